Source: an optimization exercise on an open RTL-to-GDS flow (aim: small area). Production flows keep margins and buffers that such runs may drop. In this exercise RTL edits were held to simulation tests only and were not proved equivalent to the original. Order is by start time. A run may have started before the one above it ended, and the first run may already hold edits. Not every run is shown, and edits may drop behaviour that the tests do not exercise. Power figures rest on the tool's default switching activity, not on a simulated workload. The clock port is modelled as an ideal driver; clocking choices that lean on that would not hold on a real chip.

==> design.v <==
`timescale 1 ps / 1 ps
module instruction_cache (
		input  wire        clock,
		input  wire        reset,
		output wire [31:0] memory_address,
		output wire        memory_read,
		input  wire [63:0] memory_readdata,
		input  wire        memory_waitrequest,
		output wire [3:0]  memory_burstcount,
		input  wire        memory_readdatavalid,
		input  wire [31:0] core_inst_address,
		output wire [31:0] core_instruction,
		output wire        core_waitrequest,
		input  wire        core_read,
		output wire        core_inst_valid
	);
	integer i;
	genvar s, w, k;
	wire [23:0] tag    = core_inst_address[31:8];
	wire [1:0]  index  = core_inst_address[7:6];
	wire [2:0]  beat   = core_inst_address[5:3];
	wire [3:0]  word   = core_inst_address[5:2];
	reg        miss_recovery;
	reg [1:0]  active_index;
	reg [23:0] tag_t;
	reg [1:0]  transfer_state;
	reg [2:0]  burst_count;
	reg [7:0]  burst_state;
	reg [15:0] valid_lanes;		 
	reg [11:0] LRU;			 
	reg [2:0]  active_LRU;
	reg [23:0]  tags  [0:15];	 
	reg [511:0] lines [0:15];	 
	reg [511:0] new_lane;
	wire data_ready = (transfer_state == 2'd3);
	assign memory_read = (transfer_state == 2'd1);
	assign memory_burstcount = 4'd8;
	assign memory_address = {core_inst_address[31:3], 3'b000};
	wire [3:0] set_sel = 4'b0001 << active_index;
	wire [3:0] valid_act = valid_lanes[4*active_index+:4];
	wire [3:0] h;
	generate
		for (w = 0; w < 4; w = w + 1) begin : cmp
			wire [23:0] t = tags[{active_index, w[1:0]}];
			assign h[w] = (t == tag) & valid_act[w];
		end
	endgenerate
	wire [1:0] lane_add = {h[2] | h[3], h[1] | h[3]};
	wire index_hit = (active_index == index);
	wire hit = index_hit & (|h);
	wire [1:0] lane_to_replace =
		!valid_act[0] ? 2'd0 :
		!valid_act[1] ? 2'd1 :
		!valid_act[2] ? 2'd2 :
		!valid_act[3] ? 2'd3 :
		{active_LRU[1], active_LRU[1] ? active_LRU[2] : active_LRU[0]};
	wire [2:0] new_LRU = lane_add[1] ? {!lane_add[0], 1'b0, active_LRU[0]}
	                                 : {active_LRU[2], 1'b1, !lane_add[0]};
	wire switch_set = core_read & !hit & !index_hit & !miss_recovery;
	wire start_miss = core_read & !hit &  index_hit & !miss_recovery;
	always @(posedge clock or posedge reset) begin
		if (reset) begin
			miss_recovery <= 1'b0;
			active_index <= 2'd0;
			active_LRU <= 3'd0;
			valid_lanes <= 16'd0;
			LRU <= 12'd0;
		end else begin
			if (switch_set) begin
				active_index <= index;
				LRU[3*active_index+:3] <= active_LRU;
				active_LRU <= LRU[3*active_index+:3];
			end
			if (start_miss)
				miss_recovery <= 1'b1;
			if (hit && core_read)
				active_LRU <= new_LRU;
			if (data_ready) begin
				miss_recovery <= 1'b0;
				valid_lanes[{active_index, lane_to_replace}] <= 1'b1;
				active_LRU <= new_LRU;
			end
		end
	end
	always @(posedge clock)
		if (start_miss)
			tag_t <= tag;
	always @(posedge clock or posedge reset) begin
		if (reset) begin
			transfer_state <= 2'd0;
			burst_count <= 3'd0;
		end else begin
			case (transfer_state)
			2'd0: if (miss_recovery) begin
					burst_count <= beat;
					transfer_state <= 2'd1;
				end
			2'd1: if (!memory_waitrequest)
					transfer_state <= 2'd2;
			2'd2: begin
					if (&burst_state)
						transfer_state <= 2'd3;
					if (memory_readdatavalid)
						burst_count <= burst_count + 3'd1;
				end
			2'd3: transfer_state <= 2'd0;
			endcase
		end
	end
	always @(posedge clock) begin
		if (transfer_state == 2'd0) begin
			if (miss_recovery)
				burst_state <= 8'd0;
		end else if (transfer_state == 2'd2 && memory_readdatavalid)
			burst_state[burst_count] <= 1'b1;
	end
	generate
		for (k = 0; k < 8; k = k + 1) begin : fill
			always @(posedge clock)
				if (transfer_state == 2'd2 && memory_readdatavalid && burst_count == k)
					new_lane[64*k+:64] <= memory_readdata;
		end
	endgenerate
	generate
		for (s = 0; s < 4; s = s + 1) begin : wset
			for (w = 0; w < 4; w = w + 1) begin : wway
				wire we = data_ready & (active_index == s) & (lane_to_replace == w);
				always @(posedge clock)
					if (we) begin
						lines[4*s+w] <= new_lane;
						tags[4*s+w] <= tag_t;
					end
			end
		end
	endgenerate
	wire bypass_hit = (transfer_state != 2'd0) & index_hit & (tag == tag_t) & burst_state[beat];
	wire [16:0] line_sel;
	generate
		for (s = 0; s < 4; s = s + 1) begin : lsel
			for (w = 0; w < 4; w = w + 1) begin : lw
				assign line_sel[4*s+w] = set_sel[s] & h[w];
			end
		end
	endgenerate
	assign line_sel[16] = bypass_hit;
	wire [15:0] word_sel = 16'd1 << word;
	reg [31:0] rdata;
	integer j;
	always @(*) begin
		rdata = 32'd0;
		for (i = 0; i < 16; i = i + 1)
			for (j = 0; j < 16; j = j + 1)
				rdata = rdata | ({32{line_sel[i] & word_sel[j]}} & lines[i][32*j+:32]);
		for (j = 0; j < 16; j = j + 1)
			rdata = rdata | ({32{line_sel[16] & word_sel[j]}} & new_lane[32*j+:32]);
	end
	assign core_instruction = rdata;
	assign core_waitrequest = (!hit | miss_recovery) & !bypass_hit;
	assign core_inst_valid = hit | bypass_hit;
endmodule
==> run.sh <==
#!/bin/bash
# synth_recipe.tcl (not shown) runs the flow's synth.tcl, then flattens the netlist and writes it again
# the make line also repeats each setting of config.mk as NAME=value (left out here)
make -C /OpenROAD-flow-scripts/flow DESIGN_CONFIG=/design/flow/config.mk WORK_HOME=/design/flow/orfs CLKGATE_MAP_FILE= SYNTH_SCRIPT=/design/flow/synth_recipe.tcl finish
==> config.mk <==
export PLATFORM = sky130hd
export DESIGN_NAME = instruction_cache
export DESIGN_NICKNAME = instruction_cache
export VERILOG_FILES = /design/flow/design.v
export SDC_FILE = /design/flow/constraint.sdc
export NUM_CORES = 8
export LEC_CHECK = 0
export CAP_MARGIN = 20
export CORE_MARGIN = 2
export CORE_UTILIZATION = 30
export SLEW_MARGIN = 20
export SYNTH_MEMORY_MAX_BITS = 16384
==> constraint.sdc <==
create_clock -name core_clock -period 15.0 [get_ports {clock}]
set_input_delay 3.0000 -clock core_clock [delete_from_list [all_inputs] [get_ports {clock}]]
set_output_delay 3.0000 -clock core_clock [all_outputs]
set_load 0.01 [all_outputs]
==> results of run 1 <==
## logic make-up after synthesis
logic type | Yosys count
other cells | 2
mux | 25
fa+ha+maj | 24
xor+xnor | 45
buf+inv | 1233
simple gates | 2575
compound gates | 4903
flops | 9159
## layout make-up
type / instances / area [sq um] / share of cell area [%]
clock buffer: 1093 / 23000 / 5.94
tap: 14700 / 18400 / 4.77
inverter: 53 / 201 / 0.0521
multi-input combinational: 7579 / 54100 / 14.0
antenna: 220 / 551 / 0.142
timing repair buffer: 1178 / 11000 / 2.83
clock inverter: 532 / 4620 / 1.19
sequential: 9159 / 275000 / 71.1
## cell usage after synthesis (113+ instances only)
cell type	n	area share, %
clkbuf_1	817	0.92
nor2_1	179	0.20
edfxtp_1	9120	82
nand3_1	398	0.60
a22o_1	565	1.5
a221oi_1	485	1.3
nand2_1	713	0.80
and3_1	306	0.58
nor3_1	133	0.20
nor4_1	178	0.33
buf_1	238	0.27
a22oi_1	3028	6.8
a222oi_1	153	0.46
a21oi_1	113	0.17
nand4_1	441	0.83
## sequential cells by signal, indices dropped and copies added, names as in the netlist
signal / count
LRU: 12
lines: 8192
valid_lanes: 16
tag_t: 24
miss_recovery: 1
transfer_state: 2
active_LRU: 3
tags: 384
burst_count: 3
active_index: 2
new_lane: 512
burst_state: 8
## worst reg2reg max path: stages, from the launching register on
cell,delay [ns]
dfrtp_1,0.98
inv_1,0.40
ha_4,0.38
or4_2,0.87
buf_4,0.33
and3_1,0.24
or3_1,0.31
a2111oi_0,0.61
buf_4,0.24
and4_1,0.81
and3_4,1.10
buf_4,0.51
nor4_2,0.21
nor4bb_4,0.26
buf_4,0.30
## per-stage QoR
step	total power, mW	area, sq um	worst slack (ns)	util [%]
2_1_floorplan	35.1	333000	-1.40	-
3_3_place_gp	36.9	358000	2.42	32.4
3_5_place_dp	37.0	359000	2.35	32.4
4_1_cts	58.0	386000	2.12	34.9
5_1_grt	59.4	386000	1.85	34.9
6_report	58.3	387000	1.52	35.0
## worst max-delay path by stage
stage / from / end
after global placement: core_inst_address[26] / core_instruction[15]
after global routing: active_index[0]$_DFFE_PP0P_ / core_instruction[9]
final: active_index[0]$_DFFE_PP0P_ / core_instruction[9]
after detailed placement: core_inst_address[30] / core_instruction[15]
after floorplan: active_index[0]$_DFFE_PP0P_ / lines[15][0]$_DFFE_PP_
after CTS: active_index[0]$_DFFE_PP0P_ / core_instruction[15]
## routing by layer
metal / wire [microns] / share of wire [%] / vias to the layer above
li1: - / - / 78200
met3: 239000 / 17 / 4739
met2: 595000 / 43 / 24500
met1: 462000 / 33 / 111000
met4: 91100 / 6.6 / 81
met5: 921 / 0.066 / -
## power breakdown
group          switching [mW]  internal [mW]
registers               0.588           30.3
logic                    4.67           1.16
clock network            9.86           11.7
total                    15.1           43.2
==> flow_summary.ini, run 1 <==
[status]
status = timing/DRC/antenna clean

[timing]
hold_viol_final = 0
fin_crit_ns = 13.48
worstMarginPinSlew_ns = 1.31
hold_slack_ns = 0.453
finalSetupViolCount = 0
drv_slew = 0
rsz0062_at_grt = false
fin_skew_ns = 0.0880
fmax_ghz = 0.0742
finalSetupTns_ns = 0
post-route-period-util_pct = 89.9
relSlewSlack_pct = 12.5

[finish]
layout_common_cells = edfxtp_1 (9120), a22oi_1 (3028), clkbuf_16 (886)
drive_above_1_share_pct = 12.3
fillers = 102000
area_growth_syn_to_layout_pct = 16.2
layout_commonest_cell = edfxtp_1
instances_no_fill = 34600
nets = 19000

[clocking]
post_cts_buffers = 0
htreeDepth = 6
cts_resized = 0
clk_latency_ns = 1.23
cts.path.max_buffers = 4
cts_hold_buf = 0
cts_tree = built
cts.clk_slew.worst_paths_ns = 0.06
root_buffer = clkbuf_16
clock-sinks = 9159
cts_made_buffers = 880

[synthesis]
yosysWarnings = 3
ys_seq_area_share_pct = 82.6
syn-instance-count = 18000
synth-compound-area-share_pct = 11.6
synth_edf_count = 9120
syn-cell-area_sq_um = 333000
ys.flop_type = edfxtp_1
synth_top_family_by_area = compound AO/OA/AOI/OAI gates
yosys.area_share.xor_xnor_pct = 0.118
ys_async_sr_fraction_pct = 0.426
synth_adder_area_share_pct = 0.0902
synth-seq-cells = 9159
synth_cell_type_count = 88
yosys.area_share.simple_pct = 4.07
synth_mux_area_share_pct = 0.111
syn_area_per_cell_sq_um = 18.5

[power]
ir_worst_vdd_mv = 0.167
power_density_nw_per_um2 = 151
p_leak_nw = 119

[flow_run]
cap_viol_max_count = 0

[hold_path]
min_path_type = reg2reg
min_to = valid_lanes[9]$_DFFE_PP0P_
hold_depth = 1
min_from = valid_lanes[9]$_DFFE_PP0P_

[grt]
grt_overflow = 0
grt_usage_pct = 23.6
antenna_found_initial = 174
met3_usage_pct = 8.58
grt_pass1_vias = 200000
met1_usage_pct = 30.1
grt_max_degree = 131
grt_busiest_layer = met2
met2_usage_pct = 34.8
grt_pass1_wl_microns = 1830000

[route]
drt_iter0_markers = 47700
wire_per_inst_microns = 40.1
ant_nets = 0
first_pass_iters = 10
viasPerCell = 6.33
drc = 0
vias = 219000
routed_wl_microns = 1390000

[setup_path]
r2r-start = active_index[0]$_DFFE_PP0P_
worst-r2r-cell-count = 14
cp_max_fo = 48
cp-start-kind = register
critical_path_arrival_ns = 10.48
cp_top_family = simple AND/OR/NAND/NOR gates
worst_path_largest_cell_delay_ns = 0.98
crit_buf_inv = 5
cp_common_cell = buf_4
worst_r2r_endpoint = tag_t[12]$_DFFE_PP_
crit_path_end_kind = output pin
reg2reg_slack_ns = 7.06
slowest_stage = dfrtp_1
critPathKind = reg2out
path_cells = inv_1, ha_4, or4_2, buf_4, nand3_1, mux2_2, nand4_1, nor4_2, buf_4, nand3_4, buf_4, o221ai_1, a2111oi_0, nand4_1, clkdlybuf4s50_1
required_ns = 12.00
path_depth = 15

[placement]
port_buffers = 162
dpl.cell_count = 32700
routabilityCongestion = 0.847
hpwl_microns = 705000

[die]
core_sq_um = 1110000
fp.dieArea_sq_um = 1120000
start_util_pct = 30.1
die_h_microns = 1060
rows = 386
dieWidth_microns = 1060
io_pins = 172
==> run 2, diff against run 1 <==
==> design.v (replaced) <==
`timescale 1 ps / 1 ps
module rd_aoi3 (
		input  wire d0, s0, d1, s1, d2, s2,
		output wire y
	);
	assign y = ~((d0 & s0) | (d1 & s1) | (d2 & s2));
endmodule
module rd_oh4 (
		input  wire [3:0] d, s,
		output wire y
	);
	assign y = |(d & s);
endmodule
module rd_bit #(
		parameter n = 272
	)(
		input  wire [n-1:0] d,
		input  wire [n-1:0] s,
		output wire y
	);
	localparam m = (n + 2) / 3;
	wire [3*m-1:0] dd, ss;
	wire [m-1:0] p;		 
	genvar i;
	generate
		if (3*m > n) begin : pad
			assign dd = {{(3*m-n){1'b0}}, d};
			assign ss = {{(3*m-n){1'b0}}, s};
		end else begin : nopad
			assign dd = d;
			assign ss = s;
		end
		for (i = 0; i < m; i = i + 1) begin : leaf
			rd_aoi3 a (.d0(dd[3*i]), .s0(ss[3*i]), .d1(dd[3*i+1]), .s1(ss[3*i+1]),
			           .d2(dd[3*i+2]), .s2(ss[3*i+2]), .y(p[i]));
		end
	endgenerate
	assign y = ~&p;
endmodule
`timescale 1 ps / 1 ps
module ring_mux (
		input  wire [3:0] a, b,
		input  wire       s, sn,
		output wire [3:0] y
	);
	assign y = (a & {4{sn}}) | (b & {4{s}});
endmodule
module sel_mux16 (
		input  wire [15:0] a, b,
		input  wire        s,
		output wire [15:0] y
	);
	assign y = s ? b : a;
endmodule
`timescale 1 ps / 1 ps
module instruction_cache (
		input  wire        clock,
		input  wire        reset,
		output wire [31:0] memory_address,
		output wire        memory_read,
		input  wire [63:0] memory_readdata,
		input  wire        memory_waitrequest,
		output wire [3:0]  memory_burstcount,
		input  wire        memory_readdatavalid,
		input  wire [31:0] core_inst_address,
		output wire [31:0] core_instruction,
		output wire        core_waitrequest,
		input  wire        core_read,
		output wire        core_inst_valid
	);
	genvar s, w, k, j;
	wire [23:0] tag   = core_inst_address[31:8];
	wire [1:0]  index = core_inst_address[7:6];
	wire [2:0]  beat  = core_inst_address[5:3];
	wire        half  = core_inst_address[2];
	reg        miss_recovery;
	reg [1:0]  active_index;
	reg [23:0] tag_t;		 
	reg [1:0]  transfer_state;
	reg [2:0]  burst_count;		 
	reg [7:0]  burst_state;		 
	reg [15:0] valid_lanes;		 
	reg [11:0] LRU;			 
	reg [2:0]  active_LRU;
	reg [2:0]  phase;		 
	reg [2:0]  off;			 
	reg [7:0]  cp_pend;		 
	reg [3:0]  cp_line;		 
	reg [2:0]  cp_first;		 
	reg [2:0]  cp_off;		 
	wire       cp_busy = |cp_pend;	 
	wire data_ready = (transfer_state == 2'd3);
	assign memory_read = (transfer_state == 2'd1);
	assign memory_burstcount = 4'd8;
	assign memory_address = {core_inst_address[31:3], 3'b000};
	wire [3:0] set_sel = 4'b0001 << active_index;
	wire [3:0] valid_act = valid_lanes[4*active_index+:4];
	wire tag_late = cp_pend[{1'b0, cp_line[3:2]}] & cp_pend[{1'b1, cp_line[3:2]}];
	wire eq_t = (tag == tag_t);
	wire [1:0] tslot = active_index - phase[1:0];
	wire [3:0] tslot_sel = 4'b0001 << tslot;
	wire [3:0] tins;
	wire [3:0] h;
	generate
		for (w = 0; w < 4; w = w + 1) begin : tway
			reg [95:0] tring;
			wire [23:0] tin;
			ring_mux tm [5:0] (.a(tring[23:0]), .b(tag_t), .s(tins[w]), .sn(~tins[w]), .y(tin));
			always @(posedge clock)
				tring <= {tin, tring[95:24]};
			wire [23:0] t;
			for (k = 0; k < 24; k = k + 1) begin : tb
				rd_oh4 m (.d({tring[72+k], tring[48+k], tring[24+k], tring[k]}), .s(tslot_sel), .y(t[k]));
			end
			wire over = tag_late & (cp_line == {active_index, w[1:0]});
			assign h[w] = (over ? eq_t : (t == tag)) & valid_act[w];
		end
	endgenerate
	wire [1:0] lane_add = {h[2] | h[3], h[1] | h[3]};
	wire index_hit = (active_index == index);
	wire hit = index_hit & (|h);
	wire [1:0] lane_to_replace =
		!valid_act[0] ? 2'd0 :
		!valid_act[1] ? 2'd1 :
		!valid_act[2] ? 2'd2 :
		!valid_act[3] ? 2'd3 :
		{active_LRU[1], active_LRU[1] ? active_LRU[2] : active_LRU[0]};
	wire [3:0] victim = {active_index, lane_to_replace};
	generate
		for (w = 0; w < 4; w = w + 1) begin : ti
			assign tins[w] = (data_ready & (lane_to_replace == w) & (phase[1:0] == active_index)) |
			                 (tag_late & (cp_line[1:0] == w) & (phase[1:0] == cp_line[3:2]));
		end
	endgenerate
	wire [2:0] new_LRU = lane_add[1] ? {!lane_add[0], 1'b0, active_LRU[0]}
	                                 : {active_LRU[2], 1'b1, !lane_add[0]};
	wire switch_set = core_read & !hit & !index_hit & !miss_recovery;
	wire start_miss = core_read & !hit &  index_hit & !miss_recovery;
	wire start_fill = (transfer_state == 2'd0) & miss_recovery;
	wire accept = (transfer_state == 2'd1) & !memory_waitrequest;
	always @(posedge clock or posedge reset) begin
		if (reset) begin
			miss_recovery <= 1'b0;
			active_index <= 2'd0;
			active_LRU <= 3'd0;
			valid_lanes <= 16'd0;
			LRU <= 12'd0;
		end else begin
			if (switch_set) begin
				active_index <= index;
				LRU[3*active_index+:3] <= active_LRU;
				active_LRU <= LRU[3*active_index+:3];
			end
			if (start_miss)
				miss_recovery <= 1'b1;
			if (hit && core_read)
				active_LRU <= new_LRU;
			if (data_ready) begin
				miss_recovery <= 1'b0;
				valid_lanes[victim] <= 1'b1;
				active_LRU <= new_LRU;
			end
		end
	end
	always @(posedge clock)
		if (accept)
			tag_t <= tag;
	always @(posedge clock or posedge reset) begin
		if (reset) begin
			transfer_state <= 2'd0;
			burst_count <= 3'd0;
		end else begin
			case (transfer_state)
			2'd0: if (miss_recovery) begin
					burst_count <= beat;
					transfer_state <= 2'd1;
				end
			2'd1: if (!memory_waitrequest)
					transfer_state <= 2'd2;
			2'd2: begin
					if (&burst_state)
						transfer_state <= 2'd3;
					if (memory_readdatavalid)
						burst_count <= burst_count + 3'd1;
				end
			2'd3: transfer_state <= 2'd0;
			endcase
		end
	end
	always @(posedge clock) begin
		if (start_fill)
			burst_state <= 8'd0;
		else if (transfer_state == 2'd2 && memory_readdatavalid)
			burst_state[burst_count] <= 1'b1;
	end
	wire [2:0] wslot = burst_count + off;
	wire [511:0] fbuf;
	generate
		for (k = 0; k < 8; k = k + 1) begin : fill
			reg [63:0] q;
			wire [63:0] d;
			wire we = (transfer_state == 2'd2) & memory_readdatavalid & (wslot == k);
			ring_mux fm [15:0] (.a(q), .b(memory_readdata), .s(we), .sn(~we), .y(d));
			always @(posedge clock)
				q <= d;
			assign fbuf[64*k+:64] = q;
		end
	endgenerate
	wire [2:0] roff = cp_busy ? cp_off : off;
	wire [2:0] rslot = phase + roff;
	wire [7:0] rslot_sel = 8'd1 << rslot;
	wire [63:0] copy_beat;
	generate
		for (k = 0; k < 64; k = k + 1) begin : cm
			wire [7:0] d;
			for (w = 0; w < 8; w = w + 1) begin : cw
				assign d[w] = fbuf[64*w+k];
			end
			rd_bit #(8) m (.d(d), .s(rslot_sel), .y(copy_beat[k]));
		end
	endgenerate
	always @(posedge clock or posedge reset) begin
		if (reset) begin
			phase <= 3'd0;
			off <= 3'd0;
			cp_pend <= 8'd0;
			cp_first <= 3'd0;
			cp_off <= 3'd0;
		end else begin
			phase <= phase + 3'd1;
			if (start_fill)
				off <= cp_first - beat;
			if (data_ready) begin
				cp_pend <= ~(8'd1 << phase);
				cp_first <= rslot;
				cp_off <= off;
			end else
				cp_pend <= cp_pend & ~(8'd1 << phase);
		end
	end
	always @(posedge clock)
		if (data_ready)
			cp_line <= victim;
	wire [15:0] ins;
	wire [511:0] ring_q [0:15];
	generate
		for (s = 0; s < 16; s = s + 1) begin : wline
			reg [511:0] ring;
			wire [63:0] ring_in;
			assign ring_q[s] = ring;
			assign ins[s] = (data_ready & (victim == s)) | (cp_busy & (cp_line == s));
			ring_mux m [15:0] (.a(ring[63:0]), .b(copy_beat), .s(ins[s]), .sn(~ins[s]), .y(ring_in));
			always @(posedge clock)
				ring <= {ring_in, ring[511:64]};
		end
	endgenerate
	wire bypass_hit = (transfer_state != 2'd0) & index_hit & eq_t & burst_state[beat];
	wire from_fbuf = cp_pend[beat];
	wire pend_hit = from_fbuf & (active_index == cp_line[3:2]) & h[cp_line[1:0]];
	wire [3:0] hq;
	generate
		for (w = 0; w < 4; w = w + 1) begin : hqw
			assign hq[w] = h[w] & ~(from_fbuf & (cp_line == {active_index, w[1:0]}));
		end
	endgenerate
	wire [2:0] rbeat = beat - phase;
	wire [2:0] fbeat_b = beat + off;	 
	wire [2:0] fbeat_p = beat + cp_off;	 
	wire [15:0] word_sel_r = 16'd1 << {rbeat, half};
	wire [15:0] word_sel_b = 16'd1 << {fbeat_b, half};
	wire [15:0] word_sel_p = 16'd1 << {fbeat_p, half};
	wire [15:0] word_sel_f;
	sel_mux16 fsel (.a(word_sel_p), .b(word_sel_b), .s(bypass_hit), .y(word_sel_f));
	wire fbuf_hit = bypass_hit | pend_hit;
	wire [63:0] sw;		 
	generate
		for (s = 0; s < 4; s = s + 1) begin : ssel
			for (w = 0; w < 16; w = w + 1) begin : wsel
				assign sw[16*s+w] = set_sel[s] & word_sel_r[w];
			end
		end
	endgenerate
	wire [31:0] rdata;
	generate
		for (k = 0; k < 32; k = k + 1) begin : rb
			wire [3:0] tw;		 
			wire tf;		 
			for (w = 0; w < 4; w = w + 1) begin : way
				wire [63:0] d;
				for (s = 0; s < 4; s = s + 1) begin : rl
					for (j = 0; j < 16; j = j + 1) begin : rw
						assign d[16*s+j] = ring_q[4*s+w][32*j+k];
					end
				end
				rd_bit #(64) m (.d(d), .s(sw), .y(tw[w]));
			end
			wire [15:0] df;
			for (j = 0; j < 16; j = j + 1) begin : fw
				assign df[j] = fbuf[32*j+k];
			end
			rd_bit #(16) mf (.d(df), .s(word_sel_f), .y(tf));
			assign rdata[k] = |({fbuf_hit, hq} & {tf, tw});
		end
	endgenerate
	assign core_instruction = rdata;
	assign core_waitrequest = (!hit | miss_recovery) & !bypass_hit;
	assign core_inst_valid = hit | bypass_hit;
endmodule
--- a/config.mk
+++ b/config.mk
@@ -9,4 +9,7 @@
 export CORE_MARGIN = 2
-export CORE_UTILIZATION = 30
+export CORE_UTILIZATION = 60
+export CTS_CLUSTER_DIAMETER = 80
+export CTS_CLUSTER_SIZE = 24
 export SLEW_MARGIN = 20
+export SYNTH_HIERARCHICAL = 1
 export SYNTH_MEMORY_MAX_BITS = 16384
==> flow_summary.ini, run 2 <==
[die]
dieWidth_microns = 646
io_pins = 172
rows = 235
core_sq_um = 410000
die_h_microns = 646
start_util_pct = 60.3
fp.dieArea_sq_um = 417000

[synthesis]
synth_top_area_share_pct = 73.7
synth_top_area_cell = dfxtp_1
yosysWarnings = 7
synth-seq-cells = 9183
ys_seq_area_share_pct = 74.6
ys_top_cells_by_area = dfxtp_1 (74%), a222oi_1 (13%), a22o_1 (5.8%)
ys.flop_type = dfxtp_1
syn-cell-area_sq_um = 247000
synth_adder_area_share_pct = 0.206
synth_edf_count = 28
yosys.area_share.xor_xnor_pct = 0.511
synth-compound-area-share_pct = 20.0
yosys-top-cells-count = dfxtp_1 (9096), a222oi_1 (3200), a22o_1 (1649), nand4_1 (649), a22oi_1 (258)
synth_top_family_by_area = compound AO/OA/AOI/OAI gates
synth_mux_area_share_pct = 0.256
yosys.area_share.simple_pct = 3.59
synthMostInstantiatedCell = dfxtp_1
synth_cell_type_count = 74
syn_area_per_cell_sq_um = 14.9
ys_async_sr_fraction_pct = 0.642
syn-instance-count = 16500

[route]
drt_iter0_markers = 46300
wire_per_inst_microns = 41.8
first_pass_iters = 13
ant_nets = 0
drc = 0
routed_wl_microns = 983000
viasPerCell = 7.65
vias = 180000

[timing]
fmax_ghz = 0.0798
relSlewSlack_pct = 13.1
finalSetupViolCount = 0
drv_slew = 0
fin_skew_ns = 0.0479
worstMarginPinSlew_ns = 1.30
hold_viol_final = 0
rsz0062_at_grt = false
fin_crit_ns = 12.53
post-route-period-util_pct = 83.5
finalSetupTns_ns = 0

[status]
status = timing/DRC/antenna clean

[setup_path]
crit_path_end_kind = output pin
cp_max_fo = 22
worst_r2r_endpoint = wline[8].ring[498]$_DFF_P_
required_ns = 12.00
critical_path_arrival_ns = 9.53
reg2reg_slack_ns = 9.43
worst-r2r-cell-count = 15
critPathKind = in2out
cp-start-kind = input port
r2r-start = cp_pend[4]$_DFF_PP0_

[grt]
grt_usage_pct = 45.1
grt_pass1_wl_microns = 1320000
grt_pass1_vias = 168000
grt_overflow = 0
grt_max_degree = 97
antenna_found_initial = 96

[clocking]
htreeDepth = 5
cts_hold_buf = 0
cts.path.max_buffers = 4
root_buffer = clkbuf_16
cts_tree = built
clock-sinks = 9183
cts_made_buffers = 421
cts.clk_slew.worst_paths_ns = 0.09
clk_latency_ns = 1.08
post_cts_buffers = 0
cts_resized = 0

[finish]
regMostFlops = wline.ring
nets = 18100
instances_no_fill = 23500
design_area_sq_um = 273000
reg_top3 = wline.ring (8192), fill.q (512), tway.tring (384)
area_growth_syn_to_layout_pct = 10.5
layout_common_cells = dfxtp_1 (9096), a222oi_1 (3200), a22o_1 (1641)
largest_register_ffs = 8192
drive_above_1_share_pct = 5.96
layout_commonest_cell = dfxtp_1
fillers = 30300

[placement]
place_area_sq_um = 262000
port_buffers = 162
routabilityCongestion = 0.894
hpwl_microns = 532000
dpl.cell_count = 23000

[hold_path]
min_from = wline[11].ring[411]$_DFF_P_
min_path_type = reg2reg
min_to = wline[11].ring[347]$_DFF_P_
hold_depth = 0

[power]
ir_worst_vdd_mv = 0.159
power_mw = 60.5
power_density_nw_per_um2 = 222
p_leak_nw = 103

[flow_run]
cap_viol_max_count = 0
-- run 2: cell types whose count changed in the layout (fill, tap and decap cells not counted), sizes merged, moves of 291 or more --
cell,previous run,this run
clkinv,451,18
a22oi,3028,258
a22o,565,1649
nand3,398,107
conb,7,775
a221oi,485,0
clkbuf,1094,445
buf,1019,401
edfxtp,9120,28
a222oi,153,3200
nand2,713,161
and3,306,6
dfxtp,0,9096
-- run 2: cell families after synthesis --
family                     count (synthesis)
muxes                                     41
AOI/OAI and AO/OA                       5241
DFF                                     9183
and+or+nand+nor                         1470
other                                    226
adders and majority gates                 37
buffers and inverters                    190
xor gates and xnor gates                 144
-- run 2: report_power, final --
part | switching (mW) | leakage (nW) | internal (mW)
clock | 7.47 | 5.40 | 5.13
sequential | 4.44 | 75.7 | 32.4
combinational | 7.80 | 21.5 | 3.30
total | 19.7 | 103 | 40.8
-- run 2: worst max path at each step --
stage | startpoint | to | slack [ns] | cells past startpoint
floorplan | core_inst_address[3] | core_instruction[30] | 4.35 | 15
detailed placement | core_inst_address[23] | core_instruction[30] | 2.72 | 14
global route | core_inst_address[23] | core_instruction[30] | 2.57 | 14
CTS | core_inst_address[23] | core_instruction[30] | 2.71 | 14
global placement | core_inst_address[23] | core_instruction[30] | 2.76 | 14
finish | core_inst_address[23] | core_instruction[30] | 2.47 | 14
-- run 2: worst max-delay path: stages --
cell and delay [ns]:
clkdlybuf4s50_1 0.80, xor2_1 0.20, nor4_1 0.70, nand4_1 0.39, or2_1 0.40, nor4b_4 0.28
buf_4 0.42, mux2_2 1.02, a222oi_1 0.14, and4_1 0.27, nand3_1 0.19, inv_1 0.10
o211ai_1 0.82, clkdlybuf4s50_1 0.73
-- run 2: routing by layer --
metal  vias up  wire length [microns]  track usage, %
li1      71100                      -               -
met1     90200                 365000            60.9
met2     15800                 401000            63.4
met3      3010                 154000            15.2
met4        18                  62800            25.4
met5         -                    199           0.127
-- run 2: cell type report --
type                            instances  area [sq um]  area share (%)
Antenna cell                           88           220          0.0807
Clock buffer                          445         10700            3.93
Clock inverter                         22           289           0.106
Inverter                               81           394           0.144
Multi-Input combinational cell       7708         64200            23.5
Sequential cell                      9183        184000            67.6
Tap cell                             5451          6820            2.50
Timing Repair Buffer                  563          5800            2.13
-- run 2: metrics by stage --
| step | worst slack, ns | hold slack [ns] | utilization [%] |
|---|---|---|---|
| global placement | 2.76 | 0.331 | 63.8 |
| global route | 2.57 | 0.335 | 66.6 |
| detailed placement | 2.72 | 0.334 | 63.8 |
| CTS | 2.71 | 0.334 | 66.5 |
| floorplan | 4.35 | 0.330 | - |
| finish | 2.47 | 0.322 | 66.6 |
-- run 2: Yosys stat by module (local to each module, per instance), excerpt --
module | copies in the design | cell area [sq um] | cells | flops+latches
rd_aoi3 | 3200 | 10.0 | 1 | 0
rd_oh4 | 96 | 18.8 | 3 | 0
ring_mux | 408 | 35.0 | 4 | 0
instruction_cache | 1 | 191000 | 10100 | 9183
sel_mux16 | 1 | 249 | 18 | 0
==> run 3, diff against run 2 <==
--- a/design.v
+++ b/design.v
@@ -47,9 +47,2 @@
 endmodule
-module sel_mux16 (
-		input  wire [15:0] a, b,
-		input  wire        s,
-		output wire [15:0] y
-	);
-	assign y = s ? b : a;
-endmodule
 `timescale 1 ps / 1 ps
@@ -164,5 +157,6 @@
 	end
+	wire [23:0] tag_t_in;
+	ring_mux ttm [5:0] (.a(tag_t), .b(tag), .s(accept), .sn(~accept), .y(tag_t_in));
 	always @(posedge clock)
-		if (accept)
-			tag_t <= tag;
+		tag_t <= tag_t_in;
 	always @(posedge clock or posedge reset) begin
@@ -170,17 +164,10 @@
 			transfer_state <= 2'd0;
-			burst_count <= 3'd0;
 		end else begin
 			case (transfer_state)
-			2'd0: if (miss_recovery) begin
-					burst_count <= beat;
+			2'd0: if (miss_recovery)
 					transfer_state <= 2'd1;
-				end
 			2'd1: if (!memory_waitrequest)
 					transfer_state <= 2'd2;
-			2'd2: begin
-					if (&burst_state)
-						transfer_state <= 2'd3;
-					if (memory_readdatavalid)
-						burst_count <= burst_count + 3'd1;
-				end
+			2'd2: if (&burst_state)
+					transfer_state <= 2'd3;
 			2'd3: transfer_state <= 2'd0;
@@ -191,2 +178,8 @@
 		if (start_fill)
+			burst_count <= beat;
+		else if (transfer_state == 2'd2 && memory_readdatavalid)
+			burst_count <= burst_count + 3'd1;
+	end
+	always @(posedge clock) begin
+		if (start_fill)
 			burst_state <= 8'd0;
@@ -272,3 +265,3 @@
 	wire [15:0] word_sel_f;
-	sel_mux16 fsel (.a(word_sel_p), .b(word_sel_b), .s(bypass_hit), .y(word_sel_f));
+	ring_mux fsel [3:0] (.a(word_sel_p), .b(word_sel_b), .s(bypass_hit), .sn(~bypass_hit), .y(word_sel_f));
 	wire fbuf_hit = bypass_hit | pend_hit;
--- a/config.mk
+++ b/config.mk
@@ -9,5 +9,5 @@
 export CORE_MARGIN = 2
-export CORE_UTILIZATION = 60
-export CTS_CLUSTER_DIAMETER = 80
-export CTS_CLUSTER_SIZE = 24
+export CORE_UTILIZATION = 70
+export CTS_CLUSTER_DIAMETER = 70
+export CTS_CLUSTER_SIZE = 28
 export SLEW_MARGIN = 20
==> flow_summary.ini, run 3 <==
[die]
core_sq_um = 350000
io_pins = 172
dieWidth_microns = 598
start_util_pct = 70.5
die_h_microns = 598
fp.dieArea_sq_um = 357000
rows = 217

[power]
power_density_nw_per_um2 = 221
p_leak_nw = 101
power_mw = 59.7
ir_worst_vdd_mv = 0.231

[placement]
routabilityCongestion = 0.908
dp_slack_ns = 3.23
dpl.cell_count = 22100
port_buffers = 162
hpwl_microns = 501000

[timing]
hold_viol_final = 0
fin_crit_ns = 12.16
finalSetupViolCount = 0
worstMarginPinSlew_ns = 1.36
drv_slew = 0
fmax_ghz = 0.0822
fin_skew_ns = 0.0563
fin_ws_ns = 2.84
relSlewSlack_pct = 9.48
rsz0062_at_grt = false
finalSetupTns_ns = 0
post-route-period-util_pct = 81.1

[setup_path]
worst_r2r_endpoint = active_LRU[0]$_DFFE_PP0P_
required_ns = 12.00
reg2reg_slack_ns = 9.41
critPathKind = in2out
r2r-start = active_index[0]$_DFFE_PP0P_
worst_path_largest_cell_delay_ns = 0.92
crit_path_end_kind = output pin
cp_max_fo = 37
cp-start-kind = input port
critical_path_arrival_ns = 9.16
worst-r2r-cell-count = 16
slowest_stage = and2_4
path_cells = clkdlybuf4s50_1, buf_4, inv_1, ha_1, inv_1, fa_1, xnor2_1, xnor2_1, or2_2, nor3_1, and2_4, buf_4, a222oi_1, and4_1, nand4_1, a22oi_1, nand3_1, clkdlybuf4s50_1

[grt]
grt_overflow = 0
grt_pass1_vias = 171000
grt_usage_pct = 50.5
grt_max_degree = 89
antenna_found_initial = 86
grt_pass1_wl_microns = 1280000

[route]
drt_iter0_markers = 48900
drc = 0
viasPerCell = 8.09
vias = 183000
ant_nets = 0
routed_wl_microns = 942000
first_pass_iters = 22
wire_per_inst_microns = 41.6

[synthesis]
ys.flop_type = dfxtp_1
syn-instance-count = 16600
synth_cell_type_count = 60
ys_top_cells_by_area = dfxtp_1 (74%), a222oi_1 (13%), a22o_1 (6.0%)
synth_top_area_cell = dfxtp_1
synth_edf_count = 7
synthMostInstantiatedCell = dfxtp_1
syn-cell-area_sq_um = 247000
yosysWarnings = 7
synth-seq-cells = 9183
synth_top_area_share_pct = 74.0
yosys-top-cells-count = dfxtp_1 (9120), a222oi_1 (3201), a22o_1 (1681), nand4_1 (681), a22oi_1 (258)
syn_area_per_cell_sq_um = 14.9
ys_seq_area_share_pct = 74.7
ys_async_sr_fraction_pct = 0.610

[clocking]
cts_tree = built
clk_latency_ns = 1.05
clock-sinks = 9183
cts_resized = 0
cts.clk_slew.worst_paths_ns = 0.10
cts_made_buffers = 374
cts_hold_buf = 0
post_cts_buffers = 0
htreeDepth = 5
root_buffer = clkbuf_16
cts.path.max_buffers = 4

[hold_path]
min_path_type = reg2reg
min_from = wline[6].ring[326]$_DFF_P_
hold_depth = 0
min_to = wline[6].ring[262]$_DFF_P_

[finish]
layout_common_cells = dfxtp_1 (9120), a222oi_1 (3201), a22o_1 (1665)
nets = 18000
largest_register_ffs = 8192
area_growth_syn_to_layout_pct = 9.60
regMostFlops = wline.ring
drive_above_1_share_pct = 5.55
layout_commonest_cell = dfxtp_1
reg_top3 = wline.ring (8192), fill.q (512), tway.tring (384)
instances_no_fill = 22700

[flow_run]
cap_viol_max_count = 0

[status]
status = timing/DRC/antenna clean
-- run 3: changes by cell type after synthesis, sizes merged, moves of 24 or more --
cell	delta
a22o	+32
dfxtp	+24
nand2	+35
nand3	+27
nand4	+32
nor4	-27
o211ai	-33
xnor2	+123
xor2	-121
-- run 3: layout make-up --
| class | count | area [sq um] |
|---|---|---|
| flip-flops and latches | 9183 | 184000 |
| fillers | 21800 | 79700 |
| multi-input cells | 7758 | 64300 |
| clock buffers | 402 | 9790 |
| well taps | 4599 | 5750 |
| repair buffers | 513 | 5290 |
| clock inverters | 44 | 449 |
| inverters | 58 | 305 |
| diodes | 103 | 258 |
-- run 3: critical path: cells and delay by family --
kind / cells / cell delay, ns
and+or+nand+nor: 6 / 2.60
buffers and inverters: 6 / 2.23
adders and majority gates: 2 / 0.51
AOI/OAI and AO/OA: 2 / 0.40
xor gates and xnor gates: 2 / 0.34
-- run 3: per-module statistics from Yosys (local to each module, per instance), excerpt --
module / flip-flops and latches / cell area, sq um
instruction_cache: 9183 / 191000
ring_mux: 0 / 35.0
rd_oh4: 0 / 18.8
rd_aoi3: 0 / 10.0
-- run 3: cells by family (layout without fill, tap and decap cells) --
group | count (synthesis) | in the layout | synth area share [%]
buf+inv | 166 | 1017 | 0.335
compound gates | 5240 | 5240 | 20.0
fa+ha+maj | 37 | 37 | 0.206
mux | 25 | 25 | 0.170
other cells | 226 | 878 | 0.344
flops | 9183 | 9183 | 74.7
xor+xnor | 146 | 146 | 0.518
simple gates | 1535 | 1535 | 3.72
-- run 3: per-stage QoR --
stage	util, %	hold WS (ns)	cell area, sq um
floorplan	-	0.330	249000
global route	77.2	0.336	270000
detailed placement	74.2	0.334	260000
finish	77.2	0.318	270000
global placement	74.2	0.331	260000
CTS	77.1	0.327	270000
-- run 3: worst max-delay path by stage --
stage	startpoint	endpoint	depth (start not counted)
3_3_place_gp	core_inst_address[3]	core_instruction[4]	20
3_5_place_dp	core_inst_address[13]	core_instruction[2]	14
2_1_floorplan	core_inst_address[3]	core_instruction[27]	15
6_report	core_inst_address[3]	core_instruction[26]	18
5_1_grt	core_inst_address[3]	core_instruction[3]	20
4_1_cts	core_inst_address[22]	core_instruction[2]	14
-- run 3: where the power goes --
part	internal (mW)	switching [mW]	total, mW
clock network	4.75	7.34	12.1
logic	3.17	7.28	10.5
registers	32.5	4.63	37.1
total	40.4	19.2	59.7
-- run 3: routing by layer --
metal,track usage (%),vias up,share of wire (%)
met4,35.4,38,8.3
met3,20.3,4395,17
met1,63.9,89700,34
met5,0.374,-,0.032
li1,-,71100,-
met2,70.4,18200,41
==> run 4, diff against run 3 <==
--- a/design.v
+++ b/design.v
@@ -13,2 +13,8 @@
 endmodule
+module rd_nand (
+		input  wire d0, s0,
+		output wire y
+	);
+	assign y = ~(d0 & s0);
+endmodule
 module rd_bit #(
@@ -20,17 +26,13 @@
 	);
-	localparam m = (n + 2) / 3;
-	wire [3*m-1:0] dd, ss;
-	wire [m-1:0] p;		 
+	localparam m3 = n / 3;		 
+	localparam m1 = n % 3;		 
+	wire [m3+m1-1:0] p;		 
 	genvar i;
 	generate
-		if (3*m > n) begin : pad
-			assign dd = {{(3*m-n){1'b0}}, d};
-			assign ss = {{(3*m-n){1'b0}}, s};
-		end else begin : nopad
-			assign dd = d;
-			assign ss = s;
+		for (i = 0; i < m3; i = i + 1) begin : leaf
+			rd_aoi3 a (.d0(d[3*i]), .s0(s[3*i]), .d1(d[3*i+1]), .s1(s[3*i+1]),
+			           .d2(d[3*i+2]), .s2(s[3*i+2]), .y(p[i]));
 		end
-		for (i = 0; i < m; i = i + 1) begin : leaf
-			rd_aoi3 a (.d0(dd[3*i]), .s0(ss[3*i]), .d1(dd[3*i+1]), .s1(ss[3*i+1]),
-			           .d2(dd[3*i+2]), .s2(ss[3*i+2]), .y(p[i]));
+		for (i = 0; i < m1; i = i + 1) begin : one
+			rd_nand a (.d0(d[3*m3+i]), .s0(s[3*m3+i]), .y(p[m3+i]));
 		end
==> flow_summary.ini, run 4 <==
[status]
status = complete, but fails checks
failed_checks = slew limit

[synthesis]
yosys-top-cells-count = dfxtp_1 (9120), a222oi_1 (2977), a22o_1 (1682), nand4_1 (744), nand2_1 (485)
syn-instance-count = 16400
ys.flop_type = dfxtp_1
yosys.area_share.simple_pct = 4.20
ys_seq_area_share_pct = 75.2
synth_top_area_cell = dfxtp_1
synth_top_family_by_area = compound AO/OA/AOI/OAI gates
synth_mux_area_share_pct = 0.179
synth-compound-area-share_pct = 19.3
yosys.area_share.xor_xnor_pct = 0.522
ys_async_sr_fraction_pct = 0.610
syn-cell-area_sq_um = 245000
syn_area_per_cell_sq_um = 14.9
synth_cell_type_count = 66
synth_edf_count = 7
synth_adder_area_share_pct = 0.207
synth_top_area_share_pct = 74.6
synth-seq-cells = 9183
yosysWarnings = 7
synthMostInstantiatedCell = dfxtp_1
ys_top_cells_by_area = dfxtp_1 (75%), a222oi_1 (12%), a22o_1 (6.0%)

[finish]
area_growth_syn_to_layout_pct = 8.85
nets = 17300
regMostFlops = wline.ring
largest_register_ffs = 8192
fillers = 22000
layout_commonest_cell = dfxtp_1
fin_util_pct = 76.4
drive_above_1_share_pct = 5.77
reg_top3 = wline.ring (8192), fill.q (512), tway.tring (384)
layout_common_cells = dfxtp_1 (9120), a222oi_1 (2977), a22o_1 (1666)

[clocking]
post_cts_buffers = 0
clock-sinks = 9183
clk_latency_ns = 1.07
cts_made_buffers = 374
htreeDepth = 5
root_buffer = clkbuf_16
cts_resized = 0
cts_tree = built
cts.path.max_buffers = 4
cts_hold_buf = 0
cts.clk_slew.worst_paths_ns = 0.10

[timing]
fin_skew_ns = 0.0528
drv_slew = 17
post-route-period-util_pct = 82.7
relSlewSlack_pct = -2.26
finalSetupTns_ns = 0
finalSetupViolCount = 0
hold_viol_final = 0
fmax_ghz = 0.0806
worstMarginPinSlew_ns = 1.53
fin_crit_ns = 12.41
rsz0062_at_grt = false

[setup_path]
cp_top_family = simple AND/OR/NAND/NOR gates
critical_path_arrival_ns = 9.41
required_ns = 12.00
path_cells = clkdlybuf4s50_1, buf_4, inv_1, ha_1, inv_1, fa_1, nand2b_1, nor2_1, and2_4, buf_4, a222oi_1, nand4_1, nor4_1, nand4_1, a22oi_1, nand3_1, clkdlybuf4s50_1
worst-r2r-cell-count = 16
slowest_stage = and2_4
cp-start-kind = input port
cp_max_fo = 34
crit_path_end_kind = output pin
path_depth = 17
worst_path_largest_cell_delay_ns = 1.09
critPathKind = in2out
crit_buf_inv = 6

[die]
die_h_microns = 595
start_util_pct = 70.2
fp.dieArea_sq_um = 355000
core_sq_um = 349000
io_pins = 172
dieWidth_microns = 595
rows = 217

[power]
p_leak_nw = 98.1
ir_worst_vdd_mv = 0.184
power_density_nw_per_um2 = 228

[route]
ant_nets = 0
drt_iter0_markers = 48600
vias = 181000
viasPerCell = 8.22
first_pass_iters = 15
wire_per_inst_microns = 42.7
routed_wl_microns = 940000
drc = 0

[grt]
antenna_found_initial = 96
grt_max_degree = 88
grt_pass1_vias = 169000
grt_overflow = 0
grt_pass1_wl_microns = 1270000
grt_usage_pct = 50.6

[placement]
hpwl_microns = 495000
routabilityCongestion = 0.915
port_buffers = 162

[hold_path]
min_path_type = reg2reg
hold_depth = 0

[flow_run]
cap_viol_max_count = 0
-- run 4: cell count changes after synthesis, moves of 11 or more --
| cell | delta |
|---|---|
| nand2_1 | +309 |
| nand2_2 | -20 |
| clkbuf_8 | +11 |
| conb_1 | -224 |
| a222oi_1 | -224 |
| buf_2 | -12 |
| nand4_1 | +63 |
| nand3_1 | -62 |
-- run 4: final timing paths --
check	start	end	slack, ns
setup / recovery	core_inst_address[3]	core_instruction[26]	2.59
max in group asynchronous	reset	off[2]$_DFFE_PP0P_	12.02
setup reg to reg	active_index[0]$_DFFE_PP0P_	active_LRU[2]$_DFFE_PP0P_	9.13
hold / removal	wline[12].ring[310]$_DFF_P_	wline[12].ring[246]$_DFF_P_	0.32
hold reg to reg	wline[12].ring[310]$_DFF_P_	wline[12].ring[246]$_DFF_P_	0.32
min in group asynchronous	reset	transfer_state[1]$_DFFE_PP0P_	2.47
-- run 4: per-layer routing --
metal  track usage [%]  vias to the layer above  wire (microns)
li1                  -                    69700               -
met1              64.9                    88600          324000
met2              68.8                    18300          373000
met3              22.1                     4136          168000
met4              34.5                       52           74200
met5             0.690                        -             654
-- run 4: Yosys stat by module (local to each module, per instance), excerpt --
module,cells,cell area (sq um),flip-flops and latches
rd_aoi3,1,10.0,0
ring_mux,4,35.0,0
rd_oh4,3,18.8,0
rd_nand,1,3.75,0
instruction_cache,10100,191000,9183
-- run 4: cells by family (layout without fill, tap and decap cells) --
logic type,count (synthesis),in the layout
AO/OA/AOI/OAI,5015,5015
XOR/XNOR,146,146
adder cells (fa/ha/maj),37,37
buffers and inverters,166,1048
flip-flops,9183,9183
multiplexers,26,26
other,2,129
AND/OR/NAND/NOR,1816,1816
-- run 4: area by class of cell --
cell class | count | area, sq um | area share (%)
sequential | 9183 | 184000 | 69.1
multi-input combinational | 7047 | 60300 | 22.6
clock buffer | 402 | 9760 | 3.66
tap | 4599 | 5750 | 2.16
timing repair buffer | 538 | 5330 | 2.00
clock inverter | 50 | 614 | 0.231
inverter | 58 | 308 | 0.115
antenna | 122 | 305 | 0.115
-- run 4: worst register-to-register path, stage by stage (launching register included) --
cell and delay, ns:
dfrtp_1 0.34, buf_4 0.29, inv_1 0.24, ha_1 0.30, xor2_1 0.31, and2_4 0.73
buf_4 0.55, a22oi_1 0.18, nand2_1 0.13, xnor2_1 0.22, nand4_1 0.24, nor4_1 0.97
a21oi_1 0.39, nand2_1 0.23, a22o_1 0.24, a21oi_1 0.13, a311oi_1 0.30
-- run 4: report_power, final --
group	switching (mW)	leakage, nW	internal [mW]
Combinational	7.74	18.1	3.28
Sequential	4.82	74.9	32.8
Clock	7.34	5.10	4.84
-- run 4: through the flow --
step	setup slack, ns	area (sq um)	cells	hold WS (ns)	power (mW)
after floorplan	4.39	245000	16400	0.330	41.5
after global placement	3.21	256000	21400	0.330	47.4
after detailed placement	3.11	256000	21400	0.335	47.9
after CTS	3.09	266000	21900	0.329	59.5
after global routing	2.83	266000	21900	0.336	62.0
final	2.59	267000	22000	0.321	60.9
==> run 5, diff against run 4 <==
--- a/config.mk
+++ b/config.mk
@@ -10,5 +10,5 @@
 export CORE_UTILIZATION = 70
-export CTS_CLUSTER_DIAMETER = 70
-export CTS_CLUSTER_SIZE = 28
-export SLEW_MARGIN = 20
+export CTS_CLUSTER_DIAMETER = 80
+export CTS_CLUSTER_SIZE = 24
+export SLEW_MARGIN = 35
 export SYNTH_HIERARCHICAL = 1
==> flow_summary.ini, run 5 <==
[finish]
reg_top3 = wline.ring (8192), fill.q (512), tway.tring (384)
largest_register_ffs = 8192
area_growth_syn_to_layout_pct = 9.38
fillers = 21700
regArea_sq_um = 184000
drive_above_1_share_pct = 6.02
design_area_sq_um = 268000
fin_util_pct = 76.8
instances_no_fill = 22000
nets = 17400
layout_common_cells = dfxtp_1 (9120), a222oi_1 (2977), a22o_1 (1666)
layout_commonest_cell = dfxtp_1
multiInputGateArea_sq_um = 60300
regMostFlops = wline.ring

[setup_path]
critPathKind = in2out
critical_path_arrival_ns = 9.34
crit_path_end_kind = output pin
cp-start-kind = input port
required_ns = 12.00
worst_path_largest_cell_delay_ns = 0.66
cp_top_family = simple AND/OR/NAND/NOR gates
crit_buf_inv = 6
path_cells = clkdlybuf4s50_1, buf_4, inv_1, ha_1, inv_1, fa_1, xnor2_1, xnor2_1, nand2b_1, nor3_1, and2_4, buf_4, a222oi_1, nand4_1, nor4_1, nand4_1, a22oi_1, nand3_1, clkdlybuf4s50_1
slowest_stage = a222oi_1
cp_max_fo = 35

[synthesis]
syn-cell-area_sq_um = 245000
synthMostInstantiatedCell = dfxtp_1
syn_area_per_cell_sq_um = 14.9
synth_top_area_share_pct = 74.6
synth-compound-area-share_pct = 19.3
ys_seq_area_share_pct = 75.2
synth_top_area_cell = dfxtp_1
synth-seq-cells = 9183
synth_top_family_by_area = compound AO/OA/AOI/OAI gates
ys_async_sr_fraction_pct = 0.610
synth_adder_area_share_pct = 0.207
syn-instance-count = 16400
synth_edf_count = 7
yosys-top-cells-count = dfxtp_1 (9120), a222oi_1 (2977), a22o_1 (1682), nand4_1 (744), nand2_1 (485)
ys.flop_type = dfxtp_1
yosys.area_share.simple_pct = 4.20
yosys.area_share.xor_xnor_pct = 0.522
yosysWarnings = 7
synth_cell_type_count = 66
synth_mux_area_share_pct = 0.179
ys_top_cells_by_area = dfxtp_1 (75%), a222oi_1 (12%), a22o_1 (6.0%)

[clocking]
cts.path.max_buffers = 4
root_buffer = clkbuf_16
cts_resized = 0
clock-sinks = 9183
cts_hold_buf = 0
cts_tree = built
clk_latency_ns = 1.07
cts_made_buffers = 422
htreeDepth = 5
post_cts_buffers = 0
cts.clk_slew.worst_paths_ns = 0.09

[timing]
rsz0062_at_grt = false
post-route-period-util_pct = 82.3
finalSetupViolCount = 0
finalSetupTns_ns = 0
hold_viol_final = 0
worstMarginPinSlew_ns = 1.16
fin_skew_ns = 0.0673
fin_crit_ns = 12.34
drv_slew = 0
hold_slack_ns = 0.304
fin_ws_ns = 2.66
fmax_ghz = 0.0810
relSlewSlack_pct = 22.5

[power]
ir_worst_vdd_mv = 0.172
power_density_nw_per_um2 = 229
power_mw = 61.4
p_leak_nw = 98.7

[placement]
place_area_sq_um = 256000
routabilityCongestion = 0.915
port_buffers = 162
hpwl_microns = 502000
dpl.cell_count = 21400
dp_slack_ns = 3.13

[grt]
grt_overflow = 0
met2_usage_pct = 68.9
grt_max_degree = 88
met1_usage_pct = 65.3
met3_usage_pct = 21.5
grt_pass1_wl_microns = 1280000
antenna_found_initial = 101
grt_busiest_layer = met2
grt_usage_pct = 50.8
grt_pass1_vias = 170000

[route]
first_pass_iters = 21
routed_wl_microns = 943000
wire_per_inst_microns = 42.8
vias = 182000
ant_nets = 0
viasPerCell = 8.24
drc = 0
drt_iter0_markers = 47900

[status]
status = timing/DRC/antenna clean

[flow_run]
cap_viol_max_count = 0

[hold_path]
min_path_type = reg2reg

[die]
die_h_microns = 595
core_sq_um = 349000
start_util_pct = 70.2
rows = 217
dieWidth_microns = 595
io_pins = 172
fp.dieArea_sq_um = 355000
-- run 5: final cells by class --
type / count / share of cell area, %
diodes: 112 / 0.105
repair buffers: 564 / 2.20
flip-flops and latches: 9183 / 68.8
multi-input cells: 7047 / 22.5
inverters: 58 / 0.117
clock inverters: 20 / 0.0967
clock buffers: 440 / 4.05
well taps: 4599 / 2.15
-- run 5: where the power goes --
part / internal [mW] / switching [mW]
sequential: 32.9 / 4.84
combinational: 3.33 / 7.78
clock: 5.19 / 7.39
-- run 5: worst paths after layout --
| kind | startpoint | slack, ns | endpoint | cells after the start |
|---|---|---|---|---|
| setup reg to reg | active_index[0]$_DFFE_PP0P_ | 9.20 | active_LRU[0]$_DFFE_PP0P_ | 16 |
| hold / removal | wline[15].ring[292]$_DFF_P_ | 0.30 | wline[15].ring[228]$_DFF_P_ | 0 |
| hold reg to reg | wline[15].ring[292]$_DFF_P_ | 0.30 | wline[15].ring[228]$_DFF_P_ | 0 |
| min in group asynchronous | reset | 2.50 | transfer_state[0]$_DFFE_PP0P_ | 3 |
| setup / recovery | core_inst_address[3] | 2.66 | core_instruction[30] | 19 |
| max in group asynchronous | reset | 12.01 | off[0]$_DFFE_PP0P_ | 3 |
-- run 5: routing by layer --
| metal | part of all wire (%) | wire length [microns] | up-vias |
|---|---|---|---|
| met5 | 0.045 | 421 | - |
| met4 | 7.9 | 74700 | 52 |
| met3 | 18 | 167000 | 4216 |
| met2 | 40 | 376000 | 18500 |
| met1 | 34 | 325000 | 89000 |
| li1 | - | - | 69900 |
-- run 5: worst reg2reg max path: stages (launching register included) --
cell	delay (ns)
dfrtp_1	0.33
buf_4	0.29
inv_1	0.26
ha_1	0.31
xnor2_1	0.32
and2_4	0.59
buf_4	0.64
a22oi_1	0.23
nand2_1	0.12
xnor2_1	0.19
nand4_1	0.23
nor4_2	0.76
a31oi_2	0.31
a32oi_1	0.58
mux2i_1	0.15
a21oi_1	0.17
o311ai_0	0.15
-- run 5: kinds of logic (layout without fill, tap and decap cells) --
family	count (synthesis)	after routing
AO/OA/AOI/OAI	5015	5015
other	2	119
AND/OR/NAND/NOR	1816	1816
XOR/XNOR	146	146
flip-flops	9183	9183
multiplexers	26	26
buffers and inverters	166	1082
adder cells (fa/ha/maj)	37	37
-- run 5: modules after synthesis (local to each module, per instance), excerpt --
module,cells inside,flops+latches,area (sq um)
rd_nand,1,0,3.75
ring_mux,4,0,35.0
rd_oh4,3,0,18.8
rd_aoi3,1,0,10.0
instruction_cache,10100,9183,191000
==> run 6, diff against run 5 <==
--- a/design.v
+++ b/design.v
@@ -13,2 +13,8 @@
 endmodule
+module sel_and (
+		input  wire a, b,
+		output wire y
+	);
+	assign y = a & b;
+endmodule
 module rd_nand (
@@ -269,7 +275,9 @@
 	wire fbuf_hit = bypass_hit | pend_hit;
-	wire [63:0] sw;		 
+	wire [63:0] sw [0:3];	 
 	generate
-		for (s = 0; s < 4; s = s + 1) begin : ssel
-			for (w = 0; w < 16; w = w + 1) begin : wsel
-				assign sw[16*s+w] = set_sel[s] & word_sel_r[w];
+		for (k = 0; k < 4; k = k + 1) begin : swy
+			for (s = 0; s < 4; s = s + 1) begin : ssel
+				for (w = 0; w < 16; w = w + 1) begin : wsel
+					sel_and a (.a(set_sel[s]), .b(word_sel_r[w]), .y(sw[k][16*s+w]));
+				end
 			end
@@ -289,3 +297,3 @@
 				end
-				rd_bit #(64) m (.d(d), .s(sw), .y(tw[w]));
+				rd_bit #(64) m (.d(d), .s(sw[w]), .y(tw[w]));
 			end
==> flow/run.sh (new file) <==
#!/bin/bash
# Layout flow: the standard flow (standard.sh, unchanged synthesis and
# every other step) with two settings passed to ORFS through the
# environment:
#  - the clock tree is built without dummy loads (same clustering as
#    config.mk's CTS_CLUSTER_SIZE / CTS_CLUSTER_DIAMETER);
#  - the input and output ports are buffered with buf_1 cells.
# standard.sh's full output goes to standard.log in the work folder.
set -o pipefail
export CTS_ARGS="-sink_clustering_enable -repair_clock_nets -sink_clustering_size 24 -sink_clustering_max_diameter 80 -dont_use_dummy_load"
export BUFFER_PORTS_ARGS="-buffer_cell sky130_fd_sc_hd__buf_1"
bash standard.sh > standard.log 2>&1
==> standard.sh (new file) <==
#!/bin/bash
# synth_recipe.tcl (not shown) runs the flow's synth.tcl, then flattens the netlist and writes it again
# the make line also repeats each setting of config.mk as NAME=value (left out here)
make -C /OpenROAD-flow-scripts/flow DESIGN_CONFIG=/design/flow/config.mk WORK_HOME=/design/flow/orfs CLKGATE_MAP_FILE= SYNTH_SCRIPT=/design/flow/synth_recipe.tcl "${@:-finish}"
--- a/config.mk
+++ b/config.mk
@@ -12,3 +12,3 @@
 export CTS_CLUSTER_SIZE = 24
-export SLEW_MARGIN = 35
+export SLEW_MARGIN = 30
 export SYNTH_HIERARCHICAL = 1
removed: run.sh
==> flow_summary.ini, run 6 <==
[synthesis]
syn-cell-area_sq_um = 246000
synth_edf_count = 7
syn_area_per_cell_sq_um = 14.9
syn-instance-count = 16500
yosysWarnings = 7
synth_top_area_share_pct = 74.2
ys_async_sr_fraction_pct = 0.610
yosys-top-cells-count = dfxtp_1 (9120), a222oi_1 (2977), a22o_1 (1689), nand4_1 (732), nand2_1 (449)
ys_seq_area_share_pct = 74.9
synth_top_area_cell = dfxtp_1
ys.flop_type = dfxtp_1
synth-seq-cells = 9183
synth_cell_type_count = 78
synthMostInstantiatedCell = dfxtp_1
ys_top_cells_by_area = dfxtp_1 (74%), a222oi_1 (12%), a22o_1 (6.0%)

[hold_path]
min_from = wline[10].ring[141]$_DFF_P_
hold_depth = 0
min_to = wline[10].ring[77]$_DFF_P_
min_path_type = reg2reg

[route]
ant_nets = 0
vias = 177000
wire_per_inst_microns = 41.3
viasPerCell = 7.97
drc = 0
first_pass_iters = 14
drt_iter0_markers = 43600
routed_wl_microns = 915000

[die]
fp.dieArea_sq_um = 356000
core_sq_um = 350000
dieWidth_microns = 597
die_h_microns = 597
rows = 217
start_util_pct = 70.3
io_pins = 172

[placement]
port_buffers = 162
routabilityCongestion = 0.966
hpwl_microns = 520000
place_area_sq_um = 256000

[finish]
layout_common_cells = dfxtp_1 (9120), a222oi_1 (2977), a22o_1 (1665)
nets = 17600
design_area_sq_um = 267000
reg_top3 = wline.ring (8192), fill.q (512), tway.tring (384)
fin_util_pct = 76.3
largest_register_ffs = 8192
regMostFlops = wline.ring
layout_commonest_cell = dfxtp_1
drive_above_1_share_pct = 7.38
area_growth_syn_to_layout_pct = 8.42
fillers = 22200

[clocking]
cts_hold_buf = 0
cts.clk_slew.worst_paths_ns = 0.09
root_buffer = clkbuf_16
clk_latency_ns = 1.08
cts_tree = built
cts_made_buffers = 421
clock-sinks = 9183
post_cts_buffers = 0
cts_resized = 0
cts.path.max_buffers = 4
htreeDepth = 5

[setup_path]
crit_buf_inv = 6
worst_r2r_endpoint = active_LRU[2]$_DFFE_PP0P_
worst_path_largest_cell_delay_ns = 0.99
r2r-start = active_index[0]$_DFFE_PP0P_
critical_path_arrival_ns = 10.24
worst-r2r-cell-count = 17
slowest_stage = nor2_2
path_cells = buf_1, inv_1, ha_1, inv_1, fa_1, xnor2_1, xnor2_1, nand2_1, nor2_2, buf_4, and2_2, buf_4, a222oi_1, nand4_1, nor4_1, nand4_1, a221o_2, a221o_1, buf_1
crit_path_end_kind = output pin
critPathKind = in2out
reg2reg_slack_ns = 8.42
cp_top_family = simple AND/OR/NAND/NOR gates
required_ns = 12.00
cp_max_fo = 19
crit_start = core_inst_address[3]
cp-start-kind = input port

[timing]
worstMarginPinSlew_ns = 1.20
finalSetupTns_ns = 0
fin_skew_ns = 0.0954
hold_viol_final = 0
hold_slack_ns = 0.282
fmax_ghz = 0.0755
finalSetupViolCount = 0
relSlewSlack_pct = 20.2
post-route-period-util_pct = 88.3
fin_crit_ns = 13.24
rsz0062_at_grt = false
drv_slew = 0

[power]
p_leak_nw = 98.7
power_density_nw_per_um2 = 233
ir_worst_vdd_mv = 0.405

[grt]
grt_overflow = 0
grt_usage_pct = 49.2
grt_max_degree = 66
grt_pass1_wl_microns = 1240000
antenna_found_initial = 87
grt_pass1_vias = 166000

[status]
status = timing/DRC/antenna clean

[flow_run]
cap_viol_max_count = 0
[run 6: per-stage QoR]
| stage | cells | setup slack [ns] | total power, mW |
|---|---|---|---|
| 3_3_place_gp | 21700 | 2.45 | 48.4 |
| 3_5_place_dp | 21700 | 2.41 | 48.9 |
| 4_1_cts | 22100 | 2.37 | 60.7 |
| 2_1_floorplan | 16500 | 5.56 | 41.0 |
| 6_report | 22200 | 1.76 | 62.2 |
| 5_1_grt | 22100 | 2.05 | 63.1 |
[run 6: cell families after synthesis]
| kind of cell | count (synthesis) | synth area share, % |
|---|---|---|
| buffers and inverters | 155 | 0.354 |
| xor gates and xnor gates | 146 | 0.520 |
| and+or+nand+nor | 1972 | 4.62 |
| muxes | 24 | 0.164 |
| AOI/OAI and AO/OA | 5017 | 19.3 |
| adders and majority gates | 37 | 0.206 |
| other | 2 | 0.00305 |
| DFF | 9183 | 74.9 |
[run 6: worst max path at each step]
stage	end	depth (start not counted)
after floorplan	core_instruction[13]	17
after global placement	core_instruction[13]	19
after detailed placement	core_instruction[13]	19
after CTS	core_instruction[13]	19
after global routing	core_instruction[13]	19
final	core_instruction[13]	19
[run 6: per-layer routing]
metal | wire, microns | vias to the layer above | part of all wire (%) | GRT usage, %
met5 | 389 | - | 0.043 | 0
met4 | 82500 | 54 | 9.0 | 38.4
met3 | 152000 | 3444 | 17 | 19.7
met2 | 364000 | 16100 | 40 | 67.1
met1 | 316000 | 86700 | 35 | 62.0
li1 | - | 70400 | - | -
[run 6: area by class of cell]
class	count	area (sq um)	area share, %
Sequential cell	9183	184000	69.1
Multi-Input combinational cell	7203	61700	23.1
Clock buffer	421	10500	3.95
Tap cell	4599	5750	2.16
Timing Repair Buffer	621	4120	1.55
Inverter	54	205	0.0769
Antenna cell	71	178	0.0666
[run 6: report_power, final]
part | leakage, nW | internal [mW] | switching (mW)
logic | 18.7 | 2.99 | 9.27
registers | 74.8 | 32.8 | 4.80
clock network | 5.19 | 5.01 | 7.27
[run 6: Yosys stat by module, one instance, submodules excluded, a selection]
module	flip-flops and latches	cells	copies in the design
rd_nand	0	1	288
rd_aoi3	0	1	2976
sel_and	0	1	256
rd_oh4	0	3	96
instruction_cache	9183	10000	1
ring_mux	0	4	418
==> run 7, diff against run 6 <==
--- a/design.v
+++ b/design.v
@@ -13,8 +13,2 @@
 endmodule
-module sel_and (
-		input  wire a, b,
-		output wire y
-	);
-	assign y = a & b;
-endmodule
 module rd_nand (
@@ -275,9 +269,7 @@
 	wire fbuf_hit = bypass_hit | pend_hit;
-	wire [63:0] sw [0:3];	 
+	wire [63:0] sw;		 
 	generate
-		for (k = 0; k < 4; k = k + 1) begin : swy
-			for (s = 0; s < 4; s = s + 1) begin : ssel
-				for (w = 0; w < 16; w = w + 1) begin : wsel
-					sel_and a (.a(set_sel[s]), .b(word_sel_r[w]), .y(sw[k][16*s+w]));
-				end
+		for (s = 0; s < 4; s = s + 1) begin : ssel
+			for (w = 0; w < 16; w = w + 1) begin : wsel
+				assign sw[16*s+w] = set_sel[s] & word_sel_r[w];
 			end
@@ -297,3 +289,3 @@
 				end
-				rd_bit #(64) m (.d(d), .s(sw[w]), .y(tw[w]));
+				rd_bit #(64) m (.d(d), .s(sw), .y(tw[w]));
 			end
--- a/config.mk
+++ b/config.mk
@@ -12,3 +12,3 @@
 export CTS_CLUSTER_SIZE = 24
-export SLEW_MARGIN = 30
+export SLEW_MARGIN = 45
 export SYNTH_HIERARCHICAL = 1
==> flow_summary.ini, run 7 <==
[timing]
fin_skew_ns = 0.0682
finalSetupTns_ns = 0
hold_viol_final = 0
relSlewSlack_pct = 12.9
drv_slew = 0
fin_crit_ns = 12.00
worstMarginPinSlew_ns = 1.31
hold_slack_ns = 0.302
post-route-period-util_pct = 80.0
fmax_ghz = 0.0834
finalSetupViolCount = 0
fin_ws_ns = 3.00
rsz0062_at_grt = false

[die]
core_sq_um = 349000
fp.dieArea_sq_um = 355000
die_h_microns = 595
io_pins = 172
dieWidth_microns = 595
rows = 217
start_util_pct = 70.2

[synthesis]
syn-cell-area_sq_um = 245000
synth_top_area_cell = dfxtp_1
syn-instance-count = 16400
ys.flop_type = dfxtp_1
ys_async_sr_fraction_pct = 0.610
yosys-top-cells-count = dfxtp_1 (9120), a222oi_1 (2977), a22o_1 (1682), nand4_1 (744), nand2_1 (485)
synth-seq-cells = 9183
synth_edf_count = 7
synth_top_area_share_pct = 74.6
syn_area_per_cell_sq_um = 14.9
synthMostInstantiatedCell = dfxtp_1
ys_seq_area_share_pct = 75.2
yosysWarnings = 7
ys_top_cells_by_area = dfxtp_1 (75%), a222oi_1 (12%), a22o_1 (6.0%)
synth_cell_type_count = 66

[finish]
layout_commonest_cell = dfxtp_1
reg_top3 = wline.ring (8192), fill.q (512), tway.tring (384)
drive_above_1_share_pct = 6.16
area_growth_syn_to_layout_pct = 9.22
largest_register_ffs = 8192
nets = 17500
layout_common_cells = dfxtp_1 (9120), a222oi_1 (2977), a22o_1 (1666)
fillers = 21700
design_area_sq_um = 267000
regMostFlops = wline.ring

[clocking]
clock-sinks = 9183
cts_tree = built
cts_hold_buf = 0
cts_made_buffers = 421
cts.clk_slew.worst_paths_ns = 0.09
htreeDepth = 5
post_cts_buffers = 0
cts_resized = 0
root_buffer = clkbuf_16
cts.path.max_buffers = 4
clk_latency_ns = 1.07

[route]
drc = 0
ant_nets = 1
drt_iter0_markers = 48600
vias = 181000
routed_wl_microns = 941000
first_pass_iters = 14
viasPerCell = 8.22
wire_per_inst_microns = 42.7

[grt]
grt_usage_pct = 50.9
grt_pass1_vias = 171000
grt_pass1_wl_microns = 1280000
antenna_found_initial = 101
grt_max_degree = 97
grt_overflow = 0

[placement]
place_area_sq_um = 256000
hpwl_microns = 509000
routabilityCongestion = 0.913
dp_slack_ns = 3.57
port_buffers = 162

[hold_path]
hold_depth = 0
min_path_type = reg2reg

[setup_path]
crit_path_end_kind = output pin
critPathKind = in2out
cp-start-kind = input port
worst-r2r-cell-count = 15
required_ns = 12.00
cp_max_fo = 30
critical_path_arrival_ns = 9.00

[status]
status = complete, but fails checks
failed_checks = antenna rules

[flow_run]
cap_viol_max_count = 0

[power]
power_density_nw_per_um2 = 228
p_leak_nw = 98.5
ir_worst_vdd_mv = 0.178
-- run 7: cell types whose count changed in the layout (fill, tap and decap cells not counted), sizes merged, moves of 7 or more --
cell   delta
and2    -233
a221o    -64
a22oi    +64
diode    +46
nand2    +37
nand3    +31
xnor2    +26
xor2     -26
nand4    +12
a21oi    +10
a32o     +10
a22o      -7
-- run 7: cells by family after synthesis --
| group | Yosys count | synth area share, % |
|---|---|---|
| compound gates | 5015 | 19.3 |
| mux | 26 | 0.179 |
| fa+ha+maj | 37 | 0.207 |
| simple gates | 1816 | 4.20 |
| other cells | 2 | 0.00307 |
| xor+xnor | 146 | 0.522 |
| flops | 9183 | 75.2 |
| buf+inv | 166 | 0.388 |
-- run 7: layout make-up --
| class | instances | area (sq um) | share of cell area, % |
|---|---|---|---|
| multi-input cells | 7047 | 60300 | 22.6 |
| clock buffers | 421 | 10500 | 3.94 |
| repair buffers | 617 | 6000 | 2.24 |
| flip-flops and latches | 9183 | 184000 | 68.9 |
| diodes | 117 | 293 | 0.109 |
| inverters | 58 | 323 | 0.121 |
| well taps | 4599 | 5750 | 2.15 |
-- run 7: report_power, final --
part	total [mW]	internal (mW)	switching, mW
Combinational	11.0	3.37	7.66
Clock	12.3	5.01	7.30
Sequential	37.7	32.9	4.88
Total	61.1	41.2	19.8
-- run 7: Yosys stat by module (local to each module, per instance), a selection --
module	flip-flops and latches	cells
instruction_cache	9183	10100
rd_aoi3	0	1
rd_nand	0	1
rd_oh4	0	3
ring_mux	0	4
-- run 7: metrics by stage --
step / std cells / power, mW / utilization [%]
floorplan: 16400 / 41.5 / -
global placement: 21400 / 47.3 / 72.9
detailed placement: 21500 / 47.9 / 73.4
CTS: 21900 / 59.7 / 76.5
global route: 22000 / 62.2 / 76.6
finish: 22000 / 61.1 / 76.6
-- run 7: routing by layer --
layer | track usage, % | up-vias | routed length (microns) | share of wire, %
met5 | 1.19 | - | 798 | 0.085
met4 | 35.2 | 50 | 74200 | 7.9
met3 | 20.8 | 4140 | 163000 | 17
met2 | 69.8 | 18400 | 380000 | 40
met1 | 65.3 | 88800 | 323000 | 34
li1 | - | 69900 | - | -
-- run 7: critical path: stages --
cell	delay, ns
buf_1	0.07
buf_4	0.19
inv_1	0.08
ha_1	0.13
inv_1	0.05
fa_1	0.38
xnor2_1	0.16
xnor2_1	0.43
nand2_1	0.21
nor2_1	0.27
and2_4	0.67
buf_4	0.81
buf_4	0.84
a222oi_1	0.27
nand4_1	0.18
nor4_1	0.07
nand4_1	0.15
a22oi_1	0.12
nand3_1	0.64
buf_1	0.24
-- run 7: final timing paths --
path                       slack (ns)                   startpoint                             to
max reg2reg                      9.55  active_index[0]$_DFFE_PP0P_      active_LRU[0]$_DFFE_PP0P_
max in group asynchronous       12.53                        reset    active_index[1]$_DFFE_PP0P_
min                              0.30   wline[7].ring[334]$_DFF_P_     wline[7].ring[270]$_DFF_P_
max                              3.00         core_inst_address[3]           core_instruction[30]
min reg2reg                      0.30   wline[7].ring[334]$_DFF_P_     wline[7].ring[270]$_DFF_P_
min in group asynchronous        2.07                        reset  transfer_state[1]$_DFFE_PP0P_
==> run 8, diff against run 7 <==
--- a/design.v
+++ b/design.v
@@ -13,2 +13,8 @@
 endmodule
+module sel_nor (
+		input  wire an, bn,
+		output wire y
+	);
+	assign y = ~(an | bn);
+endmodule
 module rd_nand (
@@ -269,7 +275,9 @@
 	wire fbuf_hit = bypass_hit | pend_hit;
-	wire [63:0] sw;		 
+	wire [63:0] sw [0:3];	 
 	generate
-		for (s = 0; s < 4; s = s + 1) begin : ssel
-			for (w = 0; w < 16; w = w + 1) begin : wsel
-				assign sw[16*s+w] = set_sel[s] & word_sel_r[w];
+		for (k = 0; k < 4; k = k + 1) begin : swy
+			for (s = 0; s < 4; s = s + 1) begin : ssel
+				for (w = 0; w < 16; w = w + 1) begin : wsel
+					sel_nor a (.an(~set_sel[s]), .bn(~word_sel_r[w]), .y(sw[k][16*s+w]));
+				end
 			end
@@ -289,3 +297,3 @@
 				end
-				rd_bit #(64) m (.d(d), .s(sw), .y(tw[w]));
+				rd_bit #(64) m (.d(d), .s(sw[w]), .y(tw[w]));
 			end
--- a/flow/run.sh
+++ b/flow/run.sh
@@ -9,3 +9,3 @@
 set -o pipefail
-export CTS_ARGS="-sink_clustering_enable -repair_clock_nets -sink_clustering_size 24 -sink_clustering_max_diameter 80 -dont_use_dummy_load"
+export CTS_ARGS="-sink_clustering_enable -repair_clock_nets -sink_clustering_size 26 -sink_clustering_max_diameter 75 -dont_use_dummy_load"
 export BUFFER_PORTS_ARGS="-buffer_cell sky130_fd_sc_hd__buf_1"
--- a/config.mk
+++ b/config.mk
@@ -10,5 +10,5 @@
 export CORE_UTILIZATION = 70
-export CTS_CLUSTER_DIAMETER = 80
-export CTS_CLUSTER_SIZE = 24
-export SLEW_MARGIN = 45
+export CTS_CLUSTER_DIAMETER = 75
+export CTS_CLUSTER_SIZE = 26
+export SLEW_MARGIN = 30
 export SYNTH_HIERARCHICAL = 1
==> flow_summary.ini, run 8 <==
[route]
wl_met3_microns = 160000
wl_met2_microns = 363000
first_pass_iters = 22
highest_layer = met5
ant_nets = 0
vias = 179000
wl_met1_microns = 315000
wire_per_inst_microns = 41.0
drc = 0
drt_iter0_markers = 44700
routed_wl_microns = 914000
viasPerCell = 8.01

[clocking]
cts_made_buffers = 392
cts_hold_buf = 0
post_cts_buffers = 0
cts_tree = built
clk_latency_ns = 1.07
root_buffer = clkbuf_16
cts.clk_slew.worst_paths_ns = 0.10
htreeDepth = 5
cts.path.max_buffers = 4
cts_resized = 0
clock-sinks = 9183

[die]
io_pins = 172
fp.dieArea_sq_um = 355000
core_sq_um = 349000
rows = 217
dieWidth_microns = 596
start_util_pct = 70.3
die_h_microns = 596

[grt]
grt_max_degree = 66
grt_pass1_wl_microns = 1250000
grt_pass1_vias = 169000
grt_usage_pct = 49.2
antenna_found_initial = 81
grt_overflow = 0

[timing]
rsz0062_at_grt = false
post-route-period-util_pct = 91.1
fin_crit_ns = 13.67
finalSetupTns_ns = 0
finalSetupViolCount = 0
drv_slew = 0
relSlewSlack_pct = 21.6
fmax_ghz = 0.0732
hold_viol_final = 0
worstMarginPinSlew_ns = 1.17
fin_skew_ns = 0.0886

[finish]
layout_common_cells = dfxtp_1 (9120), a222oi_1 (2977), a22o_1 (1665)
layout_commonest_cell = dfxtp_1
nets = 17800
drive_above_1_share_pct = 7.54
largest_register_ffs = 8192
regMostFlops = wline.ring
design_area_sq_um = 268000
reg_top3 = wline.ring (8192), fill.q (512), tway.tring (384)
area_growth_syn_to_layout_pct = 9.20

[power]
power_density_nw_per_um2 = 235
ir_worst_vdd_mv = 0.242
power_mw = 63.0
p_leak_nw = 98.4

[setup_path]
worst_r2r_endpoint = active_LRU[2]$_DFFE_PP0P_
crit_buf_inv = 7
r2r-start = active_index[1]$_DFFE_PP0P_
cp-start-kind = input port
critPathKind = in2out
required_ns = 12.00
cp_top_family = simple AND/OR/NAND/NOR gates
worst_path_largest_cell_delay_ns = 1.14
reg2reg_slack_ns = 9.16
critical_path_arrival_ns = 10.67
path_cells = buf_1, buf_4, inv_1, ha_1, inv_1, fa_1, xnor2_1, xnor2_2, nor2b_1, nand3_2, buf_4, nor2_4, buf_4, a222oi_1, nand4_1, nor4_1, nand4_1, a22oi_1, nand4_1, buf_1
crit_path_end_kind = output pin
slowest_stage = a22oi_1
worst-r2r-cell-count = 14
cp_max_fo = 32

[hold_path]
min_to = wline[5].ring[307]$_DFF_P_
min_path_type = reg2reg
hold_depth = 0
min_from = wline[5].ring[371]$_DFF_P_

[placement]
place_area_sq_um = 258000
routabilityCongestion = 0.994
port_buffers = 162
hpwl_microns = 516000

[synthesis]
yosys-top-cells-count = dfxtp_1 (9120), a222oi_1 (2977), a22o_1 (1681), nand4_1 (758), nand2_1 (503)
ys_top_cells_by_area = dfxtp_1 (74%), a222oi_1 (12%), a22o_1 (6.0%)
synth_edf_count = 7
synth_cell_type_count = 58
yosysWarnings = 7
syn-cell-area_sq_um = 245000
synth_top_area_share_pct = 74.4
syn_area_per_cell_sq_um = 14.8
synthMostInstantiatedCell = dfxtp_1
ys_seq_area_share_pct = 75.0
syn-instance-count = 16600
synth-seq-cells = 9183
ys.flop_type = dfxtp_1
synth_top_area_cell = dfxtp_1
ys_async_sr_fraction_pct = 0.610

[status]
status = timing/DRC/antenna clean

[flow_run]
cap_viol_max_count = 0
==> run 8: cell types whose count changed after synthesis, moves of 13 or more <==
cell,change
a32o_1,-13
and2_1,-58
buf_2,+22
nand2_1,+18
nand4_1,+14
nor2_1,+247
nor4_1,+14
xnor2_1,-48
xor2_1,+48
==> run 8: cell type report <==
type / instances / area (sq um)
Multi-Input combinational cell: 7289 / 62900
Timing Repair Buffer: 699 / 4990
Tap cell: 4599 / 5750
Fill cell: 22000 / 81100
Inverter: 58 / 241
Antenna cell: 84 / 210
Sequential cell: 9183 / 184000
Clock buffer: 392 / 9810
==> run 8: where the power goes <==
| group | internal (mW) | total [mW] | switching [mW] |
|---|---|---|---|
| logic | 3.29 | 13.4 | 10.1 |
| clock network | 4.69 | 11.9 | 7.21 |
| registers | 32.9 | 37.7 | 4.88 |
| total | 40.8 | 63.0 | 22.2 |
==> run 8: logic make-up after synthesis <==
kind of cell	synth area share, %
compound gates	19.2
xor+xnor	0.521
fa+ha+maj	0.222
buf+inv	0.339
flops	75.0
mux	0.176
other cells	0.00306
simple gates	4.52
==> run 8: through the flow <==
| step | util (%) | worst slack (ns) | cells | hold WS, ns |
|---|---|---|---|---|
| after detailed placement | 73.8 | 2.17 | 21800 | 0.334 |
| final | 76.8 | 1.33 | 22300 | 0.296 |
| after global routing | 76.7 | 1.50 | 22200 | 0.305 |
| after global placement | 73.8 | 2.23 | 21800 | 0.331 |
| after floorplan | - | 5.38 | 16600 | 0.330 |
| after CTS | 76.6 | 2.15 | 22200 | 0.300 |
==> run 8: worst max-delay path by stage <==
| stage | slack, ns | cells past startpoint | end | from |
|---|---|---|---|---|
| floorplan | 5.38 | 16 | core_instruction[18] | core_inst_address[3] |
| global placement | 2.23 | 19 | core_instruction[5] | core_inst_address[3] |
| detailed placement | 2.17 | 20 | core_instruction[29] | core_inst_address[3] |
| CTS | 2.15 | 20 | core_instruction[29] | core_inst_address[3] |
| global route | 1.50 | 20 | core_instruction[3] | core_inst_address[3] |
| finish | 1.33 | 20 | core_instruction[3] | core_inst_address[3] |
==> run 8: routing by layer <==
layer	GRT usage, %	vias up
met5	1.64	-
met4	33.7	100
met3	22.6	3750
met2	67.3	16400
met1	61.6	87700
li1	-	70800
==> run 8: Yosys stat by module (local to each module, per instance), excerpt <==
module,cells,copies in the design,flops+latches
sel_nor,1,256,0
instruction_cache,10100,1,9183
rd_aoi3,1,2976,0
ring_mux,4,418,0
rd_nand,1,288,0
rd_oh4,3,96,0
==> run 9, diff against run 8 <==
--- a/design.v
+++ b/design.v
@@ -7,13 +7,7 @@
 endmodule
-module rd_oh4 (
-		input  wire [3:0] d, s,
+module sel_and (
+		input  wire a, b,
 		output wire y
 	);
-	assign y = |(d & s);
-endmodule
-module sel_nor (
-		input  wire an, bn,
-		output wire y
-	);
-	assign y = ~(an | bn);
+	assign y = a & b;
 endmodule
@@ -113,3 +107,3 @@
 			for (k = 0; k < 24; k = k + 1) begin : tb
-				rd_oh4 m (.d({tring[72+k], tring[48+k], tring[24+k], tring[k]}), .s(tslot_sel), .y(t[k]));
+				rd_bit #(4) m (.d({tring[72+k], tring[48+k], tring[24+k], tring[k]}), .s(tslot_sel), .y(t[k]));
 			end
@@ -280,3 +274,3 @@
 				for (w = 0; w < 16; w = w + 1) begin : wsel
-					sel_nor a (.an(~set_sel[s]), .bn(~word_sel_r[w]), .y(sw[k][16*s+w]));
+					sel_and a (.a(set_sel[s]), .b(word_sel_r[w]), .y(sw[k][16*s+w]));
 				end
==> flow_summary.ini, run 9 <==
[status]
status = timing/DRC/antenna clean

[clocking]
clock-sinks = 9183
cts_hold_buf = 0
root_buffer = clkbuf_16
cts_tree = built
clk_latency_ns = 1.07
cts.clk_slew.worst_paths_ns = 0.10
htreeDepth = 5
post_cts_buffers = 0
cts_resized = 0
cts.path.max_buffers = 4
cts_made_buffers = 392

[die]
die_h_microns = 597
start_util_pct = 70.4
io_pins = 172
rows = 217
fp.dieArea_sq_um = 356000
dieWidth_microns = 597
core_sq_um = 349000

[placement]
dpl.cell_count = 21700
hpwl_microns = 525000
dp_slack_ns = 2.66
port_buffers = 162
place_area_sq_um = 256000
routabilityCongestion = 0.956

[synthesis]
ys_async_sr_fraction_pct = 0.610
syn_area_per_cell_sq_um = 14.9
synth-compound-area-share_pct = 19.1
synthMostInstantiatedCell = dfxtp_1
ys_top_cells_by_area = dfxtp_1 (74%), a222oi_1 (13%), a22o_1 (6.0%)
synth_cell_type_count = 78
synth_top_family_by_area = compound AO/OA/AOI/OAI gates
ys_seq_area_share_pct = 74.9
synth_top_area_cell = dfxtp_1
yosys-top-cells-count = dfxtp_1 (9120), a222oi_1 (3073), a22o_1 (1689), nand4_1 (732), nand2_1 (545)
yosys.area_share.xor_xnor_pct = 0.520
synth_adder_area_share_pct = 0.207
synth_mux_area_share_pct = 0.164
synth-seq-cells = 9183
synth_edf_count = 7
syn-cell-area_sq_um = 246000
syn-instance-count = 16500
synth_top_area_share_pct = 74.3
yosysWarnings = 7
yosys.area_share.simple_pct = 4.77
ys.flop_type = dfxtp_1

[timing]
fin_ws_ns = 2.01
fmax_ghz = 0.0770
worstMarginPinSlew_ns = 1.22
fin_crit_ns = 12.99
finalSetupViolCount = 0
drv_slew = 0
hold_slack_ns = 0.301
fin_skew_ns = 0.0853
finalSetupTns_ns = 0
relSlewSlack_pct = 18.8
hold_viol_final = 0
rsz0062_at_grt = false
post-route-period-util_pct = 86.6

[setup_path]
crit_start = core_inst_address[3]
cp_top_family = simple AND/OR/NAND/NOR gates
worst_r2r_endpoint = active_LRU[2]$_DFFE_PP0P_
worst-r2r-cell-count = 17
path_cells = buf_1, inv_1, ha_1, inv_1, fa_1, xnor2_1, xnor2_1, nand2_1, nor3_2, buf_4, and2_2, buf_4, a222oi_1, and4_1, nand4_1, a221o_1, a221o_1, buf_1
crit_path_end_kind = output pin
slowest_stage = and2_2
critical_path_arrival_ns = 9.99
crit_buf_inv = 6
cp-start-kind = input port
required_ns = 12.00
r2r-start = active_index[0]$_DFFE_PP0P_
reg2reg_slack_ns = 8.73
worst_path_largest_cell_delay_ns = 0.93
critPathKind = in2out
cp_max_fo = 24

[finish]
multiInputGateArea_sq_um = 61700
instances_no_fill = 22100
area_growth_syn_to_layout_pct = 8.17
nets = 17600
layout_commonest_cell = dfxtp_1
regArea_sq_um = 184000
fin_util_pct = 76.1
design_area_sq_um = 266000
fillers = 22300
layout_common_cells = dfxtp_1 (9120), a222oi_1 (3073), a22o_1 (1665)
drive_above_1_share_pct = 7.28
reg_top3 = wline.ring (8192), fill.q (512), tway.tring (384)
largest_register_ffs = 8192
regMostFlops = wline.ring

[power]
power_mw = 61.8
power_density_nw_per_um2 = 232
p_int_mw = 40.5
sequentialPowerShare_pct = 60.9
swShare_pct = 34.5
ir_worst_vdd_mv = 0.317
p_comb_share_pct = 19.9
p_leak_nw = 98.5
power.share.clock_pct = 19.3
p_sw_mw = 21.3

[route]
vias = 178000
wire_per_inst_microns = 41.6
drc = 0
routed_wl_microns = 921000
first_pass_iters = 14
drt_iter0_markers = 44800
viasPerCell = 8.04
ant_nets = 0

[flow_run]
cap_viol_max_count = 0

[grt]
met2_usage_pct = 67.1
grt_busiest_layer = met2
grt_max_degree = 70
met3_usage_pct = 20.8
grt_pass1_wl_microns = 1250000
antenna_found_initial = 85
grt_overflow = 0
grt_pass1_vias = 167000
met1_usage_pct = 62.5
grt_usage_pct = 49.6

[hold_path]
min_to = wline[3].ring[147]$_DFF_P_
hold_depth = 0
min_path_type = reg2reg
min_from = wline[3].ring[211]$_DFF_P_
## run 9: cell count changes after synthesis, sizes merged, moves of 26 or more
cell / previous run / this run
nor2: 330 / 87
nand2: 505 / 545
nand3: 76 / 41
nand4: 758 / 732
and2: 12 / 303
a221o: 0 / 64
a22oi: 258 / 2
a222oi: 2977 / 3073
## run 9: layout make-up
| type | count | area share [%] |
|---|---|---|
| flip-flops and latches | 9183 | 69.3 |
| multi-input cells | 7203 | 23.2 |
| clock buffers | 392 | 3.69 |
| well taps | 4599 | 2.16 |
| repair buffers | 631 | 1.58 |
| inverters | 54 | 0.0776 |
| diodes | 59 | 0.0555 |
## run 9: layer usage
metal | vias to the layer above | share of wire [%]
li1 | 70300 | -
met1 | 87700 | 34
met2 | 16300 | 39
met3 | 3545 | 17
met4 | 64 | 9.2
met5 | - | 0.097
## run 9: worst max path at each step
stage	end	cells after the start
final	core_instruction[7]	18
after floorplan	core_instruction[13]	17
after global routing	core_instruction[7]	18
after detailed placement	core_instruction[7]	18
after global placement	core_instruction[7]	18
after CTS	core_instruction[7]	18
## run 9: Yosys stat by module, one instance, submodules excluded, excerpt
module | flops+latches | area [sq um] | copies in the design
instruction_cache | 9183 | 190000 | 1
ring_mux | 0 | 35.0 | 418
rd_aoi3 | 0 | 10.0 | 3072
sel_and | 0 | 6.26 | 256
rd_nand | 0 | 3.75 | 384
## run 9: worst reg2reg max path: cells and delay by family, from the launching register on
family / cells / cell delay (ns)
AOI/OAI and AO/OA: 4 / 1.14
xor gates and xnor gates: 2 / 0.35
adders and majority gates: 1 / 0.33
buffers and inverters: 3 / 1.34
DFF: 1 / 0.90
and+or+nand+nor: 7 / 2.14
## run 9: cell families after synthesis
family | Yosys count
xor+xnor | 146
mux | 24
simple gates | 2068
compound gates | 4921
other cells | 2
buf+inv | 155
flops | 9183
fa+ha+maj | 37
## run 9: power groups by stage
stage               registers [mW]  clock network, mW  logic (mW)
floorplan                     36.1                  0        4.92
global placement              37.4                  0        11.1
detailed placement            37.7                  0        11.2
CTS                           37.3               11.8        11.2
global route                  38.3               12.6        11.9
finish                        37.6               11.9        12.3
==> run 10, diff against run 9 <==
--- a/flow/run.sh
+++ b/flow/run.sh
@@ -9,3 +9,3 @@
 set -o pipefail
-export CTS_ARGS="-sink_clustering_enable -repair_clock_nets -sink_clustering_size 26 -sink_clustering_max_diameter 75 -dont_use_dummy_load"
+export CTS_ARGS="-sink_clustering_enable -repair_clock_nets -sink_clustering_size 28 -sink_clustering_max_diameter 70 -dont_use_dummy_load"
 export BUFFER_PORTS_ARGS="-buffer_cell sky130_fd_sc_hd__buf_1"
--- a/config.mk
+++ b/config.mk
@@ -10,4 +10,4 @@
 export CORE_UTILIZATION = 70
-export CTS_CLUSTER_DIAMETER = 75
-export CTS_CLUSTER_SIZE = 26
+export CTS_CLUSTER_DIAMETER = 70
+export CTS_CLUSTER_SIZE = 28
 export SLEW_MARGIN = 30
==> flow_summary.ini, run 10 <==
[die]
fp.dieArea_sq_um = 356000
dieWidth_microns = 597
io_pins = 172
core_sq_um = 349000
rows = 217
start_util_pct = 70.4
die_h_microns = 597

[grt]
grt_pass1_wl_microns = 1250000
grt_pass1_vias = 167000
grt_overflow = 0
grt_usage_pct = 49.4
grt_max_degree = 70
antenna_found_initial = 85

[route]
first_pass_iters = 15
ant_nets = 0
wire_per_inst_microns = 41.5
routed_wl_microns = 918000
drt_iter0_markers = 44300
vias = 177000
drc = 0
viasPerCell = 8.01

[timing]
worstMarginPinSlew_ns = 1.19
finalSetupViolCount = 0
fmax_ghz = 0.0772
post-route-period-util_pct = 86.4
hold_viol_final = 0
rsz0062_at_grt = false
relSlewSlack_pct = 20.3
hold_slack_ns = 0.284
fin_crit_ns = 12.96
drv_slew = 0
fin_skew_ns = 0.0715
finalSetupTns_ns = 0

[finish]
reg_top3 = wline.ring (8192), fill.q (512), tway.tring (384)
layout_common_cells = dfxtp_1 (9120), a222oi_1 (3073), a22o_1 (1665)
fillers = 22400
area_growth_syn_to_layout_pct = 8.03
fin_util_pct = 76.0
layout_commonest_cell = dfxtp_1
regMostFlops = wline.ring
drive_above_1_share_pct = 7.20
largest_register_ffs = 8192
instances_no_fill = 22100
nets = 17600

[synthesis]
synth-compound-area-share_pct = 19.1
yosys.area_share.xor_xnor_pct = 0.520
ys_async_sr_fraction_pct = 0.610
synthMostInstantiatedCell = dfxtp_1
yosys.area_share.simple_pct = 4.77
syn_area_per_cell_sq_um = 14.9
yosys-top-cells-count = dfxtp_1 (9120), a222oi_1 (3073), a22o_1 (1689), nand4_1 (732), nand2_1 (545)
ys.flop_type = dfxtp_1
ys_top_cells_by_area = dfxtp_1 (74%), a222oi_1 (13%), a22o_1 (6.0%)
synth_top_area_share_pct = 74.3
synth_top_family_by_area = compound AO/OA/AOI/OAI gates
syn-instance-count = 16500
synth_adder_area_share_pct = 0.207
synth_mux_area_share_pct = 0.164
synth_top_area_cell = dfxtp_1
synth-seq-cells = 9183
ys_seq_area_share_pct = 74.9
synth_cell_type_count = 78
synth_edf_count = 7
yosysWarnings = 7
syn-cell-area_sq_um = 246000

[setup_path]
crit_start = core_inst_address[3]
worst_r2r_endpoint = active_LRU[2]$_DFFE_PP0P_
required_ns = 12.00
r2r-start = active_index[0]$_DFFE_PP0P_
setup.worst_path.end = core_instruction[7]
reg2reg_slack_ns = 8.67
crit_path_end_kind = output pin
critical_path_arrival_ns = 9.96
cp_max_fo = 24
critPathKind = in2out
worst-r2r-cell-count = 16
cp-start-kind = input port

[placement]
port_buffers = 162
dpl.cell_count = 21700
hpwl_microns = 525000
routabilityCongestion = 0.956

[clocking]
clk_latency_ns = 1.04
cts_made_buffers = 374
htreeDepth = 5
cts_resized = 0
cts_hold_buf = 0
post_cts_buffers = 0
clock-sinks = 9183
root_buffer = clkbuf_16
cts.clk_slew.worst_paths_ns = 0.10
cts.path.max_buffers = 4
cts_tree = built

[power]
p_leak_nw = 98.3
power_mw = 61.6
ir_worst_vdd_mv = 0.318
power_density_nw_per_um2 = 232

[status]
status = timing/DRC/antenna clean

[hold_path]
min_path_type = reg2reg

[flow_run]
cap_viol_max_count = 0
run 10: cell counts after synthesis:
No cell type changed its count.
run 10: how the worst min path moves through the flow:
stage,start,to,slack (ns),depth (start not counted)
after floorplan,wline[0].ring[192]$_DFF_P_,wline[0].ring[128]$_DFF_P_,0.33,0
after global placement,wline[5].ring[174]$_DFF_P_,wline[5].ring[110]$_DFF_P_,0.33,0
after detailed placement,wline[8].ring[233]$_DFF_P_,wline[8].ring[169]$_DFF_P_,0.33,0
after CTS,tway[2].tring[78]$_DFF_P_,tway[2].tring[54]$_DFF_P_,0.28,0
after global routing,tway[1].tring[46]$_DFF_P_,tway[1].tring[22]$_DFF_P_,0.30,0
final,tway[2].tring[78]$_DFF_P_,tway[2].tring[54]$_DFF_P_,0.28,0
run 10: area by class of cell:
cell class / count / area [sq um] / area share, %
repair buffers: 633 / 4240 / 1.60
well taps: 4599 / 5750 / 2.17
diodes: 91 / 228 / 0.0857
inverters: 54 / 206 / 0.0777
clock buffers: 374 / 9360 / 3.52
multi-input cells: 7203 / 61700 / 23.2
flip-flops and latches: 9183 / 184000 / 69.3
run 10: routing by layer:
layer	track usage, %	wire length [microns]
met1	62.3	316000
met2	67.0	363000
met3	20.6	155000
met4	38.2	82900
met5	0.365	615
run 10: per-stage QoR:
step	cell area (sq um)	setup slack, ns
2_1_floorplan	246000	5.56
3_3_place_gp	256000	2.62
3_5_place_dp	256000	2.66
4_1_cts	265000	2.65
5_1_grt	265000	2.45
6_report	266000	2.04
run 10: modules after synthesis (local to each module, per instance), a selection:
module             area [sq um]  copies in the design  flip-flops and latches
rd_nand                    3.75                   384                       0
instruction_cache        190000                     1                    9183
rd_aoi3                    10.0                  3072                       0
ring_mux                   35.0                   418                       0
sel_and                    6.26                   256                       0
run 10: where the power goes:
group | internal, mW | leakage, nW | total (mW) | switching (mW)
clock | 4.49 | 4.61 | 11.6 | 7.15
combinational | 3.00 | 18.8 | 12.3 | 9.30
sequential | 32.8 | 74.8 | 37.6 | 4.80
total | 40.3 | 98.3 | 61.6 | 21.3
run 10: critical path, stage by stage:
cell and delay, ns:
buf_1 0.14, inv_1 0.08, ha_1 0.14, inv_1 0.05, fa_1 0.37, xnor2_1 0.15
xnor2_1 0.88, nand2_1 0.43, nor3_2 0.73, buf_4 0.38, and2_2 0.91, buf_4 0.40
a222oi_1 0.16, and4_1 0.22, nand4_1 0.73, a221o_1 0.28, a221o_1 0.59, buf_1 0.22
run 10: cell families after synthesis:
family,count (synthesis)
flops,9183
mux,24
xor+xnor,146
compound gates,4921
buf+inv,155
other cells,2
fa+ha+maj,37
simple gates,2068
==> run 11, diff against run 10 <==
--- a/config.mk
+++ b/config.mk
@@ -9,3 +9,3 @@
 export CORE_MARGIN = 2
-export CORE_UTILIZATION = 70
+export CORE_UTILIZATION = 74
 export CTS_CLUSTER_DIAMETER = 70
==> flow_summary.ini, run 11 <==
[clocking]
cts.clk_slew.worst_paths_ns = 0.10
htreeDepth = 5
cts_hold_buf = 0
cts_resized = 0
cts_made_buffers = 368
clk_latency_ns = 1.05
cts.path.max_buffers = 4
cts_tree = built
clock-sinks = 9183
root_buffer = clkbuf_16
post_cts_buffers = 0

[timing]
finalSetupViolCount = 0
worstMarginPinSlew_ns = 1.28
relSlewSlack_pct = 14.2
fin_skew_ns = 0.0863
finalSetupTns_ns = 0
hold_slack_ns = 0.300
post-route-period-util_pct = 86.4
fin_crit_ns = 12.96
hold_viol_final = 0
fmax_ghz = 0.0772
drv_slew = 0
rsz0062_at_grt = false

[power]
ir_worst_vdd_mv = 0.263
power_mw = 61.8
p_leak_nw = 98.2
power_density_nw_per_um2 = 233

[synthesis]
yosys-top-cells-count = dfxtp_1 (9120), a222oi_1 (3073), a22o_1 (1689), nand4_1 (732), nand2_1 (545)
synth_cell_type_count = 78
syn-cell-area_sq_um = 246000
syn-instance-count = 16500
yosysWarnings = 7
synth_top_area_cell = dfxtp_1
ys.flop_type = dfxtp_1
ys_seq_area_share_pct = 74.9
syn_area_per_cell_sq_um = 14.9
synth_edf_count = 7
synth_top_area_share_pct = 74.3
synthMostInstantiatedCell = dfxtp_1
synth-seq-cells = 9183
ys_top_cells_by_area = dfxtp_1 (74%), a222oi_1 (13%), a22o_1 (6.0%)
ys_async_sr_fraction_pct = 0.610

[die]
die_h_microns = 580
fp.dieArea_sq_um = 337000
io_pins = 172
rows = 211
dieWidth_microns = 580
start_util_pct = 74.4
core_sq_um = 331000

[setup_path]
r2r-start = active_index[0]$_DFFE_PP0P_
required_ns = 12.00
crit_start = core_inst_address[3]
critPathKind = in2out
reg2reg_slack_ns = 9.17
setup.worst_path.end = core_instruction[3]
critical_path_arrival_ns = 9.96
worst-r2r-cell-count = 17
crit_path_end_kind = output pin
worst_r2r_endpoint = active_LRU[2]$_DFFE_PP0P_
cp_max_fo = 20
cp-start-kind = input port

[grt]
grt_pass1_wl_microns = 1250000
grt_usage_pct = 52.1
grt_overflow = 0
antenna_found_initial = 107
grt_pass1_vias = 171000
grt_max_degree = 69

[finish]
fin_util_pct = 80.2
layout_common_cells = dfxtp_1 (9120), a222oi_1 (3073), a22o_1 (1665)
reg_top3 = wline.ring (8192), fill.q (512), tway.tring (384)
regMostFlops = wline.ring
drive_above_1_share_pct = 7.16
nets = 17600
area_growth_syn_to_layout_pct = 7.85
fillers = 19300
layout_commonest_cell = dfxtp_1
largest_register_ffs = 8192

[hold_path]
min_path_type = reg2reg

[route]
ant_nets = 0
first_pass_iters = 22
drc = 0
wire_per_inst_microns = 41.9
routed_wl_microns = 919000
viasPerCell = 8.24
vias = 181000
drt_iter0_markers = 45000

[placement]
port_buffers = 162
routabilityCongestion = 0.968
hpwl_microns = 525000

[flow_run]
cap_viol_max_count = 0

[status]
status = timing/DRC/antenna clean
## run 11: cell types whose count changed in the layout (fill, tap and decap cells not counted), moves of 4 or more
| cell | delta |
|---|---|
| clkbuf_16 | -6 |
| inv_2 | +4 |
| buf_4 | -4 |
| diode_2 | +19 |
| buf_12 | -4 |
| and2_4 | +5 |
| and2_2 | -5 |
## run 11: modules after synthesis (local to each module, per instance), excerpt
module	copies in the design	cells inside	flops+latches
rd_nand	384	1	0
rd_aoi3	3072	1	0
sel_and	256	1	0
ring_mux	418	4	0
instruction_cache	1	10000	9183
## run 11: kinds of logic (layout without fill, tap and decap cells)
logic type	after synthesis	after routing	share of synthesized area [%]
DFF	9183	9183	74.9
AOI/OAI and AO/OA	4921	4921	19.1
and+or+nand+nor	2068	2068	4.77
buffers and inverters	155	1049	0.355
xor gates and xnor gates	146	146	0.520
adders and majority gates	37	37	0.207
muxes	24	24	0.164
other	2	117	0.00305
## run 11: power breakdown
group	internal [mW]	total [mW]	switching, mW
combinational	2.99	12.5	9.49
sequential	32.8	37.7	4.91
clock	4.42	11.5	7.12
total	40.2	61.8	21.5
## run 11: layer usage
metal / up-vias / part of all wire, % / track usage, %
met3: 4509 / 17 / 23.1
li1: 70300 / - / -
met4: 66 / 10 / 44.0
met5: - / 0.12 / 1.66
met1: 87800 / 33 / 62.9
met2: 18000 / 40 / 71.0
## run 11: final cells by class
type                            count  area, sq um  area share, %
Inverter                           54          203         0.0764
Multi-Input combinational cell   7203        61700           23.3
Clock buffer                      368         9210           3.47
Antenna cell                      110          275          0.104
Timing Repair Buffer              627         4170           1.57
Tap cell                         4366         5460           2.06
Sequential cell                  9183       184000           69.5
## run 11: critical path, cell delays in order
cell,delay (ns)
buf_1,0.09
buf_4,0.21
inv_1,0.08
ha_1,0.14
inv_1,0.05
fa_1,0.38
xnor2_1,0.15
xnor2_1,0.83
nand2_1,0.44
nor2_4,0.91
and2_2,1.07
buf_4,0.48
a222oi_1,0.20
nand4_1,0.16
nor4_1,0.09
nand4_1,0.64
a221o_1,0.31
a221o_1,0.42
buf_1,0.21
## run 11: worst min path at each step
| stage | startpoint | end | slack (ns) | depth (start not counted) |
|---|---|---|---|---|
| after floorplan | wline[0].ring[192]$_DFF_P_ | wline[0].ring[128]$_DFF_P_ | 0.33 | 0 |
| after detailed placement | wline[12].ring[311]$_DFF_P_ | wline[12].ring[247]$_DFF_P_ | 0.33 | 0 |
| after global placement | wline[1].ring[208]$_DFF_P_ | wline[1].ring[144]$_DFF_P_ | 0.33 | 0 |
| after global routing | wline[11].ring[426]$_DFF_P_ | wline[11].ring[362]$_DFF_P_ | 0.32 | 0 |
| final | wline[0].ring[502]$_DFF_P_ | wline[0].ring[438]$_DFF_P_ | 0.30 | 0 |
| after CTS | wline[8].ring[323]$_DFF_P_ | wline[8].ring[259]$_DFF_P_ | 0.30 | 0 |
## run 11: stage by stage
stage	setup slack [ns]	cell area [sq um]	instances
final	2.04	265000	21900
after global routing	2.46	265000	21800
after CTS	2.78	265000	21800
after detailed placement	2.80	256000	21400
after global placement	2.65	256000	21400
after floorplan	5.56	246000	16500
==> run 12, diff against run 11 <==
--- a/flow/run.sh
+++ b/flow/run.sh
@@ -9,3 +9,3 @@
 set -o pipefail
-export CTS_ARGS="-sink_clustering_enable -repair_clock_nets -sink_clustering_size 28 -sink_clustering_max_diameter 70 -dont_use_dummy_load"
+export CTS_ARGS="-sink_clustering_enable -repair_clock_nets -sink_clustering_size 30 -sink_clustering_max_diameter 70 -dont_use_dummy_load"
 export BUFFER_PORTS_ARGS="-buffer_cell sky130_fd_sc_hd__buf_1"
--- a/config.mk
+++ b/config.mk
@@ -9,5 +9,5 @@
 export CORE_MARGIN = 2
-export CORE_UTILIZATION = 74
+export CORE_UTILIZATION = 70
 export CTS_CLUSTER_DIAMETER = 70
-export CTS_CLUSTER_SIZE = 28
+export CTS_CLUSTER_SIZE = 30
 export SLEW_MARGIN = 30
==> flow_summary.ini, run 12 <==
[hold_path]
min_to = wline[0].ring[319]$_DFF_P_
min_from = wline[0].ring[383]$_DFF_P_
hold_depth = 0
min_path_type = reg2reg

[synthesis]
syn-instance-count = 16500
syn_area_per_cell_sq_um = 14.9
synth-seq-cells = 9183
ys_top_cells_by_area = dfxtp_1 (74%), a222oi_1 (13%), a22o_1 (6.0%)
ys_async_sr_fraction_pct = 0.610
synth_top_area_share_pct = 74.3
synth_top_area_cell = dfxtp_1
syn-cell-area_sq_um = 246000
ys_seq_area_share_pct = 74.9
synth_cell_type_count = 78
synthMostInstantiatedCell = dfxtp_1
yosys-top-cells-count = dfxtp_1 (9120), a222oi_1 (3073), a22o_1 (1689), nand4_1 (732), nand2_1 (545)
yosysWarnings = 7
ys.flop_type = dfxtp_1
synth_edf_count = 7

[route]
routed_wl_microns = 918000
ant_nets = 0
vias = 177000
drt_iter0_markers = 44300
first_pass_iters = 17
drc = 0
viasPerCell = 8.02
wire_per_inst_microns = 41.5

[clocking]
post_cts_buffers = 0
cts_made_buffers = 356
cts_hold_buf = 0
clk_latency_ns = 1.04
cts.clk_slew.worst_paths_ns = 0.11
htreeDepth = 5
cts_resized = 0
root_buffer = clkbuf_16
cts.path.max_buffers = 4
clock-sinks = 9183
cts_tree = built

[power]
p_int_mw = 40.1
p_leak_nw = 98.0
p_comb_share_pct = 20.1
power_density_nw_per_um2 = 231
power_mw = 61.3
swShare_pct = 34.5
p_sw_mw = 21.2
power.share.clock_pct = 18.5
sequentialPowerShare_pct = 61.4
ir_worst_vdd_mv = 0.317

[grt]
antenna_found_initial = 97
grt_pass1_vias = 167000
grt_overflow = 0
grt_pass1_wl_microns = 1250000
grt_max_degree = 70
grt_usage_pct = 49.4

[timing]
relSlewSlack_pct = 20.5
fin_ws_ns = 2.15
fin_crit_ns = 12.85
fin_skew_ns = 0.0886
worstMarginPinSlew_ns = 1.19
finalSetupTns_ns = 0
drv_slew = 0
hold_slack_ns = 0.297
finalSetupViolCount = 0
rsz0062_at_grt = false
hold_viol_final = 0
fmax_ghz = 0.0778
post-route-period-util_pct = 85.7

[setup_path]
critPathKind = in2out
required_ns = 12.00
worst-r2r-cell-count = 16
worst_r2r_endpoint = active_LRU[2]$_DFFE_PP0P_
reg2reg_slack_ns = 8.66
crit_path_end_kind = output pin
cp-start-kind = input port
cp_max_fo = 17
r2r-start = active_index[0]$_DFFE_PP0P_
critical_path_arrival_ns = 9.85
crit_start = core_inst_address[3]

[placement]
routabilityCongestion = 0.956
port_buffers = 162
dp_slack_ns = 2.66
hpwl_microns = 525000
place_area_sq_um = 256000

[die]
core_sq_um = 349000
io_pins = 172
dieWidth_microns = 597
die_h_microns = 597
fp.dieArea_sq_um = 356000
rows = 217
start_util_pct = 70.4

[finish]
reg_top3 = wline.ring (8192), fill.q (512), tway.tring (384)
largest_register_ffs = 8192
drive_above_1_share_pct = 7.09
design_area_sq_um = 265000
nets = 17600
area_growth_syn_to_layout_pct = 7.81
regMostFlops = wline.ring
layout_common_cells = dfxtp_1 (9120), a222oi_1 (3073), a22o_1 (1665)
layout_commonest_cell = dfxtp_1

[flow_run]
cap_viol_max_count = 0

[status]
status = timing/DRC/antenna clean
[run 12: cell type report]
| type | count | area, sq um |
|---|---|---|
| Timing Repair Buffer | 631 | 4200 |
| Inverter | 54 | 206 |
| Tap cell | 4599 | 5750 |
| Sequential cell | 9183 | 184000 |
| Fill cell | 22500 | 84300 |
| Antenna cell | 74 | 185 |
| Clock buffer | 356 | 8910 |
| Multi-Input combinational cell | 7203 | 61700 |
[run 12: metrics by stage]
step                      instances  util (%)
after floorplan               16500         -
after global placement        21700      73.2
after detailed placement      21700      73.2
after CTS                     22000      75.8
after global routing          22000      75.8
final                         22100      75.9
[run 12: worst max-delay path, stage by stage]
cell,delay (ns)
buf_1,0.14
inv_1,0.08
ha_1,0.14
inv_1,0.05
fa_1,0.37
xnor2_1,0.14
xnor2_1,0.79
nand2_1,0.41
nor3_2,0.70
buf_4,0.39
and2_2,0.82
buf_4,0.50
a222oi_1,0.19
nand4_1,0.16
nor4_1,0.09
nand4_1,0.65
a221o_1,0.29
a221o_1,0.63
buf_1,0.22
[run 12: worst max-delay path by stage]
| stage | end |
|---|---|
| final | core_instruction[4] |
| after CTS | core_instruction[7] |
| after floorplan | core_instruction[13] |
| after global routing | core_instruction[7] |
| after detailed placement | core_instruction[7] |
| after global placement | core_instruction[7] |
[run 12: kinds of logic (layout without fill, tap and decap cells)]
kind of cell / after synthesis / in the layout / synth area share, %
buffers and inverters: 155 / 1041 / 0.355
AND/OR/NAND/NOR: 2068 / 2068 / 4.77
AO/OA/AOI/OAI: 4921 / 4921 / 19.1
multiplexers: 24 / 24 / 0.164
adder cells (fa/ha/maj): 37 / 37 / 0.207
XOR/XNOR: 146 / 146 / 0.520
other: 2 / 81 / 0.00305
flip-flops: 9183 / 9183 / 74.9
[run 12: layer usage]
metal  vias up  GRT usage [%]  share of wire, %  wire (microns)
met1     87100           62.0                34          314000
met5         -          0.974             0.098             898
li1      70300              -                 -               -
met3      3532           20.9                17          157000
met2     16200           67.0                40          363000
met4        67           38.2               8.9           82100
[run 12: power by group through the flow]
| stage | registers, mW | logic, mW | clock network, mW |
|---|---|---|---|
| 2_1_floorplan | 36.1 | 4.92 | 0 |
| 3_3_place_gp | 37.4 | 11.1 | 0 |
| 3_5_place_dp | 37.7 | 11.2 | 0 |
| 4_1_cts | 37.3 | 11.2 | 11.3 |
| 5_1_grt | 38.3 | 11.9 | 12.1 |
| 6_report | 37.6 | 12.3 | 11.4 |
[run 12: Yosys stat by module, one instance, submodules excluded, a selection]
module,cells inside,copies in the design,cell area [sq um],flops+latches
rd_nand,1,384,3.75,0
instruction_cache,10000,1,190000,9183
rd_aoi3,1,3072,10.0,0
ring_mux,4,418,35.0,0
sel_and,1,256,6.26,0

==> port drivers added, routing unchanged <==
No port has a modelled driver above. Below, the same layouts with a new extraction and two added sets of constraints. Step 1 (the two cells are an assumption about what drives the block):
set clk [get_ports {clock}]
set_driving_cell -lib_cell sky130_fd_sc_hd__clkbuf_16 $clk
set_driving_cell -lib_cell sky130_fd_sc_hd__buf_2 [delete_from_list [all_inputs] $clk]
Step 2 times the ports against the registers' clock, not the clock port: input delays grow and output delays shrink by t, the midpoint of the rising clock arrivals with the driver on. Three values: ideal ports, drivers, drivers and shift; two values: the first two.
run	t (ns)	setup slack, ns	worst slew at a driven data input, ns	cell pins on the clock port's net
run 1	1.333	1.521 / 1.371 / 1.574	0.54	1
run 2	1.190	2.468 / 2.445 / 2.445	0.33	1
run 3	1.154	2.839 / 2.818 / 2.818	0.39	1
run 4	1.155	2.594 / 2.571 / 2.571	0.37	1
run 5	1.161	2.660 / 2.639 / 2.639	0.35	1
run 6	1.159	1.755 / 1.728 / 1.728	0.29	1
run 7	1.154	3.004 / 2.983 / 2.983	0.38	1
run 8	1.145	1.330 / 1.309 / 1.309	0.17	1
run 9	1.143	2.009 / 1.983 / 1.983	0.38	1
run 10	1.122	2.042 / 2.016 / 2.016	0.35	1
run 11	1.124	2.039 / 2.019 / 2.019	0.27	1
run 12	1.113	2.152 / 2.126 / 2.126	0.37	1
The setup slack of run 6, which loses most, moves by -0.027 ns with the drivers and by -0.027 ns with both steps.
